What follows belongs to an exercise in optimizing a design on an open flow for small area; a production flow would make more cautious choices.
In this exercise RTL edits were held to simulation tests only and were not proved equivalent to the original.
Runs are listed by start time; runs that overlapped did not see each other's results, and the first one shown may already differ from the original design.
The series may have gaps, and a smaller design here may also do less where the tests do not look.
No activity file was given, so power comes from the tool's default toggle rates.

[flow/flow/run.sh]
#!/bin/bash
# Own layout flow: the standard flow (standard.sh, unchanged synthesis, floorplan,
# power grid, placement, routing), with two changes:
#  - port buffers are sky130_fd_sc_hd__buf_1 instead of the default delay buffer;
#  - the clock tree uses small clock buffers and no dummy loads.
set -euo pipefail
bash standard.sh \
  "BUFFER_PORTS_ARGS=-buffer_cell sky130_fd_sc_hd__buf_1" \
  "CTS_ARGS=-sink_clustering_enable -repair_clock_nets -dont_use_dummy_load -buf_list {sky130_fd_sc_hd__clkbuf_4 sky130_fd_sc_hd__clkbuf_8}" \
  finish > make_finish.log 2>&1
[flow/standard.sh]
#!/bin/bash
# synth_recipe.tcl (not shown) runs the flow's synth.tcl, then flattens the netlist and writes it again
# the make line also repeats each setting of config.mk as NAME=value (left out here)
make -C /OpenROAD-flow-scripts/flow DESIGN_CONFIG=/design/flow/config.mk WORK_HOME=/design/flow/orfs CLKGATE_MAP_FILE= SYNTH_SCRIPT=/design/flow/synth_recipe.tcl "${@:-finish}"
[flow/config.mk]
export PLATFORM = sky130hd
export DESIGN_NAME = procesador_singlecycle
export DESIGN_NICKNAME = procesador_singlecycle
export VERILOG_FILES = /design/flow/design.v
export SDC_FILE = /design/flow/constraint.sdc
export NUM_CORES = 4
export LEC_CHECK = 0
export CAP_MARGIN = 20
export CORE_MARGIN = 2
export CORE_UTILIZATION = 40
export SLEW_MARGIN = 20
[flow/constraint.sdc]
create_clock -name core_clock -period 13.0 [get_ports {CLK}]
set_input_delay 2.6000 -clock core_clock [delete_from_list [all_inputs] [get_ports {CLK}]]
set_output_delay 2.6000 -clock core_clock [all_outputs]
set_load 0.01 [all_outputs]
[flow/design.v]
module ALU (A, B, sub, f3, ALU_result, eq);
input  [31:0] A, B;
input  sub;
input  [2:0] f3;
output [31:0] ALU_result;
output eq;
wire [31:0] Bx = B ^ {32{sub}};
wire [31:0] p  = A ^ Bx;
wire [31:0] g  = A & Bx;
wire [31:0] c;
adder_carry ac (.g(g), .p(p), .cin(sub), .c(c));
wire [31:0] s  = p ^ c;
assign ALU_result = f3[2] ? (f3[1] ? (g | (p & {32{~f3[0]}})) : p) : s;
assign eq = ~|p;
endmodule
module adder_carry (g, p, cin, c);
input  [31:0] g, p;
input  cin;
output [31:0] c;    
wire g0c = g[0] | (p[0] & cin);
wire G1 = g[1] | (p[1] & g0c);
wire P2 = p[1] & p[0];
wire G3 = g[3] | (p[3] & g[2]);
wire P4 = p[3] & p[2];
wire G5 = g[5] | (p[5] & g[4]);
wire P6 = p[5] & p[4];
wire G7 = g[7] | (p[7] & g[6]);
wire P8 = p[7] & p[6];
wire G9 = g[9] | (p[9] & g[8]);
wire P10 = p[9] & p[8];
wire G11 = g[11] | (p[11] & g[10]);
wire P12 = p[11] & p[10];
wire G13 = g[13] | (p[13] & g[12]);
wire P14 = p[13] & p[12];
wire G15 = g[15] | (p[15] & g[14]);
wire P16 = p[15] & p[14];
wire G17 = g[17] | (p[17] & g[16]);
wire P18 = p[17] & p[16];
wire G19 = g[19] | (p[19] & g[18]);
wire P20 = p[19] & p[18];
wire G21 = g[21] | (p[21] & g[20]);
wire P22 = p[21] & p[20];
wire G23 = g[23] | (p[23] & g[22]);
wire P24 = p[23] & p[22];
wire G25 = g[25] | (p[25] & g[24]);
wire P26 = p[25] & p[24];
wire G27 = g[27] | (p[27] & g[26]);
wire P28 = p[27] & p[26];
wire G29 = g[29] | (p[29] & g[28]);
wire P30 = p[29] & p[28];
wire G31 = g[31] | (p[31] & g[30]);
wire P32 = p[31] & p[30];
wire G33 = g[2] | (p[2] & G1);
wire P34 = p[2] & P2;
wire G35 = G3 | (P4 & G1);
wire P36 = P4 & P2;
wire G37 = g[6] | (p[6] & G5);
wire P38 = p[6] & P6;
wire G39 = G7 | (P8 & G5);
wire P40 = P8 & P6;
wire G41 = g[10] | (p[10] & G9);
wire P42 = p[10] & P10;
wire G43 = G11 | (P12 & G9);
wire P44 = P12 & P10;
wire G45 = g[14] | (p[14] & G13);
wire P46 = p[14] & P14;
wire G47 = G15 | (P16 & G13);
wire P48 = P16 & P14;
wire G49 = g[18] | (p[18] & G17);
wire P50 = p[18] & P18;
wire G51 = G19 | (P20 & G17);
wire P52 = P20 & P18;
wire G53 = g[22] | (p[22] & G21);
wire P54 = p[22] & P22;
wire G55 = G23 | (P24 & G21);
wire P56 = P24 & P22;
wire G57 = g[26] | (p[26] & G25);
wire P58 = p[26] & P26;
wire G59 = G27 | (P28 & G25);
wire P60 = P28 & P26;
wire G61 = g[30] | (p[30] & G29);
wire P62 = p[30] & P30;
wire G63 = G31 | (P32 & G29);
wire P64 = P32 & P30;
wire G65 = g[4] | (p[4] & G35);
wire P66 = p[4] & P36;
wire G67 = G5 | (P6 & G35);
wire P68 = P6 & P36;
wire G69 = G37 | (P38 & G35);
wire P70 = P38 & P36;
wire G71 = G39 | (P40 & G35);
wire P72 = P40 & P36;
wire G73 = g[12] | (p[12] & G43);
wire P74 = p[12] & P44;
wire G75 = G13 | (P14 & G43);
wire P76 = P14 & P44;
wire G77 = G45 | (P46 & G43);
wire P78 = P46 & P44;
wire G79 = G47 | (P48 & G43);
wire P80 = P48 & P44;
wire G81 = g[20] | (p[20] & G51);
wire P82 = p[20] & P52;
wire G83 = G21 | (P22 & G51);
wire P84 = P22 & P52;
wire G85 = G53 | (P54 & G51);
wire P86 = P54 & P52;
wire G87 = G55 | (P56 & G51);
wire P88 = P56 & P52;
wire G89 = g[28] | (p[28] & G59);
wire P90 = p[28] & P60;
wire G91 = G29 | (P30 & G59);
wire P92 = P30 & P60;
wire G93 = G61 | (P62 & G59);
wire P94 = P62 & P60;
wire G95 = G63 | (P64 & G59);
wire P96 = P64 & P60;
wire G97 = g[8] | (p[8] & G71);
wire P98 = p[8] & P72;
wire G99 = G9 | (P10 & G71);
wire P100 = P10 & P72;
wire G101 = G41 | (P42 & G71);
wire P102 = P42 & P72;
wire G103 = G43 | (P44 & G71);
wire P104 = P44 & P72;
wire G105 = G73 | (P74 & G71);
wire P106 = P74 & P72;
wire G107 = G75 | (P76 & G71);
wire P108 = P76 & P72;
wire G109 = G77 | (P78 & G71);
wire P110 = P78 & P72;
wire G111 = G79 | (P80 & G71);
wire P112 = P80 & P72;
wire G113 = g[24] | (p[24] & G87);
wire P114 = p[24] & P88;
wire G115 = G25 | (P26 & G87);
wire P116 = P26 & P88;
wire G117 = G57 | (P58 & G87);
wire P118 = P58 & P88;
wire G119 = G59 | (P60 & G87);
wire P120 = P60 & P88;
wire G121 = G89 | (P90 & G87);
wire P122 = P90 & P88;
wire G123 = G91 | (P92 & G87);
wire P124 = P92 & P88;
wire G125 = G93 | (P94 & G87);
wire P126 = P94 & P88;
wire G127 = G95 | (P96 & G87);
wire P128 = P96 & P88;
wire G129 = g[16] | (p[16] & G111);
wire P130 = p[16] & P112;
wire G131 = G17 | (P18 & G111);
wire P132 = P18 & P112;
wire G133 = G49 | (P50 & G111);
wire P134 = P50 & P112;
wire G135 = G51 | (P52 & G111);
wire P136 = P52 & P112;
wire G137 = G81 | (P82 & G111);
wire P138 = P82 & P112;
wire G139 = G83 | (P84 & G111);
wire P140 = P84 & P112;
wire G141 = G85 | (P86 & G111);
wire P142 = P86 & P112;
wire G143 = G87 | (P88 & G111);
wire P144 = P88 & P112;
wire G145 = G113 | (P114 & G111);
wire P146 = P114 & P112;
wire G147 = G115 | (P116 & G111);
wire P148 = P116 & P112;
wire G149 = G117 | (P118 & G111);
wire P150 = P118 & P112;
wire G151 = G119 | (P120 & G111);
wire P152 = P120 & P112;
wire G153 = G121 | (P122 & G111);
wire P154 = P122 & P112;
wire G155 = G123 | (P124 & G111);
wire P156 = P124 & P112;
wire G157 = G125 | (P126 & G111);
wire P158 = P126 & P112;
wire G159 = G127 | (P128 & G111);
wire P160 = P128 & P112;
assign c[0] = cin;
assign c[1] = g0c;
assign c[2] = G1;
assign c[3] = G33;
assign c[4] = G35;
assign c[5] = G65;
assign c[6] = G67;
assign c[7] = G69;
assign c[8] = G71;
assign c[9] = G97;
assign c[10] = G99;
assign c[11] = G101;
assign c[12] = G103;
assign c[13] = G105;
assign c[14] = G107;
assign c[15] = G109;
assign c[16] = G111;
assign c[17] = G129;
assign c[18] = G131;
assign c[19] = G133;
assign c[20] = G135;
assign c[21] = G137;
assign c[22] = G139;
assign c[23] = G141;
assign c[24] = G143;
assign c[25] = G145;
assign c[26] = G147;
assign c[27] = G149;
assign c[28] = G151;
assign c[29] = G153;
assign c[30] = G155;
assign c[31] = G157;
endmodule
module ALUcontrol (Instruction, sub);
input  [31:0] Instruction;
output sub;
assign sub = Instruction[5] & Instruction[4] & Instruction[30];
endmodule
module control (Instruction, RegWrite, MemWrite, MemtoReg, UseRs2, Branch, SType);
input  [6:0] Instruction;
output RegWrite, MemWrite, MemtoReg, UseRs2, Branch, SType;
wire b4 = Instruction[4];
wire b5 = Instruction[5];
wire b6 = Instruction[6];
assign RegWrite = b4 | ~b5;             
assign MemWrite = b5 & ~b4 & ~b6;       
assign MemtoReg = ~b4;                  
assign UseRs2   = b5 & (b4 | b6);       
assign Branch   = b6;                   
assign SType    = b5;                   
endmodule
module generador_inmediato (instruction, SType, ImmIS, ImmB);
input  [31:0] instruction;
input  SType;
output [31:0] ImmIS;
output [31:1] ImmB;
assign ImmIS = {{21{instruction[31]}}, instruction[30:25],
                SType ? instruction[11:7] : instruction[24:20]};
assign ImmB  = {{20{instruction[31]}}, instruction[7], instruction[30:25], instruction[11:8]};
endmodule
module Register (CLK, RESET_N, RegWrite, RegRead_1, RegRead_2, w_reg, w_data, r_data1, r_data2);
input  CLK, RESET_N, RegWrite;
input  [4:0] RegRead_1, RegRead_2, w_reg;
input  [31:0] w_data;
output [31:0] r_data1, r_data2;
reg  [31:1] valid;
wire [31:0] rf [1:31];
wire [31:1] we;
wire [31:0] t1 [0:31];
wire [31:0] t2 [0:31];
assign t1[0] = 32'b0;
assign t2[0] = 32'b0;
genvar i;
generate
  for (i = 1; i < 32; i = i + 1) begin : r
    reg [31:0] q;
    assign we[i] = RegWrite & (w_reg == i);
    always @(posedge CLK or negedge RESET_N)
      if (!RESET_N) valid[i] <= 1'b0;
      else if (we[i]) valid[i] <= 1'b1;
    always @(posedge CLK)
      q <= (w_data & {32{we[i]}}) | (q & {32{~we[i]}});
    wire s1 = (RegRead_1 == i) & valid[i];
    wire s2 = (RegRead_2 == i) & valid[i];
    assign t1[i] = t1[i-1] | (q & {32{s1}});
    assign t2[i] = t2[i-1] | (q & {32{s2}});
  end
endgenerate
assign r_data1 = t1[31];
assign r_data2 = t2[31];
endmodule
module procesador_singlecycle (CLK,RESET_N,idata,ddata_r,iaddr,daddr,ddata_w,d_rw);
input CLK, RESET_N;
input  [31:0] idata;
input  [31:0] ddata_r;
output [31:0] iaddr, daddr;
output [31:0] ddata_w;
output d_rw;
wire RegWrite, MemtoReg, UseRs2, Branch, SType, sub, eq;
wire [31:0] ImmIS, rs1v, rs2v, alu;
wire [31:1] ImmB;
control control (.Instruction(idata[6:0]), .RegWrite(RegWrite), .MemWrite(d_rw),
                 .MemtoReg(MemtoReg), .UseRs2(UseRs2), .Branch(Branch), .SType(SType));
ALUcontrol ALUCONTROL (.Instruction(idata), .sub(sub));
generador_inmediato gen_Imm (.instruction(idata), .SType(SType), .ImmIS(ImmIS), .ImmB(ImmB));
Register Register (.CLK(CLK), .RESET_N(RESET_N), .RegWrite(RegWrite),
                   .RegRead_1(idata[19:15]), .RegRead_2(idata[24:20]), .w_reg(idata[11:7]),
                   .w_data(MemtoReg ? ddata_r : alu), .r_data1(rs1v), .r_data2(rs2v));
ALU ALU (.A(rs1v), .B(UseRs2 ? rs2v : ImmIS), .sub(sub), .f3(idata[14:12]),
         .ALU_result(alu), .eq(eq));
reg  [31:1] PC;
wire taken = Branch & (eq ^ idata[12]);      
wire [31:0] px = {PC, 1'b0};
wire [31:0] py = {taken ? ImmB : 31'd2, 1'b0};
wire [31:0] pc_c;
pc_carry pc_add (.g(px & py), .p(px ^ py), .cin(1'b0), .c(pc_c));
wire [31:0] npc = px ^ py ^ pc_c;
always @(posedge CLK or negedge RESET_N)
  if (!RESET_N) PC <= 31'b0;
  else PC <= npc[31:1];
assign iaddr   = {PC, 1'b0};
assign daddr   = alu;
assign ddata_w = rs2v;
endmodule
module pc_carry (g, p, cin, c);
input  [31:0] g, p;
input  cin;
output [31:0] c;    
wire g0c = g[0] | (p[0] & cin);
wire G1 = g[1] | (p[1] & g0c);
wire P2 = p[1] & p[0];
wire G3 = g[3] | (p[3] & g[2]);
wire P4 = p[3] & p[2];
wire G5 = g[5] | (p[5] & g[4]);
wire P6 = p[5] & p[4];
wire G7 = g[7] | (p[7] & g[6]);
wire P8 = p[7] & p[6];
wire G9 = g[9] | (p[9] & g[8]);
wire P10 = p[9] & p[8];
wire G11 = g[11] | (p[11] & g[10]);
wire P12 = p[11] & p[10];
wire G13 = g[13] | (p[13] & g[12]);
wire P14 = p[13] & p[12];
wire G15 = g[15] | (p[15] & g[14]);
wire P16 = p[15] & p[14];
wire G17 = g[17] | (p[17] & g[16]);
wire P18 = p[17] & p[16];
wire G19 = g[19] | (p[19] & g[18]);
wire P20 = p[19] & p[18];
wire G21 = g[21] | (p[21] & g[20]);
wire P22 = p[21] & p[20];
wire G23 = g[23] | (p[23] & g[22]);
wire P24 = p[23] & p[22];
wire G25 = g[25] | (p[25] & g[24]);
wire P26 = p[25] & p[24];
wire G27 = g[27] | (p[27] & g[26]);
wire P28 = p[27] & p[26];
wire G29 = g[29] | (p[29] & g[28]);
wire P30 = p[29] & p[28];
wire G31 = g[31] | (p[31] & g[30]);
wire P32 = p[31] & p[30];
wire G33 = G3 | (P4 & G1);
wire P34 = P4 & P2;
wire G35 = G7 | (P8 & G5);
wire P36 = P8 & P6;
wire G37 = G11 | (P12 & G9);
wire P38 = P12 & P10;
wire G39 = G15 | (P16 & G13);
wire P40 = P16 & P14;
wire G41 = G19 | (P20 & G17);
wire P42 = P20 & P18;
wire G43 = G23 | (P24 & G21);
wire P44 = P24 & P22;
wire G45 = G27 | (P28 & G25);
wire P46 = P28 & P26;
wire G47 = G31 | (P32 & G29);
wire P48 = P32 & P30;
wire G49 = G35 | (P36 & G33);
wire P50 = P36 & P34;
wire G51 = G39 | (P40 & G37);
wire P52 = P40 & P38;
wire G53 = G43 | (P44 & G41);
wire P54 = P44 & P42;
wire G55 = G47 | (P48 & G45);
wire P56 = P48 & P46;
wire G57 = G51 | (P52 & G49);
wire P58 = P52 & P50;
wire G59 = G55 | (P56 & G53);
wire P60 = P56 & P54;
wire G61 = G59 | (P60 & G57);
wire P62 = P60 & P58;
wire G63 = G53 | (P54 & G57);
wire P64 = P54 & P58;
wire G65 = G37 | (P38 & G49);
wire P66 = P38 & P50;
wire G67 = G41 | (P42 & G57);
wire P68 = P42 & P58;
wire G69 = G45 | (P46 & G63);
wire P70 = P46 & P64;
wire G71 = G5 | (P6 & G33);
wire P72 = P6 & P34;
wire G73 = G9 | (P10 & G49);
wire P74 = P10 & P50;
wire G75 = G13 | (P14 & G65);
wire P76 = P14 & P66;
wire G77 = G17 | (P18 & G57);
wire P78 = P18 & P58;
wire G79 = G21 | (P22 & G67);
wire P80 = P22 & P68;
wire G81 = G25 | (P26 & G63);
wire P82 = P26 & P64;
wire G83 = G29 | (P30 & G69);
wire P84 = P30 & P70;
wire G85 = g[2] | (p[2] & G1);
wire P86 = p[2] & P2;
wire G87 = g[4] | (p[4] & G33);
wire P88 = p[4] & P34;
wire G89 = g[6] | (p[6] & G71);
wire P90 = p[6] & P72;
wire G91 = g[8] | (p[8] & G49);
wire P92 = p[8] & P50;
wire G93 = g[10] | (p[10] & G73);
wire P94 = p[10] & P74;
wire G95 = g[12] | (p[12] & G65);
wire P96 = p[12] & P66;
wire G97 = g[14] | (p[14] & G75);
wire P98 = p[14] & P76;
wire G99 = g[16] | (p[16] & G57);
wire P100 = p[16] & P58;
wire G101 = g[18] | (p[18] & G77);
wire P102 = p[18] & P78;
wire G103 = g[20] | (p[20] & G67);
wire P104 = p[20] & P68;
wire G105 = g[22] | (p[22] & G79);
wire P106 = p[22] & P80;
wire G107 = g[24] | (p[24] & G63);
wire P108 = p[24] & P64;
wire G109 = g[26] | (p[26] & G81);
wire P110 = p[26] & P82;
wire G111 = g[28] | (p[28] & G69);
wire P112 = p[28] & P70;
wire G113 = g[30] | (p[30] & G83);
wire P114 = p[30] & P84;
assign c[0] = cin;
assign c[1] = g0c;
assign c[2] = G1;
assign c[3] = G85;
assign c[4] = G33;
assign c[5] = G87;
assign c[6] = G71;
assign c[7] = G89;
assign c[8] = G49;
assign c[9] = G91;
assign c[10] = G73;
assign c[11] = G93;
assign c[12] = G65;
assign c[13] = G95;
assign c[14] = G75;
assign c[15] = G97;
assign c[16] = G57;
assign c[17] = G99;
assign c[18] = G77;
assign c[19] = G101;
assign c[20] = G67;
assign c[21] = G103;
assign c[22] = G79;
assign c[23] = G105;
assign c[24] = G63;
assign c[25] = G107;
assign c[26] = G81;
assign c[27] = G109;
assign c[28] = G69;
assign c[29] = G111;
assign c[30] = G83;
assign c[31] = G113;
endmodule
==> reports/qor.csv, run 1 <==
stage;metric;value;unit
routing;ANT nets after route;0;
timing;unrepaired setup endpoints after global routing;false;
clocking;CTS Sinks;1054;
timing;Slew Viols, Final;0;
timing;Final period util;95.95;%
synth;Synth async-reset ratio;5.882;%
synth;Mapped Area;0.04716;mm2
routing;Via density;7.797;
clocking;CTS clk-pin slew, worst paths;70;ps
finish;Area Growth Syn to Fin;10.86;%
clocking;cts hold-fix bufs;0;
run_status;status;no timing/DRC/antenna violations;
floorplanning;top-level I/O count;163;
setup_path;Arr. time, crit path;9870;ps
placed_design;half-perimeter wire length after placement;128800;um
pwr;worst-case vdd ir drop;0.1005;mV
floorplanning;die area;0.1207;mm2
timing;Hold Vio Cnt, Final;0;
worst_hold_path;Hold/Removal Path Class;reg -> reg;
clocking;Max clock buf depth;3;
floorplanning;num rows;125;
grt;first-pass GRT wire length;305400;um
grt;Top Usage Layer GRT;met2;
grt;met3 Resource Use GR;18.48;%
placed_design;dpl ws;842.4;ps
routing;total number of vias;39200;
clocking;post-cts gate resize count;0;
finish;layout cell share with drive strength beyond 1;13.56;%
synth;Mapped Cells;3321;
grt;Congestion Overflow GR;0;
setup_path;CP max FO;15;
routing;wire per inst;45.68;um
clocking;worst skew pair latency;870;ps
timing;Setup Skew;80.92;ps
timing;Slew HR;16.21;%
pwr;leak pwr;17.32;nW
finish;Final #Nets;3645;
grt;initial antenna violation count;14;
timing;setup ws final;527.2;ps
clocking;postcts setup bufs;0;
synth;Avg Cell Area, Syn;14.20;um2
pwr;P per Cell Area;148.2;mW/mm2
grt;vias in the first global route;36830;
finish;commonest non-fill, non-tap cell in the layout;edfxtp_1;
finish;# fillers;10360;
timing;Setup Viol. Count Final;0;
synth;top_reg_cell synth;edfxtp_1;
routing;DR pass1 iterations;12;
placed_design;dpl cells;4855;
clocking;H-tree depth;4;
setup_path;startpoint types;input port;
clocking;CTS root buf;clkbuf_8;
floorplanning;die width;347.4;um
synth;library cells used by synthesis;59;
run;maxcap violations;0;
grt;largest net degree at the start of global routing;63;
floorplanning;Core Area;0.1165;mm2
finish;most frequent cells in the layout;edfxtp_1 (992), a22oi_1 (577), nand3_1 (243);
placed_design;GP Congestion;0.9577;
setup_path;crit path kind;in -> out;
routing;Post-route DRC;0;
synth;register area share after synthesis;66.46;%
timing;Slew @ Worst Pin;1257;ps
floorplanning;Die Ht;347.4;um
routing;DR iter-0 viols;9236;
setup_path;Required @ worst endpoint;10400;ps
floorplanning;Starting Density;40.47;%
synth;Seq cells post-synth;1054;
clocking;TritonCTS clock tree;built;
synth;Syn Nets;3468;
timing;final setup TNS;0;ps
finish;Cell Count, Final, Fillers Out;5028;
setup_path;Setup crit end kind;primary output;
synth;Yosys warnings;2;
timing;fmax;0.08017;GHz
timing;Hold Slack;486.0;ps
placed_design;port bufs;157;
clocking;CTS buffer count;165;
grt;M1 GR Usage;43.40;%
grt;GR Layer Usage met2;53.21;%
synth;Post-synth EDFFs;992;
grt;GRT Util Overall;37.02;%
routing;Detailed Route WL;229700;um
timing;Tmin final;12470;ps
## worst paths after layout
kind	start	endpoint	slack, ps	cells past startpoint
max	idata[22]	daddr[17]	530	22
min	Register.valid[12]$_DFFE_PN0P_	Register.valid[12]$_DFFE_PN0P_	490	1
max reg2reg	Register.valid[16]$_DFFE_PN0P_	PC[31]$_DFF_PN0_	4030	30
min reg2reg	Register.valid[12]$_DFFE_PN0P_	Register.valid[12]$_DFFE_PN0P_	490	1
max in group asynchronous	RESET_N	PC[17]$_DFF_PN0_	10440	2
min in group asynchronous	RESET_N	Register.valid[11]$_DFFE_PN0P_	1910	2
## cell type report
| class | instances | area [um2] | share of cell area (%) |
|---|---|---|---|
| Clock buffer | 165 | 2271 | 4.344 |
| Tap cell | 1524 | 1907 | 3.648 |
| Inverter | 41 | 153.9 | 0.2944 |
| Antenna cell | 8 | 20.02 | 0.03829 |
| Timing Repair Buffer | 298 | 1727 | 3.303 |
| Sequential cell | 1054 | 31340 | 59.95 |
| Multi-Input combinational cell | 1938 | 14860 | 28.42 |
## power breakdown
part	switching, W	internal, W	total [W]
clock	0.00123	0.00111	0.00234
sequential	0.0000828	0.00401	0.00409
combinational	0.000941	0.000377	0.00132
total	0.00225	0.00550	0.00775
## layer usage
metal / wire length, um / vias up
met3: 44210 / 1471
met4: 21320 / 18
met1: 72100 / 18830
met2: 91720 / 4691
met5: 306 / -
li1: - / 14190
## Yosys cell counts, types with 17 or more instances
cell / count / area, um2
nand2_1: 42 / 157.7
a222oi_1: 67 / 670.6
clkbuf_1: 236 / 885.9
xnor2_1: 54 / 473.0
edfxtp_1: 992 / 29790
dfrtp_1: 62 / 1551
or4_1: 62 / 465.5
or2_2: 33 / 206.5
a22o_1: 168 / 1471
a21oi_1: 48 / 240.2
buf_1: 32 / 120.1
fa_1: 20 / 400.4
a221oi_1: 183 / 1603
mux2_2: 28 / 315.3
a22oi_1: 577 / 4332
o21ai_0: 42 / 210.2
nand3_1: 243 / 1216
nor2_1: 58 / 217.7
inv_1: 41 / 153.9
and3_1: 69 / 431.7
xor2_1: 17 / 148.9
ha_1: 61 / 763.2
nand4_1: 34 / 212.7
## per-stage QoR
stage                     area [um2]  util, %  total power (W)
after floorplan                47160        -         0.004849
after global placement         49980    42.89         0.005395
after detailed placement       49990    42.90         0.005411
after CTS                      52260    44.85         0.007658
after global routing           52260    44.85         0.007932
final                          52280    44.87         0.007748
## cell families (layout without fill, tap and decap cells)
| kind of cell | Yosys count | after routing | share of synthesized area (%) |
|---|---|---|---|
| AOI/OAI and AO/OA | 1138 | 1138 | 18.99 |
| DFF | 1054 | 1054 | 66.46 |
| and+or+nand+nor | 612 | 612 | 7.167 |
| buffers and inverters | 329 | 504 | 2.767 |
| adders and majority gates | 81 | 81 | 2.468 |
| xor gates and xnor gates | 71 | 71 | 1.319 |
| muxes | 35 | 35 | 0.8172 |
| other | 1 | 9 | 0.007952 |
## critical path, stage by stage
cell,delay (ps)
buf_1,480
and3b_1,290
and3_2,540
a22o_1,320
a221oi_1,200
nand3_1,120
or4_1,820
a22oi_1,290
xnor2_1,160
o21ai_0,180
ha_1,390
nor2b_1,160
o31ai_1,610
a21oi_1,240
o21bai_1,230
a21boi_0,290
nor2_1,300
o21ai_0,240
fa_1,470
xnor2_1,130
a21oi_1,550
buf_1,220
==> run 2, diff against run 1 <==
--- a/flow/config.mk
+++ b/flow/config.mk
@@ -9,3 +9,4 @@
 export CORE_MARGIN = 2
-export CORE_UTILIZATION = 40
+export CORE_UTILIZATION = 60
+export PLACE_DENSITY = 0.7
 export SLEW_MARGIN = 20
==> reports/qor.csv, run 2 <==
stage;metric;value;unit
setup_path;Required @ worst endpoint;10400;ps
grt;first-pass GRT wire length;301300;um
finish;Multi-input gate area;0.01486;mm2
grt;largest net degree at the start of global routing;63;
setup_path;cells on worst reg2reg path;29;
routing;DR pass1 iterations;14;
clocking;CTS Sinks;1054;
synth;Mapped Cells;3321;
synth;Mapped Area;0.04716;mm2
floorplanning;Starting Density;60.77;%
placed_design;port bufs;157;
timing;fmax;0.08025;GHz
timing;Tmin final;12460;ps
floorplanning;Die Ht;284.3;um
placed_design;half-perimeter wire length after placement;128600;um
grt;Congestion Overflow GR;0;
floorplanning;die area;0.08085;mm2
worst_hold_path;hold_sp;Register.valid[27]$_DFFE_PN0P_;
pwr;leak pwr;17.31;nW
setup_path;CP most frequent cell;a21oi_1;
clocking;post-cts gate resize count;0;
setup_path;R2R Path End;PC[31]$_DFF_PN0_;
timing;Final period util;95.86;%
floorplanning;die width;284.3;um
pwr;P per Cell Area;150.6;mW/mm2
floorplanning;Core Area;0.07759;mm2
placed_design;GP Congestion;1.034;
clocking;H-tree depth;4;
placed_design;Cell Area, Placed;0.04934;mm2
setup_path;startpoint types;input port;
run_status;status;no timing/DRC/antenna violations;
routing;Post-route DRC;0;
clocking;cts hold-fix bufs;0;
timing;Setup Skew;131.3;ps
synth;top_reg_cell synth;edfxtp_1;
timing;final setup TNS;0;ps
finish;Final #Nets;3647;
setup_path;Buf+Inv Stages, Crit Path;4;
grt;initial antenna violation count;18;
setup_path;Crit path max-delay family;compound AO/OA/AOI/OAI gates;
timing;Slew @ Worst Pin;1356;ps
finish;layout cell share with drive strength beyond 1;13.61;%
synth;library cells used by synthesis;59;
clocking;worst skew pair latency;900;ps
worst_hold_path;hold depth;1;
timing;Slew Viols, Final;0;
clocking;CTS clk-pin slew, worst paths;50;ps
worst_hold_path;Hold/Removal Path Class;reg -> reg;
setup_path;worst setup path start;idata[21];
timing;Setup Viol. Count Final;0;
timing;Slew HR;9.580;%
routing;total number of vias;41090;
clocking;CTS root buf;clkbuf_8;
finish;commonest non-fill, non-tap cell in the layout;edfxtp_1;
setup_path;crit path kind;in -> out;
run;maxcap violations;0;
clocking;Max clock buf depth;3;
worst_hold_path;WHS Endpoint;Register.valid[27]$_DFFE_PN0P_;
clocking;TritonCTS clock tree;built;
finish;Area Growth Syn to Fin;9.573;%
finish;register area;0.03134;mm2
setup_path;Arr. time, crit path;9860;ps
timing;Hold Vio Cnt, Final;0;
finish;most frequent cells in the layout;edfxtp_1 (992), a22oi_1 (577), nand3_1 (243);
synth;Synth async-reset ratio;5.882;%
timing;unrepaired setup endpoints after global routing;false;
routing;DR iter-0 viols;11740;
setup_path;Setup crit end kind;primary output;
routing;ANT nets after route;0;
synth;Post-synth EDFFs;992;
synth;top cells by count, synth;edfxtp_1 (992), a22oi_1 (577), nand3_1 (243), clkbuf_1 (236), a221oi_1 (183);
floorplanning;top-level I/O count;163;
routing;Via density;9.008;
finish;# fillers;5474;
routing;Detailed Route WL;224800;um
grt;vias in the first global route;38150;
pwr;worst-case vdd ir drop;0.08801;mV
routing;wire per inst;49.29;um
setup_path;CP Cell Sequence;buf_1 > nor2b_1 > and3_2 > buf_4 > buf_4 > a222oi_1 > nand3_1 > or4_1 > o21ai_0 > xnor2_1 > ha_1 > a21oi_1 > o21ai_0 > a221oi_1 > nand3_1 > and2_1 > a21oi_1 > xor2_1 > a21oi_1 > buf_1;
synth;top cell type's share of synthesized area;63.17;%
synth;top-count cell post-synth;edfxtp_1;
synth;Avg Cell Area, Syn;14.20;um2
setup_path;max incr delay on CP;850;ps
synth;Syn Nets;3468;
setup_path;CP max FO;13;
floorplanning;num rows;102;
synth;cell taking the most area after synthesis;edfxtp_1;
setup_path;register-to-register setup slack;3550;ps
clocking;postcts setup bufs;0;
clocking;CTS buffer count;164;
synth;Yosys warnings;2;
synth;synth top area cells;edfxtp_1 (63%), a22oi_1 (9.2%), a221oi_1 (3.4%), dfrtp_1 (3.3%), a22o_1 (3.1%);
grt;GRT Util Overall;54.67;%
synth;Seq cells post-synth;1054;
synth;register area share after synthesis;66.46;%
setup_path;Slowest cell on crit path;a21oi_1;
setup_path;RR Startpoint;Register.valid[30]$_DFFE_PN0P_;
finish;fin area;0.05167;mm2
-- run 2: cell count changes in the layout (fill, tap and decap cells not counted) --
cell / change
buf_4: +7
and3_4: +1
buf_2: -1
clkbuf_8: -1
diode_2: +15
and3_2: -1
clkbuf_2: +1
buf_12: -4
-- run 2: cell type report --
class                      count  share of cell area, %
tap                         1040                  2.518
multi-input combinational   1938                  28.76
antenna                       23                 0.1114
inverter                      41                 0.2978
clock buffer                 164                  4.368
sequential                  1054                  60.65
timing repair buffer         301                  3.288
-- run 2: power breakdown --
group          switching, W  internal, W  total, W
sequential        0.0000849      0.00400   0.00409
clock               0.00121      0.00111   0.00232
combinational      0.000988     0.000381   0.00137
total               0.00229      0.00549   0.00778
-- run 2: routing by layer --
layer  vias to the layer above  routed length [um]  global-route usage [%]
met5                         -                 805                   5.000
met4                        30               25070                   38.68
met3                      2031               49860                   34.84
met2                      5673               84350                   72.31
met1                     19150               64730                   63.80
li1                      14210                   -                       -
-- run 2: how the worst max path moves through the flow --
stage	end	slack, ps	depth (start not counted)
2_1_floorplan	PC[31]$_DFF_PN0_	3120	32
3_3_place_gp	PC[31]$_DFF_PN0_	1140	30
3_5_place_dp	daddr[16]	1110	22
4_1_cts	daddr[16]	1080	22
5_1_grt	daddr[16]	380	22
6_report	daddr[26]	540	20
-- run 2: worst register-to-register path, delay by kind of cell, from the launching register on --
| family | cells | cell delay (ps) |
|---|---|---|
| simple gates | 7 | 3150 |
| compound gates | 13 | 3130 |
| xor+xnor | 3 | 400 |
| fa+ha+maj | 3 | 1230 |
| buf+inv | 3 | 960 |
| flops | 1 | 400 |
-- run 2: cells by family after synthesis --
group	after synthesis	synth area share (%)
compound gates	1138	18.99
mux	35	0.8172
buf+inv	329	2.767
other cells	1	0.007952
flops	1054	66.46
simple gates	612	7.167
xor+xnor	71	1.319
fa+ha+maj	81	2.468
-- run 2: per-stage QoR --
step                      total power [W]  hold WS [ps]  utilization (%)  std cells  worst slack, ps
after floorplan                  0.004849         445.5                -       3321             3121
final                            0.007779         489.4            66.59       4561            538.8
after CTS                        0.007621         481.2            66.50       4537             1082
after global routing             0.007914         502.4            66.55       4547            378.5
after global placement           0.005375         456.9            63.58       4373             1137
after detailed placement         0.005416         471.2            63.59       4373             1113
==> run 3, diff against run 2 <==
--- a/flow/design.v
+++ b/flow/design.v
@@ -246,3 +246,2 @@
 reg  [31:1] valid;
-wire [31:0] rf [1:31];
 wire [31:1] we;
@@ -250,4 +249,5 @@
 wire [31:0] t2 [0:31];
-assign t1[0] = 32'b0;
-assign t2[0] = 32'b0;
+wire [31:1] a1, a2;    
+assign t1[0] = {32{|a1}};
+assign t2[0] = {32{|a2}};
 genvar i;
@@ -264,4 +264,6 @@
     wire s2 = (RegRead_2 == i) & valid[i];
-    assign t1[i] = t1[i-1] | (q & {32{s1}});
-    assign t2[i] = t2[i-1] | (q & {32{s2}});
+    assign t1[i] = t1[i-1] & (q | {32{~s1}});
+    assign t2[i] = t2[i-1] & (q | {32{~s2}});
+    assign a1[i] = s1;
+    assign a2[i] = s2;
   end
==> flow/flow/run.sh (replaced) <==
#!/bin/bash
# Own layout flow: the standard flow (standard.sh, unchanged synthesis, floorplan,
# power grid, placement, routing), with these changes:
#  - port buffers are sky130_fd_sc_hd__buf_1 instead of the default delay buffer;
#  - after global routing, gates off the critical paths are downsized (RECOVER_POWER).
set -euo pipefail
bash standard.sh \
  "RECOVER_POWER=100" \
  "BUFFER_PORTS_ARGS=-buffer_cell sky130_fd_sc_hd__buf_1" \
  "CTS_ARGS=-sink_clustering_enable -repair_clock_nets -dont_use_dummy_load -sink_clustering_size 24 -sink_clustering_max_diameter 70 -root_buf sky130_fd_sc_hd__clkbuf_8 -buf_list {sky130_fd_sc_hd__clkbuf_8 sky130_fd_sc_hd__clkbuf_16}" \
  finish > make_finish.log 2>&1
--- a/flow/config.mk
+++ b/flow/config.mk
@@ -9,4 +9,3 @@
 export CORE_MARGIN = 2
-export CORE_UTILIZATION = 60
-export PLACE_DENSITY = 0.7
+export CORE_UTILIZATION = 40
 export SLEW_MARGIN = 20
==> reports/qor.csv, run 3 <==
stage;metric;value;unit
run_status;status;failed layout checks;
run_status;Blocking Checks;max-capacitance violations, max-slew violations;
placed_design;port bufs;157;
finish;layout cell share with drive strength beyond 1;7.633;%
routing;DR iter-0 viols;9416;
timing;final setup TNS;0;ps
synth;top cells by count, synth;edfxtp_1 (992), o22ai_1 (960), nor2_1 (347), clkbuf_1 (210), nand3_1 (158);
timing;Setup Skew;145.7;ps
finish;final core area utilization;44.46;%
finish;# fillers;10320;
run;maxcap violations;36;
setup_path;Arr. time, crit path;10120;ps
clocking;post-cts gate resize count;0;
timing;setup ws final;275.3;ps
pwr;leak pwr;16.23;nW
clocking;TritonCTS clock tree;built;
timing;Final period util;97.88;%
synth;Synth async-reset ratio;5.882;%
floorplanning;top-level I/O count;163;
synth;Yosys warnings;2;
floorplanning;Core Area;0.1147;mm2
timing;unrepaired setup endpoints after global routing;false;
routing;ANT nets after route;0;
synth;Mapped Area;0.04635;mm2
synth;library cells used by synthesis;58;
clocking;cts hold-fix bufs;0;
pwr;worst-case vdd ir drop;0.1084;mV
floorplanning;Die Ht;344.4;um
synth;register area share after synthesis;67.61;%
setup_path;startpoint types;input port;
setup_path;Required @ worst endpoint;10400;ps
routing;total number of vias;40890;
finish;commonest non-fill, non-tap cell in the layout;edfxtp_1;
routing;Via density;7.787;
finish;Final #Nets;3883;
timing;Slew @ Worst Pin;5043;ps
synth;cell taking the most area after synthesis;edfxtp_1;
clocking;CTS clk-pin slew, worst paths;70;ps
floorplanning;Starting Density;40.43;%
synth;top cell type's share of synthesized area;64.26;%
clocking;CTS Sinks;1054;
setup_path;crit path kind;in -> out;
synth;Avg Cell Area, Syn;12.87;um2
timing;Slew Viols, Final;1155;
clocking;worst skew pair latency;930;ps
synth;synth top area cells;edfxtp_1 (64%), o22ai_1 (13%), dfrtp_1 (3.3%), nor2_1 (2.8%), nor4_1 (2.1%);
placed_design;GP Congestion;0.9362;
grt;Congestion Overflow GR;0;
clocking;CTS root buf;clkbuf_8;
setup_path;Setup crit end kind;primary output;
pwr;P per Cell Area;151.2;mW/mm2
grt;largest net degree at the start of global routing;63;
setup_path;CP max FO;25;
floorplanning;die width;344.4;um
routing;wire per inst;44.47;um
floorplanning;num rows;124;
grt;vias in the first global route;37000;
timing;Slew HR;-236.2;%
routing;DR pass1 iterations;10;
synth;Post-synth EDFFs;992;
grt;initial antenna violation count;8;
routing;Detailed Route WL;233500;um
clocking;CTS buffer count;61;
synth;Seq cells post-synth;1054;
timing;Setup Viol. Count Final;0;
finish;Area Growth Syn to Fin;9.973;%
routing;Post-route DRC;0;
synth;top_reg_cell synth;edfxtp_1;
placed_design;dpl ws;887.8;ps
pwr;overall power;0.007708;W
finish;most frequent cells in the layout;edfxtp_1 (992), o22ai_1 (960), nor2_1 (318);
timing;fmax;0.07859;GHz
worst_hold_path;Hold/Removal Path Class;reg -> reg;
synth;Mapped Cells;3601;
timing;Hold Vio Cnt, Final;0;
clocking;postcts setup bufs;0;
grt;GRT Util Overall;38.29;%
synth;top-count cell post-synth;edfxtp_1;
grt;first-pass GRT wire length;309100;um
clocking;H-tree depth;2;
placed_design;half-perimeter wire length after placement;120700;um
timing;Tmin final;12720;ps
clocking;Max clock buf depth;3;
floorplanning;die area;0.1186;mm2
synth;Syn Nets;3748;
run 3: cell count changes in the layout (fill, tap and decap cells not counted), sizes merged, moves of 61 or more:
| cell | change |
|---|---|
| and3 | -64 |
| a22oi | -570 |
| nor2 | +289 |
| nor4 | +148 |
| a221oi | -162 |
| o22ai | +959 |
| nand3 | -85 |
| a222oi | -65 |
| nor3 | +68 |
| or4 | -61 |
| a22o | -163 |
run 3: critical path, cell delays in order:
cell and delay (ps):
buf_1 190, nor2b_1 830, nand3_2 640, and4_1 410
nand4_1 80, nor4_1 100, buf_12 230, nor3_1 680
a222oi_1 260, xnor2_1 210, ha_1 400, nor2b_1 170
o31a_1 310, o211ai_1 780, a21oi_1 140, nor3_1 770
a21oi_1 170, clkbuf_1 250, a31oi_1 370, xnor2_1 100
o21ai_0 170, buf_1 220
run 3: path summary, 6_finish.rpt:
path                                                 from               end  slack (ps)  depth (start not counted)
max in group asynchronous                         RESET_N  PC[27]$_DFF_PN0_        7670                          2
setup / recovery                                idata[22]         daddr[31]         280                         22
min in group asynchronous                         RESET_N  PC[24]$_DFF_PN0_        3200                          2
hold / removal                            PC[1]$_DFF_PN0_   PC[1]$_DFF_PN0_         510                          1
hold reg to reg                           PC[1]$_DFF_PN0_   PC[1]$_DFF_PN0_         510                          1
setup reg to reg           Register.valid[12]$_DFFE_PN0P_  PC[31]$_DFF_PN0_        3180                         31
run 3: logic make-up (layout without fill, tap and decap cells):
| group | count (synthesis) | after routing | synth area share [%] |
|---|---|---|---|
| buf+inv | 283 | 416 | 2.319 |
| mux | 38 | 38 | 0.8961 |
| fa+ha+maj | 81 | 81 | 2.510 |
| xor+xnor | 68 | 68 | 1.285 |
| flops | 1054 | 1054 | 67.61 |
| simple gates | 928 | 928 | 9.782 |
| compound gates | 1148 | 1148 | 15.59 |
| other cells | 1 | 6 | 0.008090 |
run 3: final cells by class:
cell class	count	area [um2]	share of cell area, %
multi-input cells	2264	14430	28.30
diodes	5	12.51	0.02454
inverters	46	172.7	0.3387
well taps	1512	1892	3.711
repair buffers	309	1663	3.262
clock buffers	61	1470	2.884
flip-flops and latches	1054	31340	61.48
run 3: power breakdown:
part           leakage [nW]  internal, W  switching [W]
clock                 0.726     0.000785        0.00110
sequential             9.64      0.00407       0.000100
combinational          5.86     0.000448        0.00120
total                  16.2      0.00531        0.00240
run 3: stage by stage:
| stage | instances | hold slack, ps | instance area [um2] |
|---|---|---|---|
| finish | 5251 | 511.7 | 50980 |
| global route | 5247 | 550.4 | 50970 |
| CTS | 5245 | 517.2 | 51230 |
| detailed placement | 5184 | 500.9 | 49760 |
| global placement | 5182 | 487.1 | 49730 |
| floorplan | 3601 | 462.1 | 46350 |
run 3: per-layer routing:
layer / vias up / track usage (%) / part of all wire (%)
met5: - / 0.2804 / 0.027
li1: 14860 / - / -
met3: 1398 / 19.59 / 21
met4: 10 / 22.33 / 8.4
met1: 19490 / 48.79 / 32
met2: 5127 / 51.78 / 39
==> run 4, diff against run 3 <==
--- a/flow/design.v
+++ b/flow/design.v
@@ -245,9 +245,8 @@
 output [31:0] r_data1, r_data2;
-reg  [31:1] valid;
 wire [31:1] we;
+wire [31:0] wd = w_data & {32{RESET_N}};
 wire [31:0] t1 [0:31];
 wire [31:0] t2 [0:31];
-wire [31:1] a1, a2;    
-assign t1[0] = {32{|a1}};
-assign t2[0] = {32{|a2}};
+assign t1[0] = {32{|RegRead_1}};
+assign t2[0] = {32{|RegRead_2}};
 genvar i;
@@ -256,14 +255,9 @@
     reg [31:0] q;
-    assign we[i] = RegWrite & (w_reg == i);
-    always @(posedge CLK or negedge RESET_N)
-      if (!RESET_N) valid[i] <= 1'b0;
-      else if (we[i]) valid[i] <= 1'b1;
+    assign we[i] = (RegWrite & (w_reg == i)) | ~RESET_N;
     always @(posedge CLK)
-      q <= (w_data & {32{we[i]}}) | (q & {32{~we[i]}});
-    wire s1 = (RegRead_1 == i) & valid[i];
-    wire s2 = (RegRead_2 == i) & valid[i];
+      q <= (wd & {32{we[i]}}) | (q & {32{~we[i]}});
+    wire s1 = (RegRead_1 == i);
+    wire s2 = (RegRead_2 == i);
     assign t1[i] = t1[i-1] & (q | {32{~s1}});
     assign t2[i] = t2[i-1] & (q | {32{~s2}});
-    assign a1[i] = s1;
-    assign a2[i] = s2;
   end
--- a/flow/flow/run.sh
+++ b/flow/flow/run.sh
@@ -4,6 +4,4 @@
 #  - port buffers are sky130_fd_sc_hd__buf_1 instead of the default delay buffer;
-#  - after global routing, gates off the critical paths are downsized (RECOVER_POWER).
 set -euo pipefail
 bash standard.sh \
-  "RECOVER_POWER=100" \
   "BUFFER_PORTS_ARGS=-buffer_cell sky130_fd_sc_hd__buf_1" \
==> reports/qor.csv, run 4 <==
stage;metric;value;unit
floorplanning;top-level I/O count;163;
clocking;TritonCTS clock tree;built;
grt;Congestion Overflow GR;0;
finish;Area Growth Syn to Fin;11.38;%
routing;DRT met1 WL;73710;um
pwr;P per Cell Area;157.2;mW/mm2
setup_path;Arr. time, crit path;9110;ps
worst_hold_path;Hold/Removal Path Class;reg -> reg;
timing;Slew Viols, Final;0;
synth;register area share after synthesis;66.95;%
placed_design;GP Congestion;1.006;
finish;fin area;0.05085;mm2
timing;Setup Viol. Count Final;0;
synth;top cell type's share of synthesized area;65.25;%
setup_path;Required @ worst endpoint;10400;ps
grt;GRT Util Overall;38.76;%
run;maxcap violations;0;
timing;Setup Skew;87.26;ps
timing;Hold Vio Cnt, Final;0;
timing;Final period util;90.06;%
clocking;Max clock buf depth;3;
routing;wire per inst;44.75;um
setup_path;startpoint types;input port;
synth;Mapped Cells;3568;
synth;Avg Cell Area, Syn;12.79;um2
floorplanning;Starting Density;40.47;%
grt;largest net degree at the start of global routing;38;
routing;Post-route DRC;0;
timing;unrepaired setup endpoints after global routing;false;
floorplanning;Core Area;0.1128;mm2
timing;final setup TNS;0;ps
setup_path;Setup crit end kind;primary output;
finish;commonest non-fill, non-tap cell in the layout;edfxtp_1;
finish;most frequent cells in the layout;edfxtp_1 (992), o22ai_1 (881), nor2_1 (364);
timing;Tmin final;11710;ps
clocking;worst skew pair latency;870;ps
routing;ANT nets after route;0;
finish;Final #Nets;3879;
routing;Via density;7.789;
synth;Mapped Area;0.04565;mm2
placed_design;half-perimeter wire length after placement;133900;um
placed_design;port bufs;157;
clocking;CTS root buf;clkbuf_8;
synth;Synth async-reset ratio;3.030;%
synth;top_reg_cell synth;edfxtp_1;
timing;Slew @ Worst Pin;1304;ps
timing;Slew HR;12.76;%
grt;vias in the first global route;36790;
setup_path;crit path kind;in -> out;
clocking;CTS clk-pin slew, worst paths;90;ps
clocking;H-tree depth;2;
clocking;CTS buffer count;54;
synth;top-count cell post-synth;edfxtp_1;
floorplanning;Die Ht;341.8;um
clocking;cts hold-fix bufs;0;
floorplanning;die width;341.8;um
routing;met2 WL;91630;um
synth;cell taking the most area after synthesis;edfxtp_1;
placed_design;Cell Area, Placed;0.04949;mm2
timing;fmax;0.08542;GHz
synth;synth top area cells;edfxtp_1 (65%), o22ai_1 (12%), nor2_1 (3.0%), dfrtp_1 (1.7%), ha_1 (1.7%);
synth;top cells by count, synth;edfxtp_1 (992), o22ai_1 (881), nor2_1 (365), clkbuf_1 (165), nor4_1 (114);
synth;Seq cells post-synth;1023;
routing;DR pass1 iterations;9;
grt;initial antenna violation count;17;
pwr;worst-case vdd ir drop;0.1052;mV
clocking;post-cts gate resize count;0;
synth;library cells used by synthesis;74;
run_status;status;no timing/DRC/antenna violations;
floorplanning;num rows;123;
routing;DR iter-0 viols;8462;
finish;layout cell share with drive strength beyond 1;10.80;%
finish;# fillers;10200;
floorplanning;die area;0.1169;mm2
routing;met3 WL;46950;um
routing;Detailed Route WL;234600;um
clocking;CTS Sinks;1023;
synth;Syn Nets;3715;
synth;Yosys warnings;2;
pwr;leak pwr;17.52;nW
synth;Post-synth EDFFs;992;
setup_path;CP max FO;17;
routing;top sig layer;met5;
routing;total number of vias;40840;
clocking;postcts setup bufs;0;
grt;first-pass GRT wire length;308400;um
-- run 4: worst max-delay path: stages --
cell	delay (ps)
buf_1	250
nor3_1	160
nand2b_1	350
inv_1	130
nand2_2	840
buf_4	500
o21ai_0	180
nor4_1	400
nand4_1	150
nor3_1	830
ha_1	540
nand4_1	240
o211ai_1	200
a21o_1	270
a221o_1	400
xor2_1	150
o21ai_0	620
inv_1	90
buf_1	150
-- run 4: per-stage QoR --
| step | worst slack [ps] | std cells | utilization (%) | total power [W] | hold slack (ps) |
|---|---|---|---|---|---|
| 3_5_place_dp | 1569 | 5176 | 43.87 | 0.006203 | 509.1 |
| 2_1_floorplan | 3762 | 3568 | - | 0.005393 | 545.3 |
| 4_1_cts | 1636 | 5230 | 45.02 | 0.007854 | 532.9 |
| 6_report | 1293 | 5243 | 45.08 | 0.007994 | 535.5 |
| 3_3_place_gp | 1582 | 5176 | 43.85 | 0.006183 | 490.3 |
| 5_1_grt | 1338 | 5231 | 45.05 | 0.008159 | 548.4 |
-- run 4: kinds of logic after synthesis --
logic type | count (synthesis) | synth area share (%)
mux | 31 | 0.6852
compound gates | 1239 | 17.37
fa+ha+maj | 81 | 2.549
buf+inv | 287 | 2.390
xor+xnor | 68 | 1.305
flops | 1023 | 66.95
other cells | 1 | 0.008214
simple gates | 838 | 8.740
-- run 4: layer usage --
metal  track usage (%)  vias up
met3             21.07     1504
met5             1.307        -
met2             53.83     4857
met1             46.29    19680
li1                  -    14770
met4             24.87       26
-- run 4: path summary, 6_finish.rpt --
path,from,endpoint,slack [ps],cells past startpoint
max,idata[18],daddr[25],1290,19
min,PC[1]$_DFF_PN0_,PC[1]$_DFF_PN0_,540,1
max reg2reg,flip-flop,PC[31]$_DFF_PN0_,5050,27
min reg2reg,PC[1]$_DFF_PN0_,PC[1]$_DFF_PN0_,540,1
max in group asynchronous,RESET_N,PC[26]$_DFF_PN0_,9540,3
min in group asynchronous,RESET_N,PC[1]$_DFF_PN0_,1700,1
-- run 4: area by class of cell --
type	instances	area (um2)	share of cell area, %
clock buffers	54	1295	2.547
well taps	1500	1877	3.691
inverters	41	153.9	0.3027
repair buffers	354	2250	4.424
flip-flops and latches	1023	30560	60.11
diodes	13	32.53	0.06397
multi-input cells	2258	14680	28.86
-- run 4: power breakdown --
group / switching, W / internal (W) / total (W) / leakage, nW
registers: 0.000276 / 0.00422 / 0.00449 / 10.5
clock network: 0.00106 / 0.000696 / 0.00175 / 0.640
logic: 0.00125 / 0.000503 / 0.00175 / 6.41
total: 0.00258 / 0.00541 / 0.00799 / 17.5
==> run 5, diff against run 4 <==
--- a/flow/design.v
+++ b/flow/design.v
@@ -245,8 +245,9 @@
 output [31:0] r_data1, r_data2;
+reg  [31:1] valid;
 wire [31:1] we;
-wire [31:0] wd = w_data & {32{RESET_N}};
 wire [31:0] t1 [0:31];
 wire [31:0] t2 [0:31];
-assign t1[0] = {32{|RegRead_1}};
-assign t2[0] = {32{|RegRead_2}};
+wire [31:1] a1, a2;    
+assign t1[0] = {32{|a1}};
+assign t2[0] = {32{|a2}};
 genvar i;
@@ -255,9 +256,14 @@
     reg [31:0] q;
-    assign we[i] = (RegWrite & (w_reg == i)) | ~RESET_N;
+    assign we[i] = RegWrite & (w_reg == i);
+    always @(posedge CLK or negedge RESET_N)
+      if (!RESET_N) valid[i] <= 1'b0;
+      else if (we[i]) valid[i] <= 1'b1;
     always @(posedge CLK)
-      q <= (wd & {32{we[i]}}) | (q & {32{~we[i]}});
-    wire s1 = (RegRead_1 == i);
-    wire s2 = (RegRead_2 == i);
+      q <= (w_data & {32{we[i]}}) | (q & {32{~we[i]}});
+    wire s1 = (RegRead_1 == i) & valid[i];
+    wire s2 = (RegRead_2 == i) & valid[i];
     assign t1[i] = t1[i-1] & (q | {32{~s1}});
     assign t2[i] = t2[i-1] & (q | {32{~s2}});
+    assign a1[i] = s1;
+    assign a2[i] = s2;
   end
==> reports/qor.csv, run 5 <==
stage;metric;value;unit
run_status;status;no timing/DRC/antenna violations;
clocking;postcts setup bufs;0;
timing;Hold Vio Cnt, Final;0;
floorplanning;Starting Density;40.43;%
placed_design;GP Congestion;0.9362;
pwr;leak pwr;16.45;nW
clocking;cts hold-fix bufs;0;
synth;library cells used by synthesis;58;
floorplanning;top-level I/O count;163;
grt;Congestion Overflow GR;0;
clocking;worst skew pair latency;930;ps
synth;Mapped Area;0.04635;mm2
timing;Final period util;98.06;%
synth;top_reg_cell synth;edfxtp_1;
synth;Yosys warnings;2;
timing;Hold Slack;509.1;ps
synth;Seq cells post-synth;1054;
placed_design;half-perimeter wire length after placement;120700;um
routing;DR iter-0 viols;9589;
routing;Post-route DRC;0;
grt;initial antenna violation count;7;
floorplanning;num rows;124;
routing;wire per inst;44.46;um
grt;largest net degree at the start of global routing;63;
synth;cell taking the most area after synthesis;edfxtp_1;
timing;Slew @ Worst Pin;1220;ps
pwr;P per Cell Area;150.9;mW/mm2
synth;top-count cell post-synth;edfxtp_1;
timing;Slew HR;18.46;%
placed_design;dpl ws;887.8;ps
synth;register area share after synthesis;67.61;%
run;maxcap violations;0;
clocking;post-cts gate resize count;0;
setup_path;Setup crit end kind;primary output;
setup_path;startpoint types;input port;
finish;most frequent cells in the layout;edfxtp_1 (992), o22ai_1 (960), nor2_1 (315);
setup_path;Arr. time, crit path;10150;ps
grt;GRT Util Overall;38.29;%
timing;Tmin final;12750;ps
routing;top sig layer;met5;
floorplanning;die area;0.1186;mm2
finish;# fillers;10280;
timing;final setup TNS;0;ps
synth;top cells by count, synth;edfxtp_1 (992), o22ai_1 (960), nor2_1 (347), clkbuf_1 (210), nand3_1 (158);
synth;Avg Cell Area, Syn;12.87;um2
grt;first-pass GRT wire length;309100;um
grt;vias in the first global route;37000;
timing;setup ws final;252.8;ps
setup_path;Required @ worst endpoint;10400;ps
finish;layout cell share with drive strength beyond 1;9.963;%
pwr;overall power;0.007733;W
routing;total number of vias;41050;
placed_design;dpl cells;5184;
setup_path;crit path kind;in -> out;
floorplanning;Core Area;0.1147;mm2
setup_path;CP max FO;25;
synth;top cell type's share of synthesized area;64.26;%
finish;Final #Nets;3883;
clocking;TritonCTS clock tree;built;
floorplanning;Die Ht;344.4;um
pwr;worst-case vdd ir drop;0.1080;mV
routing;met3 WL;48220;um
timing;unrepaired setup endpoints after global routing;false;
clocking;CTS Sinks;1054;
finish;Cell Count, Final, Fillers Out;5252;
synth;Post-synth EDFFs;992;
routing;Via density;7.816;
clocking;Max clock buf depth;3;
synth;synth top area cells;edfxtp_1 (64%), o22ai_1 (13%), dfrtp_1 (3.3%), nor2_1 (2.8%), nor4_1 (2.1%);
routing;DRT met1 WL;76020;um
placed_design;port bufs;157;
floorplanning;die width;344.4;um
synth;Mapped Cells;3601;
finish;commonest non-fill, non-tap cell in the layout;edfxtp_1;
worst_hold_path;Hold/Removal Path Class;reg -> reg;
synth;Syn Nets;3748;
clocking;H-tree depth;2;
timing;Slew Viols, Final;0;
routing;Detailed Route WL;233500;um
clocking;CTS buffer count;61;
timing;Setup Viol. Count Final;0;
timing;Setup Skew;137.6;ps
routing;met2 WL;89030;um
timing;fmax;0.07845;GHz
finish;Area Growth Syn to Fin;10.57;%
routing;ANT nets after route;0;
routing;DR pass1 iterations;10;
clocking;CTS root buf;clkbuf_8;
synth;Synth async-reset ratio;5.882;%
clocking;CTS clk-pin slew, worst paths;70;ps
-- run 5: changes by cell type in the layout (fill, tap and decap cells not counted), sizes merged, moves of 30 or more --
cell	delta
buf	-45
dfrtp	+31
nand2	-46
nand3	+118
nor4	+43
o21ai	-82
o22ai	+79
or2	+30
-- run 5: worst paths after layout --
| check | endpoint | startpoint | depth (start not counted) | slack [ps] |
|---|---|---|---|---|
| max | daddr[31] | idata[22] | 22 | 250 |
| min | PC[1]$_DFF_PN0_ | PC[1]$_DFF_PN0_ | 1 | 510 |
| max reg2reg | PC[31]$_DFF_PN0_ | Register.valid[13]$_DFFE_PN0P_ | 31 | 3630 |
| min reg2reg | PC[1]$_DFF_PN0_ | PC[1]$_DFF_PN0_ | 1 | 510 |
| max in group asynchronous | PC[27]$_DFF_PN0_ | RESET_N | 2 | 10440 |
| min in group asynchronous | PC[23]$_DFF_PN0_ | RESET_N | 2 | 1970 |
-- run 5: logic make-up after synthesis --
logic type / after synthesis / share of synthesized area [%]
other: 1 / 0.008090
AO/OA/AOI/OAI: 1148 / 15.59
adder cells (fa/ha/maj): 81 / 2.510
XOR/XNOR: 68 / 1.285
multiplexers: 38 / 0.8961
flip-flops: 1054 / 67.61
buffers and inverters: 283 / 2.319
AND/OR/NAND/NOR: 928 / 9.782
-- run 5: worst max-delay path: stages --
cell,delay [ps]
buf_1,190
nor2b_1,830
nand3_2,640
and4_1,420
nand4_1,120
nor4_4,60
buf_12,220
nor3_1,660
a222oi_1,250
xnor2_1,210
ha_1,400
nor2b_1,170
o31a_1,300
o211ai_1,820
a21oi_1,140
nor3_1,850
a21oi_1,170
buf_4,210
a31oi_1,330
xnor2_1,100
o21ai_0,160
buf_1,220
-- run 5: power by group --
group,total (W),switching [W],internal [W]
logic,0.00169,0.00121,0.000478
registers,0.00416,0.000100,0.00406
clock network,0.00188,0.00110,0.000785
-- run 5: per-stage QoR --
step           cell area [um2]  util (%)
2_1_floorplan            46350         -
3_3_place_gp             49730     43.37
3_5_place_dp             49760     43.40
4_1_cts                  51230     44.68
5_1_grt                  51240     44.69
6_report                 51250     44.70
-- run 5: area by class of cell --
class,instances,area (um2),area share [%]
sequential,1054,31340,61.15
clock buffer,61,1470,2.868
inverter,46,172.7,0.3369
multi-input combinational,2264,14490,28.28
tap,1512,1892,3.691
timing repair buffer,309,1871,3.650
antenna,6,15.01,0.02929
-- run 5: per-layer routing --
metal  vias up  GRT usage, %
met3      1431         19.59
met1     19570         48.79
met5         -        0.2804
met2      5177         51.78
met4        10         22.33
li1      14870             -
==> run 6, diff against run 5 <==
--- a/flow/design.v
+++ b/flow/design.v
@@ -13,3 +13,3 @@
 assign ALU_result = f3[2] ? (f3[1] ? (g | (p & {32{~f3[0]}})) : p) : s;
-assign eq = ~|p;
+assign eq = &p;
 endmodule
@@ -216,3 +216,3 @@
 output sub;
-assign sub = Instruction[5] & Instruction[4] & Instruction[30];
+assign sub = (Instruction[5] & Instruction[4] & Instruction[30]) | Instruction[6];
 endmodule
@@ -245,9 +245,8 @@
 output [31:0] r_data1, r_data2;
-reg  [31:1] valid;
 wire [31:1] we;
+wire [31:0] wd = w_data & {32{RESET_N}};
 wire [31:0] t1 [0:31];
 wire [31:0] t2 [0:31];
-wire [31:1] a1, a2;    
-assign t1[0] = {32{|a1}};
-assign t2[0] = {32{|a2}};
+assign t1[0] = {32{|RegRead_1}};
+assign t2[0] = {32{|RegRead_2}};
 genvar i;
@@ -256,14 +255,9 @@
     reg [31:0] q;
-    assign we[i] = RegWrite & (w_reg == i);
-    always @(posedge CLK or negedge RESET_N)
-      if (!RESET_N) valid[i] <= 1'b0;
-      else if (we[i]) valid[i] <= 1'b1;
+    assign we[i] = (RegWrite & (w_reg == i)) | ~RESET_N;
     always @(posedge CLK)
-      q <= (w_data & {32{we[i]}}) | (q & {32{~we[i]}});
-    wire s1 = (RegRead_1 == i) & valid[i];
-    wire s2 = (RegRead_2 == i) & valid[i];
+      q <= (wd & {32{we[i]}}) | (q & {32{~we[i]}});
+    wire s1 = (RegRead_1 == i);
+    wire s2 = (RegRead_2 == i);
     assign t1[i] = t1[i-1] & (q | {32{~s1}});
     assign t2[i] = t2[i-1] & (q | {32{~s2}});
-    assign a1[i] = s1;
-    assign a2[i] = s2;
   end
==> reports/qor.csv, run 6 <==
stage;metric;value;unit
grt;largest net degree at the start of global routing;41;
synth;Avg Cell Area, Syn;12.85;um2
routing;DR pass1 iterations;10;
timing;Setup Viol. Count Final;0;
synth;cell taking the most area after synthesis;edfxtp_1;
clocking;postcts setup bufs;0;
floorplanning;Starting Density;40.45;%
pwr;Sw Pwr;0.002614;W
routing;Detailed Route WL;237300;um
synth;Synth async-reset ratio;3.030;%
pwr;Net Sw Frac;32.39;%
finish;fin area;0.05125;mm2
synth;top_reg_cell synth;edfxtp_1;
timing;Hold Slack;515.6;ps
finish;layout cell share with drive strength beyond 1;11.28;%
timing;Hold Vio Cnt, Final;0;
synth;Post-synth EDFFs;992;
clocking;worst skew pair latency;900;ps
finish;most frequent cells in the layout;edfxtp_1 (992), o22ai_1 (872), nor2_1 (361);
timing;Slew @ Worst Pin;1373;ps
floorplanning;Core Area;0.1130;mm2
synth;Syn Nets;3702;
placed_design;port bufs;157;
clocking;CTS clk-pin slew, worst paths;80;ps
worst_hold_path;Hold/Removal Path Class;reg -> reg;
timing;Slew HR;8.116;%
floorplanning;die width;342.0;um
clocking;CTS root buf;clkbuf_8;
grt;initial antenna violation count;11;
worst_hold_path;hold depth;1;
synth;top-count cell post-synth;edfxtp_1;
pwr;combinational share of power;22.2;%
setup_path;Setup crit end kind;primary output;
floorplanning;Die Ht;342.0;um
clocking;TritonCTS clock tree;built;
run;maxcap violations;0;
clocking;H-tree depth;2;
timing;Tmin final;11840;ps
floorplanning;die area;0.1169;mm2
routing;Post-route DRC;0;
clocking;post-cts gate resize count;0;
floorplanning;top-level I/O count;163;
synth;synth top area cells;edfxtp_1 (65%), o22ai_1 (12%), nor2_1 (3.0%), dfrtp_1 (1.7%), ha_1 (1.7%);
grt;vias in the first global route;37160;
synth;top cells by count, synth;edfxtp_1 (992), o22ai_1 (872), nor2_1 (369), nand2_1 (115);
pwr;internal power;0.005456;W
synth;Yosys warnings;2;
clocking;cts hold-fix bufs;0;
grt;first-pass GRT wire length;311800;um
synth;library cells used by synthesis;72;
synth;Seq cells post-synth;1023;
grt;Congestion Overflow GR;0;
timing;Final period util;91.07;%
setup_path;CP max FO;16;
finish;commonest non-fill, non-tap cell in the layout;edfxtp_1;
run_status;status;no timing/DRC/antenna violations;
synth;register area share after synthesis;66.89;%
routing;Via density;7.764;
routing;wire per inst;44.99;um
timing;fmax;0.08447;GHz
timing;Setup Skew;129.4;ps
floorplanning;num rows;123;
placed_design;Cell Area, Placed;0.04985;mm2
timing;unrepaired setup endpoints after global routing;false;
pwr;Clock Power Share;22.0;%
setup_path;startpoint types;input port;
clocking;Max clock buf depth;3;
clocking;CTS buffer count;55;
routing;total number of vias;40950;
finish;Area Growth Syn to Fin;12.17;%
placed_design;half-perimeter wire length after placement;139500;um
finish;Final #Nets;3907;
grt;GRT Util Overall;39.09;%
pwr;P per Cell Area;157.5;mW/mm2
pwr;worst-case vdd ir drop;0.1015;mV
timing;final setup TNS;0;ps
placed_design;GP Congestion;0.9953;
pwr;leak pwr;17.97;nW
clocking;CTS Sinks;1023;
setup_path;crit path kind;in -> out;
setup_path;cells on worst reg2reg path;25;
routing;DR iter-0 viols;8808;
routing;ANT nets after route;0;
timing;Slew Viols, Final;0;
synth;Mapped Cells;3555;
setup_path;Required @ worst endpoint;10400;ps
setup_path;Arr. time, crit path;9240;ps
synth;Mapped Area;0.04569;mm2
synth;top cell type's share of synthesized area;65.20;%
finish;# fillers;10130;
pwr;Reg power frac;55.9;%
run 6: cell types whose count changed after synthesis, moves of 33 or more:
| cell | before | now |
|---|---|---|
| buf_1 | 21 | 54 |
| buf_2 | 4 | 85 |
| clkbuf_1 | 210 | 97 |
| nand2_1 | 63 | 115 |
| nand3_1 | 158 | 47 |
| nor4_1 | 156 | 97 |
| o21ai_0 | 26 | 84 |
| o22ai_1 | 960 | 872 |
run 6: power groups by stage:
| stage | Combinational [W] | Sequential [W] | Clock (W) |
|---|---|---|---|
| 3_5_place_dp | 0.00169 | 0.00456 | 0 |
| 2_1_floorplan | 0.000915 | 0.00450 | 0 |
| 4_1_cts | 0.00170 | 0.00450 | 0.00174 |
| 5_1_grt | 0.00185 | 0.00455 | 0.00184 |
| 3_3_place_gp | 0.00167 | 0.00456 | 0 |
| 6_report | 0.00179 | 0.00451 | 0.00177 |
run 6: metrics by stage:
step	utilization [%]	cells	worst slack (ps)	power, W
2_1_floorplan	-	3555	3904	0.005416
3_3_place_gp	44.10	5202	1611	0.006238
3_5_place_dp	44.13	5203	1479	0.006257
4_1_cts	45.30	5258	1561	0.007930
5_1_grt	45.33	5259	1225	0.008244
6_report	45.37	5275	1162	0.008071
run 6: logic make-up (layout without fill, tap and decap cells):
logic type	after synthesis	in the layout	share of synthesized area, %
xor+xnor	65	65	1.246
buf+inv	277	480	2.517
flops	1023	1023	66.89
compound gates	1216	1216	17.14
simple gates	863	863	9.007
other cells	1	18	0.008207
mux	29	29	0.6462
fa+ha+maj	81	81	2.547
run 6: critical path, cell delays in order:
cell	delay [ps]
buf_1	500
nor3b_2	200
nand2_2	800
buf_4	460
o22ai_1	180
nor4_1	460
nand3_1	130
nor2_1	940
a21oi_1	210
xnor2_1	180
ha_1	380
and3_1	190
nand4_1	140
o21bai_1	240
a211o_1	300
and3b_1	230
xor2_1	150
mux2i_1	670
buf_1	230
run 6: layout make-up:
type | count | area [um2] | area share [%]
sequential | 1023 | 30560 | 59.64
timing repair buffer | 385 | 2629 | 5.129
clock buffer | 55 | 1320 | 2.576
multi-input combinational | 2255 | 14670 | 28.62
inverter | 40 | 150.1 | 0.2930
antenna | 17 | 42.54 | 0.08301
tap | 1500 | 1877 | 3.662
run 6: worst paths after layout:
check	to	slack, ps	from
setup / recovery	daddr[29]	1160	idata[24]
hold / removal	PC[1]$_DFF_PN0_	520	PC[1]$_DFF_PN0_
setup reg to reg	PC[31]$_DFF_PN0_	5160	flip-flop
hold reg to reg	PC[1]$_DFF_PN0_	520	PC[1]$_DFF_PN0_
max in group asynchronous	PC[1]$_DFF_PN0_	9990	RESET_N
min in group asynchronous	PC[19]$_DFF_PN0_	1840	RESET_N
run 6: per-layer routing:
layer / vias to the layer above / wire (um) / GRT usage (%)
met5: - / 329 / 0.7761
met4: 20 / 23010 / 26.40
met3: 1503 / 45420 / 19.72
met2: 4906 / 92560 / 54.31
met1: 19670 / 76000 / 47.22
li1: 14860 / - / -
==> run 7, diff against run 6 <==
--- a/flow/design.v
+++ b/flow/design.v
@@ -245,8 +245,9 @@
 output [31:0] r_data1, r_data2;
+reg  [31:1] valid;
 wire [31:1] we;
-wire [31:0] wd = w_data & {32{RESET_N}};
 wire [31:0] t1 [0:31];
 wire [31:0] t2 [0:31];
-assign t1[0] = {32{|RegRead_1}};
-assign t2[0] = {32{|RegRead_2}};
+wire [31:1] a1, a2;    
+assign t1[0] = {32{|a1}};
+assign t2[0] = {32{|a2}};
 genvar i;
@@ -255,9 +256,14 @@
     reg [31:0] q;
-    assign we[i] = (RegWrite & (w_reg == i)) | ~RESET_N;
+    assign we[i] = RegWrite & (w_reg == i);
+    always @(posedge CLK or negedge RESET_N)
+      if (!RESET_N) valid[i] <= 1'b0;
+      else if (we[i]) valid[i] <= 1'b1;
     always @(posedge CLK)
-      q <= (wd & {32{we[i]}}) | (q & {32{~we[i]}});
-    wire s1 = (RegRead_1 == i);
-    wire s2 = (RegRead_2 == i);
+      q <= (w_data & {32{we[i]}}) | (q & {32{~we[i]}});
+    wire s1 = (RegRead_1 == i) & valid[i];
+    wire s2 = (RegRead_2 == i) & valid[i];
     assign t1[i] = t1[i-1] & (q | {32{~s1}});
     assign t2[i] = t2[i-1] & (q | {32{~s2}});
+    assign a1[i] = s1;
+    assign a2[i] = s2;
   end
==> reports/qor.csv, run 7 <==
stage;metric;value;unit
timing;Tmin final;12280;ps
setup_path;Slowest cell on crit path;nor3_2;
timing;Hold Vio Cnt, Final;0;
synth;Mapped Area;0.04639;mm2
grt;GRT Util Overall;37.43;%
timing;Slew Viols, Final;0;
pwr;combinational share of power;23.2;%
synth;library cells used by synthesis;58;
finish;# fillers;10250;
synth;Synth async-reset ratio;5.882;%
synth;synth top area cells;edfxtp_1 (64%), o22ai_1 (13%), dfrtp_1 (3.3%), nor2_1 (2.8%), nor4_1 (2.0%);
grt;Congestion Overflow GR;0;
timing;Final period util;94.44;%
synth;Syn Nets;3742;
synth;top-count cell post-synth;edfxtp_1;
timing;Slew @ Worst Pin;1293;ps
grt;first-pass GRT wire length;302700;um
setup_path;critical path endpoint;daddr[20];
synth;Post-synth EDFFs;992;
synth;top cells by count, synth;edfxtp_1 (992), o22ai_1 (961), nor2_1 (346), clkbuf_1 (188), nand3_1 (168);
routing;Detailed Route WL;229300;um
clocking;postcts setup bufs;0;
worst_hold_path;Hold/Removal Path Class;reg -> reg;
setup_path;CP Cell Sequence;buf_1 > nor3b_1 > nand3_2 > nand4_1 > or4_1 > nor4_4 > buf_4 > nor3_2 > mux2i_1 > xnor2_1 > ha_1 > a21oi_1 > o21ai_0 > a22oi_1 > nand2_1 > o21ai_0 > a21oi_1 > nor2_1 > buf_1;
setup_path;Setup crit end kind;primary output;
synth;cell taking the most area after synthesis;edfxtp_1;
pwr;Net Sw Frac;31.81;%
finish;Area Growth Syn to Fin;10.68;%
routing;total number of vias;40530;
clocking;CTS root buf;clkbuf_8;
synth;top cell type's share of synthesized area;64.21;%
synth;Avg Cell Area, Syn;12.90;um2
placed_design;half-perimeter wire length after placement;114400;um
placed_design;dpl cells;5193;
synth;Mapped Cells;3595;
floorplanning;top-level I/O count;163;
routing;Post-route DRC;0;
setup_path;Crit path max-delay family;simple AND/OR/NAND/NOR gates;
floorplanning;num rows;124;
run;maxcap violations;0;
setup_path;crit path kind;in -> out;
pwr;Sw Pwr;0.002516;W
clocking;post-cts gate resize count;0;
pwr;overall power;0.007909;W
timing;Setup Viol. Count Final;0;
setup_path;RR Startpoint;Register.valid[7]$_DFFE_PN0P_;
setup_path;worst setup path start;idata[24];
finish;register area;0.03134;mm2
synth;Seq cells post-synth;1054;
finish;layout cell share with drive strength beyond 1;10.36;%
pwr;internal power;0.005393;W
timing;final setup TNS;0;ps
setup_path;register-to-register setup slack;3930;ps
timing;Slew HR;13.10;%
placed_design;port bufs;157;
floorplanning;Starting Density;40.46;%
pwr;P per Cell Area;154.0;mW/mm2
timing;unrepaired setup endpoints after global routing;false;
pwr;leak pwr;16.56;nW
clocking;CTS clk-pin slew, worst paths;70;ps
routing;Via density;7.696;
timing;fmax;0.08146;GHz
placed_design;GP Congestion;0.9410;
setup_path;startpoint types;input port;
setup_path;max incr delay on CP;1060;ps
worst_hold_path;hold depth;1;
finish;Cell Count, Final, Fillers Out;5266;
clocking;TritonCTS clock tree;built;
synth;top_reg_cell synth;edfxtp_1;
finish;commonest non-fill, non-tap cell in the layout;edfxtp_1;
floorplanning;Core Area;0.1147;mm2
clocking;cts hold-fix bufs;0;
floorplanning;die width;344.6;um
finish;Multi-input gate area;0.01462;mm2
pwr;Clock Power Share;23.9;%
clocking;H-tree depth;2;
finish;Final #Nets;3893;
setup_path;R2R Path End;PC[31]$_DFF_PN0_;
pwr;Reg power frac;52.9;%
floorplanning;Die Ht;344.6;um
synth;Yosys warnings;2;
synth;register area share after synthesis;67.56;%
grt;largest net degree at the start of global routing;63;
clocking;worst skew pair latency;940;ps
pwr;worst-case vdd ir drop;0.1097;mV
setup_path;CP max FO;14;
floorplanning;die area;0.1187;mm2
setup_path;Buf+Inv Stages, Crit Path;3;
setup_path;Crit path depth;19;
grt;vias in the first global route;36670;
setup_path;Required @ worst endpoint;10400;ps
timing;Setup Skew;91.94;ps
routing;ANT nets after route;0;
routing;DR iter-0 viols;9284;
clocking;CTS buffer count;61;
routing;DR pass1 iterations;10;
clocking;CTS Sinks;1054;
finish;most frequent cells in the layout;edfxtp_1 (992), o22ai_1 (961), nor2_1 (314);
grt;initial antenna violation count;18;
setup_path;cells on worst reg2reg path;31;
routing;wire per inst;43.54;um
setup_path;Arr. time, crit path;9680;ps
run_status;status;no timing/DRC/antenna violations;
clocking;Max clock buf depth;3;
[run 7: cell type report]
| cell class | instances | area share [%] |
|---|---|---|
| timing repair buffer | 318 | 3.658 |
| tap | 1512 | 3.684 |
| antenna | 10 | 0.04874 |
| inverter | 33 | 0.2412 |
| sequential | 1054 | 61.04 |
| clock buffer | 61 | 2.863 |
| multi-input combinational | 2278 | 28.47 |
[run 7: worst min-delay path by stage]
stage,start,endpoint,slack [ps]
global placement,PC[1]$_DFF_PN0_,PC[1]$_DFF_PN0_,500
detailed placement,PC[1]$_DFF_PN0_,PC[1]$_DFF_PN0_,500
floorplan,Register.valid[10]$_DFFE_PN0P_,Register.valid[10]$_DFFE_PN0P_,460
global route,PC[1]$_DFF_PN0_,PC[1]$_DFF_PN0_,530
CTS,PC[1]$_DFF_PN0_,PC[1]$_DFF_PN0_,520
finish,PC[1]$_DFF_PN0_,PC[1]$_DFF_PN0_,520
[run 7: power by group through the flow]
stage                     registers [W]  clock network, W  logic, W
after floorplan                 0.00424                 0  0.000923
after global placement          0.00425                 0   0.00170
after detailed placement        0.00426                 0   0.00173
after CTS                       0.00418           0.00186   0.00173
after global routing            0.00420           0.00197   0.00193
final                           0.00418           0.00189   0.00184
[run 7: cells by family (layout without fill, tap and decap cells)]
family	Yosys count	count (layout)	synth area share (%)
multiplexers	38	38	0.9008
adder cells (fa/ha/maj)	81	81	2.508
XOR/XNOR	67	67	1.265
buffers and inverters	263	412	2.158
AO/OA/AOI/OAI	1150	1150	15.65
other	1	11	0.008084
AND/OR/NAND/NOR	941	941	9.958
flip-flops	1054	1054	67.56
[run 7: routing by layer]
layer | wire (um) | GRT usage (%)
met5 | 934 | 2.123
met2 | 86960 | 50.56
met3 | 48650 | 21.61
met4 | 19350 | 20.85
met1 | 73360 | 46.32
[run 7: metrics by stage]
stage / cell area [um2] / setup WS, ps / util [%] / hold WS, ps
floorplan: 46390 / 3346 / - / 462.1
finish: 51350 / 723.3 / 44.78 / 524.6
global placement: 49820 / 1229 / 43.46 / 495.5
detailed placement: 49820 / 1235 / 43.46 / 502.5
global route: 51330 / 807.4 / 44.77 / 529.0
CTS: 51290 / 1358 / 44.74 / 519.1
==> run 8, diff against run 7 <==
--- a/flow/design.v
+++ b/flow/design.v
@@ -245,9 +245,18 @@
 output [31:0] r_data1, r_data2;
-reg  [31:1] valid;
 wire [31:1] we;
+wire [3:0] we_lo;
+wire [7:0] we_hi;
+genvar k;
+generate
+  for (k = 0; k < 4; k = k + 1) begin : lo
+    assign we_lo[k] = (RegWrite & (w_reg[1:0] == k)) | ~RESET_N;
+  end
+  for (k = 0; k < 8; k = k + 1) begin : hi
+    assign we_hi[k] = (w_reg[4:2] == k) | ~RESET_N;
+  end
+endgenerate
 wire [31:0] t1 [0:31];
 wire [31:0] t2 [0:31];
-wire [31:1] a1, a2;    
-assign t1[0] = {32{|a1}};
-assign t2[0] = {32{|a2}};
+assign t1[0] = {32{|RegRead_1}};
+assign t2[0] = {32{|RegRead_2}};
 genvar i;
@@ -256,14 +265,9 @@
     reg [31:0] q;
-    assign we[i] = RegWrite & (w_reg == i);
-    always @(posedge CLK or negedge RESET_N)
-      if (!RESET_N) valid[i] <= 1'b0;
-      else if (we[i]) valid[i] <= 1'b1;
+    assign we[i] = we_lo[i % 4] & we_hi[i / 4];
     always @(posedge CLK)
       q <= (w_data & {32{we[i]}}) | (q & {32{~we[i]}});
-    wire s1 = (RegRead_1 == i) & valid[i];
-    wire s2 = (RegRead_2 == i) & valid[i];
+    wire s1 = (RegRead_1 == i);
+    wire s2 = (RegRead_2 == i);
     assign t1[i] = t1[i-1] & (q | {32{~s1}});
     assign t2[i] = t2[i-1] & (q | {32{~s2}});
-    assign a1[i] = s1;
-    assign a2[i] = s2;
   end
@@ -287,5 +291,8 @@
 generador_inmediato gen_Imm (.instruction(idata), .SType(SType), .ImmIS(ImmIS), .ImmB(ImmB));
+wire sel_mem = MemtoReg & RESET_N;
+wire sel_alu = ~MemtoReg & RESET_N;
+wire [31:0] wdata = (ddata_r & {32{sel_mem}}) | (alu & {32{sel_alu}});
 Register Register (.CLK(CLK), .RESET_N(RESET_N), .RegWrite(RegWrite),
                    .RegRead_1(idata[19:15]), .RegRead_2(idata[24:20]), .w_reg(idata[11:7]),
-                   .w_data(MemtoReg ? ddata_r : alu), .r_data1(rs1v), .r_data2(rs2v));
+                   .w_data(wdata), .r_data1(rs1v), .r_data2(rs2v));
 ALU ALU (.A(rs1v), .B(UseRs2 ? rs2v : ImmIS), .sub(sub), .f3(idata[14:12]),
==> reports/qor.csv, run 8 <==
stage;metric;value;unit
synth;top_reg_cell synth;edfxtp_1;
routing;wire per inst;43.85;um
floorplanning;Core Area;0.1128;mm2
setup_path;worst setup path start;idata[22];
clocking;postcts setup bufs;0;
synth;top cell type's share of synthesized area;65.24;%
grt;largest net degree at the start of global routing;39;
floorplanning;die area;0.1169;mm2
routing;ANT nets after route;0;
finish;most frequent cells in the layout;edfxtp_1 (992), o22ai_1 (875), nor2_1 (368);
clocking;CTS clk-pin slew, worst paths;50;ps
setup_path;max incr delay on CP;890;ps
placed_design;GP Congestion;0.9776;
finish;Final #Nets;3880;
timing;Slew Viols, Final;0;
synth;top cells by count, synth;edfxtp_1 (992), o22ai_1 (875), nor2_1 (406), clkbuf_1 (154), nand2_1 (105);
synth;cell taking the most area after synthesis;edfxtp_1;
setup_path;CP max FO;18;
setup_path;Crit path depth;21;
clocking;cts hold-fix bufs;0;
setup_path;R2R Path End;PC[31]$_DFF_PN0_;
setup_path;CP Cell Sequence;buf_1 > nor2b_1 > nand2_2 > buf_4 > buf_4 > o22ai_1 > nor2_1 > nand4_1 > nor2_1 > a21oi_1 > xnor2_1 > ha_1 > and3_1 > and2_1 > a311oi_1 > and3_1 > o2111ai_1 > a41oi_1 > xor2_1 > o21ai_0 > buf_1;
floorplanning;top-level I/O count;163;
clocking;Max clock buf depth;3;
synth;Yosys warnings;2;
timing;final setup TNS;0;ps
timing;Setup Viol. Count Final;0;
synth;Seq cells post-synth;1023;
setup_path;Buf+Inv Stages, Crit Path;4;
routing;Via density;7.723;
routing;DR pass1 iterations;9;
worst_hold_path;Hold/Removal Path Class;reg -> reg;
timing;Hold Slack;513.1;ps
run_status;status;no timing/DRC/antenna violations;
setup_path;startpoint types;input port;
synth;top-count cell post-synth;edfxtp_1;
synth;Syn Nets;3716;
setup_path;Setup crit end kind;primary output;
finish;layout cell share with drive strength beyond 1;10.32;%
finish;Area Growth Syn to Fin;11.02;%
timing;unrepaired setup endpoints after global routing;false;
grt;Congestion Overflow GR;0;
timing;Final period util;93.40;%
setup_path;crit path kind;in -> out;
synth;Mapped Cells;3569;
synth;Post-synth EDFFs;992;
setup_path;register-to-register setup slack;5180;ps
setup_path;cells on worst reg2reg path;26;
pwr;worst-case vdd ir drop;0.09667;mV
routing;Detailed Route WL;230000;um
pwr;overall power;0.007946;W
clocking;TritonCTS clock tree;built;
pwr;P per Cell Area;156.7;mW/mm2
clocking;H-tree depth;2;
placed_design;half-perimeter wire length after placement;132400;um
finish;commonest non-fill, non-tap cell in the layout;edfxtp_1;
grt;vias in the first global route;36860;
timing;fmax;0.08236;GHz
finish;fin area;0.05069;mm2
pwr;leak pwr;17.13;nW
finish;register area;0.03056;mm2
placed_design;port bufs;157;
synth;synth top area cells;edfxtp_1 (65%), o22ai_1 (12%), nor2_1 (3.3%), dfrtp_1 (1.7%), ha_1 (1.7%);
synth;Avg Cell Area, Syn;12.79;um2
synth;Mapped Area;0.04566;mm2
grt;GRT Util Overall;37.97;%
grt;first-pass GRT wire length;304500;um
setup_path;Crit path max-delay family;simple AND/OR/NAND/NOR gates;
clocking;post-cts gate resize count;0;
timing;Setup Skew;95.94;ps
setup_path;Arr. time, crit path;9540;ps
timing;Slew @ Worst Pin;1387;ps
clocking;worst skew pair latency;870;ps
clocking;CTS root buf;clkbuf_8;
run;maxcap violations;0;
timing;Tmin final;12140;ps
finish;Multi-input gate area;0.01451;mm2
setup_path;Required @ worst endpoint;10400;ps
finish;# fillers;10180;
setup_path;critical path endpoint;daddr[31];
routing;DR iter-0 viols;8897;
synth;Synth async-reset ratio;3.030;%
clocking;CTS Sinks;1023;
worst_hold_path;hold_sp;PC[1]$_DFF_PN0_;
timing;Slew HR;6.765;%
routing;total number of vias;40520;
floorplanning;Starting Density;40.48;%
placed_design;Cell Area, Placed;0.04927;mm2
floorplanning;Die Ht;341.9;um
setup_path;Slowest cell on crit path;nor2_1;
synth;register area share after synthesis;66.94;%
routing;Post-route DRC;0;
clocking;CTS buffer count;55;
grt;initial antenna violation count;18;
floorplanning;num rows;123;
floorplanning;die width;341.9;um
synth;library cells used by synthesis;76;
timing;Hold Vio Cnt, Final;0;
==> run 8: cell type report <==
cell class / count / area share, %
timing repair buffer: 345 / 4.381
multi-input combinational: 2263 / 28.61
tap: 1500 / 3.702
inverter: 45 / 0.3332
clock buffer: 55 / 2.604
sequential: 1023 / 60.29
antenna: 15 / 0.07404
==> run 8: metal layers <==
| metal | global-route usage, % | routed length, um | up-vias |
|---|---|---|---|
| met5 | 0 | 300 | - |
| met4 | 25.27 | 21630 | 32 |
| met3 | 18.06 | 43160 | 1455 |
| met2 | 53.98 | 91590 | 4742 |
| met1 | 45.74 | 73350 | 19490 |
| li1 | - | - | 14800 |
==> run 8: worst min-delay path by stage <==
| stage | depth (start not counted) | slack [ps] | endpoint |
|---|---|---|---|
| after detailed placement | 1 | 520 | PC[1]$_DFF_PN0_ |
| final | 1 | 510 | PC[1]$_DFF_PN0_ |
| after global routing | 1 | 540 | PC[1]$_DFF_PN0_ |
| after floorplan | 1 | 550 | PC[1]$_DFF_PN0_ |
| after CTS | 1 | 530 | PC[1]$_DFF_PN0_ |
| after global placement | 1 | 490 | PC[1]$_DFF_PN0_ |
==> run 8: kinds of logic (layout without fill, tap and decap cells) <==
kind of cell             Yosys count  in the layout  share of synthesized area, %
AND/OR/NAND/NOR                  893            893                         9.352
AO/OA/AOI/OAI                   1195           1195                         16.81
adder cells (fa/ha/maj)           81             81                         2.548
other                              1             16                      0.008212
multiplexers                      27             27                        0.6001
XOR/XNOR                          66             66                         1.266
flip-flops                      1023           1023                         66.94
buffers and inverters            283            445                         2.482
==> run 8: stage by stage <==
stage | worst slack [ps] | util (%) | std cells
finish | 858.4 | 44.94 | 5246
global route | 885.7 | 44.91 | 5235
CTS | 1413 | 44.84 | 5230
detailed placement | 1378 | 43.67 | 5175
global placement | 1406 | 43.62 | 5172
floorplan | 3775 | - | 3569
==> run 8: report_power, final <==
part	internal, W	total [W]	switching, W
Clock	0.000708	0.00176	0.00106
Combinational	0.000491	0.00175	0.00126
Sequential	0.00418	0.00443	0.000246
Total	0.00538	0.00795	0.00256

what the ideal ports hide:
No port has a modelled driver above. Below, the same layouts with a new extraction and two added sets of constraints.
Step 1 (the two cells are an assumption about what drives the block):
set clk [get_ports {CLK}]
set_driving_cell -lib_cell sky130_fd_sc_hd__clkbuf_16 $clk
set_driving_cell -lib_cell sky130_fd_sc_hd__buf_2 [delete_from_list [all_inputs] $clk]
Step 2, shift: input delay + t, output delay - t, t = (earliest + latest rising clock arrival at the registers) / 2. This alone moves slack from input paths to output paths.
Three values: ideal ports, drivers, drivers and shift; two values: the first two.
run	t, ns	slack for setup (ns)	worst hold slack (ns)	worst slew at a driven data input, ns	pins driven straight from the clock port
run 1	0.903	0.527 / 0.470 / 0.470	0.486 / 0.486 / 0.486	0.05	1
run 2	0.904	0.539 / 0.511 / 0.511	0.489 / 0.489 / 0.489	0.07	1
run 3	0.931	0.275 / 0.208 / 0.158	0.512 / 0.512 / 0.512	0.10	1
run 4	0.899	1.293 / 1.185 / 0.948	0.535 / 0.535 / 0.535	0.11	1
run 5	0.936	0.253 / 0.186 / 0.186	0.509 / 0.509 / 0.509	0.10	1
run 6	0.903	1.162 / 1.138 / 1.016	0.516 / 0.516 / 0.516	0.07	1
run 7	0.967	0.723 / 0.691 / 0.669	0.525 / 0.525 / 0.525	0.13	1
run 8	0.893	0.858 / 0.806 / 0.806	0.513 / 0.513 / 0.513	0.11	1
For run 4, which loses most, drivers alone change the setup slack by -0.108 ns; drivers and shift together by -0.345 ns.
